From an optimization exercise on the open Yosys and OpenROAD flow, aimed at small area; shortcuts taken in it are not production practice.
RTL that was checked went through simulation tests only; none was proved equivalent to the original.
The runs stand in the order in which they began. Some may have run side by side, so a run need not build on the results above it, and the first need not be the original design.
Some runs may be left out. An edit can pass the tests and still lose a function that they never use.
For runs 1 and 2, only the layout was checked, not whether the RTL still works.
The clock port is modelled as an ideal driver; clocking choices that lean on that would not hold on a real chip.
Power and IR drop assume default switching activity.

==> design/flow/design.v <==
module freq_meter_top (
    input  wire        clk,         
    input  wire        rst_n,       
    input  wire        sig_in,      
    input  wire        sig_ref,     
    output wire [15:0] freq_cnt,    
    output wire [15:0] ref_cnt,     
    output wire [15:0] high_cnt,    
    output wire [15:0] low_cnt,     
    output wire [15:0] phase_cnt    
    );
    localparam HALF = 25000;             
    localparam CW = $clog2(HALF);
    localparam [CW-1:0] LAST = HALF - 1;
    localparam [15:0] WIN = 2 * HALF;    
    reg [CW-1:0] c;
    reg gate, win;
    wire tc = (c & LAST) == LAST;        
    always @(posedge clk or negedge rst_n) begin
        if (!rst_n) begin
            c <= 0;
            gate <= 1'b0;
            win <= 1'b0;
        end else begin
            c <= tc ? {CW{1'b0}} : c + 1'b1;
            gate <= gate ^ tc;
            win <= win ^ (tc & gate);
        end
    end
    reg s0, s1, t0, t1;
    always @(posedge clk or negedge rst_n) begin
        if (!rst_n) begin
            s0 <= 1'b0; s1 <= 1'b0; t0 <= 1'b0; t1 <= 1'b0;
        end else begin
            s0 <= sig_in; s1 <= s0; t0 <= sig_ref; t1 <= t0;
        end
    end
    wire s_rise = s0 & ~s1;
    wire r_rise = t0 & ~t1;
    reg rg;
    reg [4:0] n;
    reg [15:0] fcnt, rcnt, fbuf, rbuf;
    wire fcap = (n == 5'd1);
    wire fclr = ~rg & n[4] & n[2] & n[0];    
    always @(posedge clk or negedge rst_n) begin
        if (!rst_n) begin
            rg <= 1'b0;
            n <= 5'd21;
            fcnt <= 16'd0;
            rcnt <= 16'd0;
            fbuf <= 16'd0;
            rbuf <= 16'd0;
        end else begin
            if (s_rise) rg <= gate;
            if (rg) n <= 5'd0;
            else if (!fclr) n <= n + 1'b1;
            if (rg & s_rise) fcnt <= fcnt + 1'b1;
            else if (fclr) fcnt <= 16'd0;
            if (rg & ~c[0]) rcnt <= rcnt + 1'b1;
            else if (fclr) rcnt <= 16'd0;
            if (fcap) begin
                fbuf <= fcnt;
                rbuf <= rcnt;
            end
        end
    end
    reg w0, w1, valid, flag;
    reg [15:0] hcnt, pcnt, hbuf, pbuf;
    wire dcap = w1 & ~w0;
    wire dclr = ~win & ~w0;
    always @(posedge clk or negedge rst_n) begin
        if (!rst_n) begin
            w0 <= 1'b0;
            w1 <= 1'b0;
            valid <= 1'b0;
            flag <= 1'b0;
            hcnt <= 16'd0;
            pcnt <= 16'd0;
            hbuf <= 16'd0;
            pbuf <= 16'd0;
        end else begin
            w0 <= win;
            w1 <= w0;
            if (dcap) valid <= 1'b1;
            if (s_rise) flag <= 1'b1;
            else if (r_rise) flag <= 1'b0;
            if (win & s1) hcnt <= hcnt + 1'b1;
            else if (dclr) hcnt <= 16'd0;
            if (win & flag) pcnt <= pcnt + 1'b1;
            else if (dclr) pcnt <= 16'd0;
            if (dcap) begin
                hbuf <= hcnt;
                pbuf <= pcnt;
            end
        end
    end
    assign freq_cnt  = fbuf;
    assign ref_cnt   = rbuf;
    assign high_cnt  = hbuf;
    assign low_cnt   = valid ? WIN - hbuf : 16'd0;
    assign phase_cnt = pbuf;
endmodule
==> design/flow/run.sh <==
#!/bin/bash
# synth_recipe.tcl (not shown) runs the flow's synth.tcl, then flattens the netlist and writes it again
# the make line also repeats each setting of config.mk as NAME=value (left out here)
make -C /OpenROAD-flow-scripts/flow DESIGN_CONFIG=/design/flow/config.mk WORK_HOME=/design/flow/orfs CLKGATE_MAP_FILE= SYNTH_SCRIPT=/design/flow/synth_recipe.tcl finish
==> design/flow/config.mk <==
export PLATFORM = sky130hd
export DESIGN_NAME = freq_meter_top
export DESIGN_NICKNAME = freq_meter_top
export VERILOG_FILES = /design/flow/design.v
export SDC_FILE = /design/flow/constraint.sdc
export NUM_CORES = 4
export LEC_CHECK = 0
export CAP_MARGIN = 20
export CORE_MARGIN = 2
export CORE_UTILIZATION = 35
export SLEW_MARGIN = 20
==> design/flow/constraint.sdc <==
create_clock -name core_clock -period 5.0 [get_ports {clk}]
set_input_delay 1.0000 -clock core_clock [delete_from_list [all_inputs] [get_ports {clk}]]
set_output_delay 1.0000 -clock core_clock [all_outputs]
set_load 0.01 [all_outputs]
==> flow_metrics.py, run 1 <==
metrics = {
    "status": {
        "status": "finished clean",
    },
    "finish": {
        "drive_gt1_frac": 0.146,
        "final_cell_mix": "dfrtp_1 (156), clkdlybuf4s50_1 (82), mux2_2 (63)",
        "final_common_cell": "dfrtp_1",
        "antenna_cells": 0,
        "syn2layout_area_growth_pct": 23.5,
        "finish.utilization": 0.442,
        "num-nets-final": 735,
    },
    "placement": {
        "dpl_worst_slack_ns": 1.68,
        "gp_congestion": 0.809,
        "io_buffers": 83,
        "dpl.hpwl_um": 10000,
    },
    "sta": {
        "finalMaxSlewViolations": 0,
        "worst_slack_ns": 1.24,
        "worst_pin_slew_ns": 0.898,
        "clock_skew_ns": 0.0146,
        "timing.setup.tns_ns": 0,
        "maxClockFrequency_mhz": 266,
        "final.period_utilization": 0.752,
        "setup_viol": 0,
        "relSlewSlack": 0.401,
        "post-route-min-period_ns": 3.76,
        "finalHoldViolations": 0,
        "grt_setup_unrepaired": "no",
    },
    "floorplanning": {
        "die-height_um": 148,
        "die_w_um": 148,
        "floorplan.initialDensity": 0.358,
        "core-area_um2": 20300,
        "dieArea_um2": 21900,
        "core.rowCount": 52,
        "pin_count": 84,
    },
    "synth": {
        "syn_area_um2": 7260,
        "async_flop_share": 1.00,
        "synth-seq-area-share": 0.548,
        "synth_ff_type": "dfrtp_1",
        "netlist_instances": 648,
        "syn-num-nets": 661,
        "synth-xor-area-share": 0.0229,
        "synth_top_family_by_area": "simple AND/OR/NAND/NOR gates",
        "synth-simple-area-share": 0.161,
        "synthAdderAreaFrac": 0.0155,
        "post_synth.cell_area_avg_um2": 11.2,
        "ys_ff_latch": 159,
        "synth_warnings": 1,
        "muxShareOfSynthArea": 0.131,
        "synth_edf_count": 0,
        "synth_cell_types": 56,
        "synth_compound_area_frac": 0.0994,
    },
    "setup_path": {
        "max_stage_delay_ns": 0.53,
        "path_max_fanout": 7,
        "cp-start-kind": "register",
        "r2r_setup_slack_ns": 3.10,
        "cp_top_family": "compound AO/OA/AOI/OAI gates",
        "cp_cell_sequence": "o41a_1 -> o311a_4 -> o41ai_1 -> o211a_1 -> clkdlybuf4s50_1",
        "worstPathArrival_ns": 2.76,
        "endpoint_kind": "output port",
        "critical_path_class": "register to output port",
        "path_buf_inv": 1,
        "slowest_stage": "clkdlybuf4s50_1",
        "crit_required_ns": 4.00,
    },
    "power_and_ir_drop": {
        "power.density_nw_per_um2": 298,
        "p_leak_nw": 4.10,
        "max-vdd-ir-drop_v": 0.000243,
    },
    "global_route": {
        "grt_start_max_net_pins": 116,
        "grt_use_total": 0.140,
        "grt_overflow": 0,
        "grt_pass1_vias": 5173,
        "antenna_found_initial": 0,
        "grt_pass1_wl_um": 25300,
    },
    "routing": {
        "drtIter0Drc": 411,
        "dr.pass1.iters": 4,
        "drc_errors": 0,
        "wl_per_cell_um": 14.5,
        "wl_um": 14600,
        "viasPerCell": 5.18,
        "drtAntennaViolNets": 0,
        "vias": 5205,
    },
    "cts": {
        "cts_root_buf": "clkbuf_16",
        "cts_max_level": 4,
        "clockBufferDepth": 2,
        "clk_latency_ns": 0.43,
        "cts.sinks": 159,
        "post-cts-setup-buffers": 0,
        "cts-buffers-inserted": 17,
        "cts_tree": "done",
        "post_cts_resized": 0,
        "hold_buffers": 0,
        "clkTransAtPathRegs_ns": 0.07,
    },
    "job": {
        "drv_cap": 0,
    },
    "worst_hold_path": {
        "hp-class": "register to register",
    },
}
==> path summary, 6_finish.rpt <==
check	startpoint	endpoint	cells after the start
min reg2reg	t0	t1	0
max in group asynchronous	rst_n	c[1]	2
min in group asynchronous	rst_n	pbuf[11]	1
max	hbuf[0]	low_cnt[13]	5
min	t0	t1	0
max reg2reg	c[0]	win	5
==> cells in the mapped netlist, types with 17 or more instances <==
master | number | share of area
and3_1 | 17 | 0.015
nand2_1 | 60 | 0.031
clkbuf_1 | 27 | 0.014
and2_1 | 17 | 0.015
mux2_2 | 63 | 0.098
dfrtp_1 | 156 | 0.54
nand4_1 | 19 | 0.016
o21ai_0 | 44 | 0.030
mux2i_1 | 24 | 0.033
nor2_1 | 30 | 0.016
nand3_1 | 34 | 0.023
==> final cells by class <==
cell class,instances,area (um^2)
repair buffers,88,872
clock inverters,11,159
flip-flops and latches,159,3980
clock buffers,21,460
inverters,8,30.0
well taps,270,338
fillers,1905,11300
multi-input cells,448,3130
==> flip-flops by register name (all words and copies together) (netlist names), 5 cells and up <==
name	count
n	5
rcnt	16
fcnt	16
hcnt	16
c	15
pcnt	16
pbuf	16
rbuf	16
hbuf	16
fbuf	16
==> report_power, final <==
part | switching, mW | internal, mW
clock network | 0.529 | 0.818
registers | 0.00263 | 1.29
logic | 0.0250 | 0.00466
==> metal layers <==
layer	vias to the layer above	track usage	wire (um)
li1	2511	-	-
met1	2583	0.186	6890
met2	98	0.226	7050
met3	13	0.0301	505
met4	0	0.0529	140
met5	-	0	0
==> worst reg2reg max path, stage by stage (launching register included) <==
cell	delay (ns)
dfrtp_1	0.39
ha_1	0.22
and3_1	0.27
and4_1	0.55
ha_1	0.27
xor2_1	0.14
==> per-stage QoR <==
stage	hold slack (ns)	cell area (um^2)	power, mW	instances
after floorplan	0.355	7260	1.32	648
after global placement	0.373	8350	1.35	973
after detailed placement	0.368	8350	1.35	973
after CTS	0.387	8970	2.70	1005
after global routing	0.416	8970	2.76	1005
final	0.383	8970	2.67	1005
==> cell families (layout without fill, tap and decap cells) <==
| family | count (synthesis) | count (layout) |
|---|---|---|
| AOI/OAI and AO/OA | 110 | 110 |
| xor gates and xnor gates | 19 | 19 |
| adders and majority gates | 9 | 9 |
| buffers and inverters | 41 | 128 |
| DFF | 159 | 159 |
| muxes | 87 | 87 |
| and+or+nand+nor | 223 | 223 |
==> run 2: changes to the inputs <==
--- a/design/flow/design.v
+++ b/design/flow/design.v
@@ -10,18 +10,20 @@
     output wire [15:0] phase_cnt    
     );
-    localparam HALF = 25000;             
-    localparam CW = $clog2(HALF);
-    localparam [CW-1:0] LAST = HALF - 1;
-    localparam [15:0] WIN = 2 * HALF;    
-    reg [CW-1:0] c;
+    localparam W = 15, TAP = 6;
+    localparam [W-1:0] START = 15'd19488, TC_VAL = 15'd9744, TC_MASK = 15'd30717;
+    localparam [15:0] WIN = 16'd50000;   
+    reg [W-1:0] lf;
+    reg ph;                              
     reg gate, win;
-    wire tc = (c & LAST) == LAST;        
+    wire tc = ((lf ^ TC_VAL) & TC_MASK) == {W{1'b0}};
     always @(posedge clk or negedge rst_n) begin
         if (!rst_n) begin
-            c <= 0;
+            lf <= START;
+            ph <= 1'b0;
             gate <= 1'b0;
             win <= 1'b0;
         end else begin
-            c <= tc ? {CW{1'b0}} : c + 1'b1;
+            lf <= {lf[W-2:0], ~(lf[W-1] ^ lf[TAP]) ^ tc};
+            ph <= ~ph;
             gate <= gate ^ tc;
             win <= win ^ (tc & gate);
@@ -47,6 +49,4 @@
             rg <= 1'b0;
             n <= 5'd21;
-            fcnt <= 16'd0;
-            rcnt <= 16'd0;
             fbuf <= 16'd0;
             rbuf <= 16'd0;
@@ -55,8 +55,4 @@
             if (rg) n <= 5'd0;
             else if (!fclr) n <= n + 1'b1;
-            if (rg & s_rise) fcnt <= fcnt + 1'b1;
-            else if (fclr) fcnt <= 16'd0;
-            if (rg & ~c[0]) rcnt <= rcnt + 1'b1;
-            else if (fclr) rcnt <= 16'd0;
             if (fcap) begin
                 fbuf <= fcnt;
@@ -64,4 +60,10 @@
             end
         end
+    end
+    always @(posedge clk) begin
+        if (rg & s_rise) fcnt <= fcnt + 1'b1;
+        else if (fclr) fcnt <= 16'd0;
+        if (rg & ~ph) rcnt <= rcnt + 1'b1;
+        else if (fclr) rcnt <= 16'd0;
     end
     reg w0, w1, valid, flag;
@@ -75,6 +77,4 @@
             valid <= 1'b0;
             flag <= 1'b0;
-            hcnt <= 16'd0;
-            pcnt <= 16'd0;
             hbuf <= 16'd0;
             pbuf <= 16'd0;
@@ -85,8 +85,4 @@
             if (s_rise) flag <= 1'b1;
             else if (r_rise) flag <= 1'b0;
-            if (win & s1) hcnt <= hcnt + 1'b1;
-            else if (dclr) hcnt <= 16'd0;
-            if (win & flag) pcnt <= pcnt + 1'b1;
-            else if (dclr) pcnt <= 16'd0;
             if (dcap) begin
                 hbuf <= hcnt;
@@ -94,4 +90,10 @@
             end
         end
+    end
+    always @(posedge clk) begin
+        if (win & s1) hcnt <= hcnt + 1'b1;
+        else if (dclr) hcnt <= 16'd0;
+        if (win & flag) pcnt <= pcnt + 1'b1;
+        else if (dclr) pcnt <= 16'd0;
     end
     assign freq_cnt  = fbuf;
==> design/flow/flow/run.sh (new file) <==
#!/bin/bash
set -euo pipefail
export BUFFER_PORTS_ARGS="-buffer_cell sky130_fd_sc_hd__buf_1"
export CTS_ARGS="-sink_clustering_enable -repair_clock_nets -dont_use_dummy_load -buf_list sky130_fd_sc_hd__clkbuf_8"
bash standard.sh > standard.log 2>&1
==> design/flow/standard.sh (new file) <==
#!/bin/bash
# synth_recipe.tcl (not shown) runs the flow's synth.tcl, then flattens the netlist and writes it again
# the make line also repeats each setting of config.mk as NAME=value (left out here)
make -C /OpenROAD-flow-scripts/flow DESIGN_CONFIG=/design/flow/config.mk WORK_HOME=/design/flow/orfs CLKGATE_MAP_FILE= SYNTH_SCRIPT=/design/flow/synth_recipe.tcl "${@:-finish}"
removed: design/flow/run.sh
==> flow_metrics.py, run 2 <==
metrics = {
    "cts": {
        "post_cts_resized": 0,
        "cts.sinks": 160,
        "clockBufferDepth": 2,
        "clk_latency_ns": 0.46,
        "clkTransAtPathRegs_ns": 0.07,
        "hold_buffers": 0,
        "cts-buffers-inserted": 17,
        "cts_tree": "done",
        "cts_max_level": 4,
        "cts_root_buf": "clkbuf_8",
        "post-cts-setup-buffers": 0,
    },
    "floorplanning": {
        "pin_count": 84,
        "die-height_um": 147,
        "floorplan.initialDensity": 0.356,
        "die_w_um": 147,
        "core.rowCount": 52,
        "dieArea_um2": 21700,
        "core-area_um2": 20200,
    },
    "global_route": {
        "grt_pass1_wl_um": 23000,
        "grt_use_total": 0.129,
        "grt_overflow": 0,
        "antenna_found_initial": 0,
        "grt_start_max_net_pins": 70,
        "grt_pass1_vias": 4744,
    },
    "routing": {
        "dr.pass1.iters": 4,
        "viasPerCell": 5.06,
        "drtIter0Drc": 294,
        "drc_errors": 0,
        "wl_per_cell_um": 14.3,
        "vias": 4770,
        "drtAntennaViolNets": 0,
        "wl_um": 13500,
    },
    "synth": {
        "syn_area_um2": 7200,
        "synth_common_cells": "dfrtp_1 (89), edfxtp_1 (64), nor2_1 (64)",
        "yosysTopAreaCell": "dfrtp_1",
        "netlist_instances": 585,
        "synth_edf_count": 64,
        "ys_ff_latch": 160,
        "async_flop_share": 0.600,
        "synth-seq-area-share": 0.602,
        "synth_warnings": 1,
        "post_synth.cell_area_avg_um2": 12.3,
        "syn-num-nets": 597,
        "yosysMostFrequentCell": "dfrtp_1",
        "synth_ff_type": "dfrtp_1",
        "synth_top_area_frac": 0.309,
        "synth_cell_types": 51,
        "yosys-top-cells-area": "dfrtp_1 (31%), edfxtp_1 (27%), mux2_2 (9.7%), xnor2_1 (3.7%), nor2_1 (3.3%)",
    },
    "worst_hold_path": {
        "hp-class": "register to register",
    },
    "placement": {
        "dpl_worst_slack_ns": 2.11,
        "gp_congestion": 0.788,
        "io_buffers": 83,
        "place_inst": 926,
        "dpl.hpwl_um": 9200,
    },
    "sta": {
        "worst_slack_ns": 1.68,
        "relSlewSlack": 0.362,
        "timing.setup.tns_ns": 0,
        "clock_skew_ns": 0.0439,
        "finalHoldViolations": 0,
        "grt_setup_unrepaired": "no",
        "final.period_utilization": 0.663,
        "setup_viol": 0,
        "maxClockFrequency_mhz": 302,
        "hold_ws_ns": 0.352,
        "post-route-min-period_ns": 3.32,
        "worst_pin_slew_ns": 0.957,
        "finalMaxSlewViolations": 0,
    },
    "finish": {
        "antenna_cells": 0,
        "syn2layout_area_growth_pct": 12.1,
        "final-instance-count-excl-fill": 943,
        "n_fill_cell": 1969,
        "final_common_cell": "dfrtp_1",
        "num-nets-final": 687,
        "seqCellArea_um2": 4330,
        "final_cell_mix": "dfrtp_1 (89), buf_1 (82), nor2_1 (64), edfxtp_1 (64), mux2_2 (62)",
        "multi_input_area_um2": 2740,
        "drive_gt1_frac": 0.147,
    },
    "setup_path": {
        "critical_path_class": "register to output port",
        "cp-start-kind": "register",
        "cp_top_family": "compound AO/OA/AOI/OAI gates",
        "path_max_fanout": 7,
        "endpoint_kind": "output port",
        "path_buf_inv": 1,
        "worstPathArrival_ns": 2.32,
        "slowest_stage": "o41a_1",
        "crit_required_ns": 4.00,
        "cp_cell_sequence": "o41a_1 -> o311a_4 -> o41ai_1 -> o211a_1 -> buf_1",
        "max_stage_delay_ns": 0.51,
    },
    "job": {
        "drv_cap": 0,
    },
    "status": {
        "status": "finished clean",
    },
}
==> run 2: cell count changes after synthesis, moves of 22 or more <==
cell	delta
nand2_1	-28
dfrtp_1	-67
mux2i_1	-22
o21ai_0	-29
edfxtp_1	+64
nor2_1	+34
xnor2_1	+23
==> run 2: routing by layer <==
metal  vias to the layer above  global-route usage  share of wire  routed length, um
li1                       2282                   -              -                  -
met1                      2367               0.169           0.47               6320
met2                       109               0.212           0.48               6450
met3                        12              0.0318          0.044                592
met4                         0              0.0385          0.010                138
met5                         -                   0              0                  0
==> run 2: layout make-up <==
type	instances	area share
Tap cell	270	0.0419
Inverter	15	0.00698
Multi-Input combinational cell	391	0.340
Clock buffer	17	0.0290
Timing Repair Buffer	90	0.0456
Sequential cell	160	0.537
==> run 2: logic make-up (layout without fill, tap and decap cells) <==
group	Yosys count	count (layout)	share of synthesized area
simple gates	208	208	0.147
flops	160	160	0.602
mux	64	64	0.0998
compound gates	61	61	0.0581
xor+xnor	50	50	0.0608
buf+inv	34	122	0.0183
fa+ha+maj	8	8	0.0139
==> run 2: final timing paths <==
kind / depth (start not counted) / endpoint / start / slack, ns
max reg2reg: 4 / fcnt[3] / s1 / 2.90
min: 0 / lf[11] / lf[10] / 0.35
max in group asynchronous: 2 / win / rst_n / 3.27
min in group asynchronous: 1 / rbuf[7] / rst_n / 0.73
min reg2reg: 0 / lf[11] / lf[10] / 0.35
max: 5 / low_cnt[13] / hbuf[1] / 1.68
==> run 2: metrics by stage <==
stage,utilization,cell area (um^2)
global placement,0.387,7840
CTS,0.399,8070
finish,0.399,8070
detailed placement,0.387,7840
global route,0.399,8070
floorplan,-,7200
Power of run 2 is not shown: the default activity estimate is doubtful for this run.
==> run 3: changes to the inputs <==
--- a/design/flow/design.v
+++ b/design/flow/design.v
@@ -62,8 +62,6 @@
     end
     always @(posedge clk) begin
-        if (rg & s_rise) fcnt <= fcnt + 1'b1;
-        else if (fclr) fcnt <= 16'd0;
-        if (rg & ~ph) rcnt <= rcnt + 1'b1;
-        else if (fclr) rcnt <= 16'd0;
+        fcnt <= (fcnt & {16{~fclr}}) + (rg & s_rise);
+        rcnt <= (rcnt & {16{~fclr}}) + (rg & ~ph);
     end
     reg w0, w1, valid, flag;
@@ -92,8 +90,6 @@
     end
     always @(posedge clk) begin
-        if (win & s1) hcnt <= hcnt + 1'b1;
-        else if (dclr) hcnt <= 16'd0;
-        if (win & flag) pcnt <= pcnt + 1'b1;
-        else if (dclr) pcnt <= 16'd0;
+        hcnt <= (hcnt & {16{~dclr}}) + (win & s1);
+        pcnt <= (pcnt & {16{~dclr}}) + (win & flag);
     end
     assign freq_cnt  = fbuf;
==> flow_metrics.py, run 3 <==
metrics = {
    "sta": {
        "setup_viol": 0,
        "maxClockFrequency_mhz": 297,
        "worst_pin_slew_ns": 0.897,
        "clock_skew_ns": 0.0285,
        "grt_setup_unrepaired": "no",
        "post-route-min-period_ns": 3.36,
        "final.period_utilization": 0.672,
        "relSlewSlack": 0.402,
        "timing.setup.tns_ns": 0,
        "finalMaxSlewViolations": 0,
        "finalHoldViolations": 0,
    },
    "setup_path": {
        "critical_path_class": "register to output port",
        "crit_required_ns": 4.00,
        "cp-start-kind": "register",
        "path_max_fanout": 7,
        "r2r_setup_slack_ns": 2.21,
        "endpoint_kind": "output port",
        "worstPathArrival_ns": 2.36,
    },
    "cts": {
        "cts_root_buf": "clkbuf_8",
        "cts_max_level": 4,
        "post_cts_resized": 0,
        "clkTransAtPathRegs_ns": 0.08,
        "clockBufferDepth": 2,
        "post-cts-setup-buffers": 0,
        "cts_tree": "done",
        "cts.sinks": 160,
        "clk_latency_ns": 0.45,
        "cts-buffers-inserted": 17,
        "hold_buffers": 0,
    },
    "finish": {
        "drive_gt1_frac": 0.153,
        "num-nets-final": 683,
        "final_cell_mix": "dfrtp_1 (89), buf_1 (82), mux2_2 (64), dfxtp_1 (64), nand2_1 (42)",
        "antenna_cells": 0,
        "syn2layout_area_growth_pct": 11.9,
        "finish.utilization": 0.398,
        "multi_input_area_um2": 2850,
        "seqCellArea_um2": 3690,
        "final_common_cell": "dfrtp_1",
        "n_fill_cell": 1808,
    },
    "synth": {
        "netlist_instances": 583,
        "synth-seq-area-share": 0.554,
        "synth_top_area_frac": 0.334,
        "syn_area_um2": 6660,
        "async_flop_share": 0.600,
        "syn-num-nets": 599,
        "synth_cell_types": 54,
        "yosysMostFrequentCell": "dfrtp_1",
        "ys_ff_latch": 160,
        "synth_edf_count": 0,
        "yosys-top-cells-area": "dfrtp_1 (33%), dfxtp_1 (19%), mux2_2 (11%), xor2_1 (3.0%), dfstp_2 (2.8%)",
        "yosysTopAreaCell": "dfrtp_1",
        "synth_warnings": 1,
        "synth_ff_type": "dfrtp_1",
        "synth_common_cells": "dfrtp_1 (89), dfxtp_1 (64), mux2_2 (64)",
        "post_synth.cell_area_avg_um2": 11.4,
    },
    "worst_hold_path": {
        "hp-class": "register to register",
    },
    "floorplanning": {
        "die_w_um": 142,
        "pin_count": 84,
        "die-height_um": 142,
        "dieArea_um2": 20200,
        "floorplan.initialDensity": 0.356,
        "core-area_um2": 18700,
        "core.rowCount": 50,
    },
    "global_route": {
        "antenna_found_initial": 1,
        "grt_pass1_wl_um": 21400,
        "grt_start_max_net_pins": 66,
        "grt_overflow": 0,
        "grt_pass1_vias": 4406,
        "grt_use_total": 0.132,
    },
    "placement": {
        "gp_congestion": 0.766,
        "io_buffers": 83,
        "dpl.hpwl_um": 8760,
    },
    "routing": {
        "vias": 4599,
        "dr.pass1.iters": 4,
        "drtAntennaViolNets": 0,
        "wl_per_cell_um": 14.1,
        "wl_um": 12700,
        "drc_errors": 0,
        "viasPerCell": 5.12,
        "drtIter0Drc": 208,
    },
    "status": {
        "status": "finished clean",
    },
    "job": {
        "drv_cap": 0,
    },
}
==> run 3: cell types whose count changed in the layout (fill, tap and decap cells not counted), moves of 6 or more <==
cell / before / now
and2_1: 10 / 21
nor4_1: 11 / 2
nand2_1: 32 / 42
dfxtp_1: 0 / 64
nor2_1: 64 / 40
edfxtp_1: 64 / 0
xnor2_1: 30 / 20
and4_1: 3 / 9
==> run 3: logic make-up (layout without fill, tap and decap cells) <==
kind of cell               count (synthesis)  in the layout  synth area share
xor gates and xnor gates                  43             43            0.0565
muxes                                     69             69             0.116
buffers and inverters                     32            114            0.0193
and+or+nand+nor                          205            205             0.169
DFF                                      160            160             0.554
adders and majority gates                 12             12            0.0225
AOI/OAI and AO/OA                         62             62            0.0629
==> run 3: metrics by stage <==
stage                     setup WS, ns  std cells  area [um^2]  hold slack (ns)
after global placement            2.16        882         7220            0.335
after global routing              1.51        899         7450            0.363
after CTS                         1.59        899         7450            0.345
final                             1.64        899         7450            0.346
after detailed placement          2.10        882         7220            0.354
after floorplan                   2.27        583         6660            0.331
==> run 3: routing by layer <==
metal  track usage  up-vias  routed length [um]
met5             0        -                  12
met4        0.0432        2                 138
met3        0.0441       14                 564
met2         0.217       98                6030
met1         0.164     2264                5930
li1              -     2221                   -
==> run 3: area by class of cell <==
cell class	instances	area share
inverter	10	0.00504
timing repair buffer	87	0.0463
multi-input combinational	391	0.383
sequential	160	0.495
tap	234	0.0393
clock buffer	17	0.0314
==> run 3: critical path, cell delays in order, from the launching register on <==
cell and delay [ns]:
dfrtp_1 0.44, o41a_1 0.50, o311a_4 0.37, o41ai_1 0.28, o211a_1 0.20, buf_1 0.14
==> run 3: final timing paths <==
path                         start          end  cells after the start
max                        hbuf[0]  low_cnt[13]                      5
min                          lf[1]        lf[2]                      0
max reg2reg                   n[2]     fcnt[12]                      8
min reg2reg                  lf[1]        lf[2]                      0
max in group asynchronous    rst_n         n[2]                      2
min in group asynchronous    rst_n     pbuf[13]                      1
Power of run 3 is not shown: the default activity estimate is doubtful for this run.
==> run 4: changes to the inputs <==
==> design/flow/flow/run.sh (replaced) <==
#!/bin/bash
# The standard layout (standard.sh) with these changes:
#  - synthesis maps the logic with an area-oriented ABC script (synth.tcl,
#    area.abc) and without ORFS's adder cells; registers are unchanged;
#  - the port buffers are the smallest buffer cell;
#  - clock tree synthesis uses clkbuf_8 and no dummy loads.
# The make output goes to standard.log here; ORFS's own per-step logs are
# under orfs/logs/.
set -euo pipefail
F="$(pwd)/flow"
export AREA_ABC_SCRIPT="$F/area.abc"
export BUFFER_PORTS_ARGS="-buffer_cell sky130_fd_sc_hd__buf_1"
export CTS_ARGS="-sink_clustering_enable -repair_clock_nets -dont_use_dummy_load -buf_list sky130_fd_sc_hd__clkbuf_8"
bash standard.sh SYNTH_SCRIPT="$F/synth.tcl" ADDER_MAP_FILE= finish > standard.log 2>&1
==> design/flow/flow/area.abc (new file) <==
strash
&get -n
&st
&syn2
&dch -f
&nf -R 1000
&st
&syn2
&dch -f
&nf -R 1000
&put
==> design/flow/flow/synth.tcl (new file) <==
# The standard flow's synthesis script (synth_recipe.tcl), except that ABC maps the logic
# with the area-oriented script in AREA_ABC_SCRIPT instead of ORFS's speed
# script. The registers come out as in the standard synthesis.
proc synth {args} { yosys synth -nofsm -noshare {*}$args }
proc abc {args} {
  set i [lsearch -exact $args -script]
  if { $i >= 0 } { lset args [expr { $i + 1 }] $::env(AREA_ABC_SCRIPT) }
  yosys abc {*}$args
}
source $::env(SCRIPTS_DIR)/synth.tcl
# left out here: clear keep_hierarchy, flatten, clean up, hide names made inside functions, write 1_2_yosys.v
==> flow_metrics.py, run 4 <==
metrics = {
    "global_route": {
        "grt_pass1_wl_um": 18500,
        "grt_start_max_net_pins": 52,
        "grt_overflow": 0,
        "grt_pass1_vias": 3920,
        "grt_use_total": 0.130,
        "antenna_found_initial": 0,
    },
    "floorplanning": {
        "die_w_um": 133,
        "floorplan.initialDensity": 0.355,
        "dieArea_um2": 17700,
        "core.rowCount": 47,
        "core-area_um2": 16400,
        "die-height_um": 133,
        "pin_count": 84,
    },
    "sta": {
        "grt_setup_unrepaired": "no",
        "final.period_utilization": 0.949,
        "relSlewSlack": 0.425,
        "finalMaxSlewViolations": 0,
        "finalHoldViolations": 0,
        "clock_skew_ns": 0.0222,
        "post-route-min-period_ns": 4.74,
        "timing.setup.tns_ns": 0,
        "setup_viol": 0,
        "maxClockFrequency_mhz": 211,
        "worst_pin_slew_ns": 0.860,
        "worst_slack_ns": 0.255,
    },
    "synth": {
        "syn_area_um2": 5830,
        "synth-seq-area-share": 0.634,
        "yosysTopAreaCell": "dfrtp_1",
        "synth_top_area_frac": 0.382,
        "ys_ff_latch": 160,
        "synth_edf_count": 0,
        "yosys-top-cells-area": "dfrtp_1 (38%), dfxtp_1 (22%), mux2_1 (12%), a21oi_1 (4.6%), dfstp_2 (3.2%)",
        "netlist_instances": 486,
        "synth_ff_type": "dfrtp_1",
        "syn-num-nets": 490,
        "synth_warnings": 1,
        "yosysMostFrequentCell": "dfrtp_1",
        "synth_common_cells": "dfrtp_1 (89), dfxtp_1 (64), mux2_1 (64)",
        "async_flop_share": 0.600,
        "post_synth.cell_area_avg_um2": 12.0,
        "synth_cell_types": 36,
    },
    "finish": {
        "num-nets-final": 597,
        "antenna_cells": 0,
        "drive_gt1_frac": 0.0508,
        "final_cell_mix": "dfrtp_1 (89), buf_1 (82), mux2_1 (64), dfxtp_1 (64), a21oi_1 (54)",
        "syn2layout_area_growth_pct": 14.8,
        "final_common_cell": "dfrtp_1",
    },
    "cts": {
        "clk_latency_ns": 0.44,
        "post_cts_resized": 0,
        "post-cts-setup-buffers": 0,
        "cts_max_level": 4,
        "hold_buffers": 0,
        "clockBufferDepth": 2,
        "clkTransAtPathRegs_ns": 0.08,
        "cts.sinks": 160,
        "cts_root_buf": "clkbuf_8",
        "cts_tree": "done",
        "cts-buffers-inserted": 17,
    },
    "worst_hold_path": {
        "hold_path_startpoint": "lf[2]",
        "hp-class": "register to register",
        "hold_end": "lf[3]",
        "hold_depth": 0,
    },
    "setup_path": {
        "r2r_setup_slack_ns": 1.87,
        "path_max_fanout": 7,
        "r2r_end": "hcnt[15]",
        "crit_required_ns": 4.00,
        "r2r.worst_path.cells": 12,
        "cp-start-kind": "register",
        "worstReg2RegStart": "win",
        "critical_path_class": "register to output port",
        "worstPathArrival_ns": 3.74,
        "endpoint_kind": "output port",
    },
    "routing": {
        "vias": 3917,
        "wl_met3_um": 589,
        "drc_errors": 0,
        "wl_met1_um": 4990,
        "viasPerCell": 4.83,
        "route.met2.wl_um": 5090,
        "wl_um": 10800,
        "wl_per_cell_um": 13.3,
        "drtIter0Drc": 199,
        "routed.top_layer": "met4",
        "dr.pass1.iters": 4,
        "drtAntennaViolNets": 0,
    },
    "placement": {
        "dpl.hpwl_um": 7510,
        "dpl_worst_slack_ns": 0.742,
        "gp_congestion": 0.739,
        "io_buffers": 83,
    },
    "status": {
        "status": "finished clean",
    },
    "job": {
        "drv_cap": 0,
    },
}
## run 4: per-layer routing
metal  vias to the layer above  global-route usage
met5                         -                   0
met2                        84               0.216
met1                      1885               0.160
met3                        15              0.0421
li1                       1933                   -
met4                         0              0.0466
## run 4: area by class of cell
| type | instances | area (um^2) |
|---|---|---|
| Clock buffer | 17 | 234 |
| Fill cell | 1608 | 9720 |
| Inverter | 2 | 7.51 |
| Multi-Input combinational cell | 324 | 2130 |
| Sequential cell | 160 | 3690 |
| Tap cell | 220 | 275 |
| Timing Repair Buffer | 88 | 353 |
## run 4: worst max-delay path by stage
stage / depth (start not counted) / slack [ns] / startpoint / to
2_1_floorplan: 10 / 0.91 / hbuf[0] / low_cnt[14]
5_1_grt: 11 / 0.04 / hbuf[0] / low_cnt[14]
3_5_place_dp: 11 / 0.74 / hbuf[0] / low_cnt[14]
3_3_place_gp: 11 / 0.82 / hbuf[0] / low_cnt[14]
4_1_cts: 11 / 0.23 / hbuf[0] / low_cnt[14]
6_report: 11 / 0.26 / hbuf[0] / low_cnt[14]
## run 4: through the flow
stage	utilization	hold slack, ns	std cells	cell area (um^2)
floorplan	-	0.331	486	5830
global placement	0.393	0.336	794	6450
detailed placement	0.393	0.346	794	6450
CTS	0.408	0.371	811	6690
global route	0.408	0.377	811	6690
finish	0.408	0.364	811	6690
## run 4: logic make-up (layout without fill, tap and decap cells)
family / after synthesis / after routing / share of synthesized area
flops: 160 / 160 / 0.634
simple gates: 154 / 154 / 0.133
compound gates: 91 / 91 / 0.0855
mux: 65 / 65 / 0.125
xor+xnor: 14 / 14 / 0.0210
buf+inv: 2 / 107 / 0.00129
## run 4: critical path, stage by stage (launching register included)
cell and delay [ns]:
dfrtp_1 0.44, or3_1 0.39, or2_0 0.26, and2_0 0.21
or2_0 0.28, a21o_1 0.25, and3_1 0.22, or3_1 0.36
or3_1 0.36, or2_0 0.21, a21boi_0 0.15, buf_1 0.17
Power of run 4 is not shown: the default activity estimate is doubtful for this run.
==> run 5: changes to the inputs <==
--- a/design/flow/flow/run.sh
+++ b/design/flow/flow/run.sh
@@ -11,4 +11,4 @@
 export AREA_ABC_SCRIPT="$F/area.abc"
 export BUFFER_PORTS_ARGS="-buffer_cell sky130_fd_sc_hd__buf_1"
-export CTS_ARGS="-sink_clustering_enable -repair_clock_nets -dont_use_dummy_load -buf_list sky130_fd_sc_hd__clkbuf_8"
+export CTS_ARGS="-sink_clustering_enable -repair_clock_nets -dont_use_dummy_load -buf_list sky130_fd_sc_hd__clkbuf_8 -sink_clustering_size 30 -sink_clustering_max_diameter 100"
 bash standard.sh SYNTH_SCRIPT="$F/synth.tcl" ADDER_MAP_FILE= finish > standard.log 2>&1
==> flow_metrics.py, run 5 <==
metrics = {
    "global_route": {
        "grt_overflow": 0,
        "antenna_found_initial": 0,
        "met3_usage": 0.0421,
        "grt_pass1_vias": 3920,
        "grtUsageMet2": 0.216,
        "grt_pass1_wl_um": 18500,
        "grt_start_max_net_pins": 52,
        "met1_usage": 0.160,
        "busiest_layer": "met2",
        "grt_use_total": 0.130,
    },
    "routing": {
        "drc_errors": 0,
        "drtIter0Drc": 199,
        "drtAntennaViolNets": 0,
        "wl_um": 10800,
        "vias": 3917,
        "wl_per_cell_um": 13.3,
        "dr.pass1.iters": 4,
        "viasPerCell": 4.83,
    },
    "finish": {
        "antenna_cells": 0,
        "syn2layout_area_growth_pct": 14.8,
        "n_fill_cell": 1608,
        "final_common_cell": "dfrtp_1",
        "final_cell_mix": "dfrtp_1 (89), buf_1 (82), mux2_1 (64), dfxtp_1 (64), a21oi_1 (54)",
        "drive_gt1_frac": 0.0508,
        "multi_input_area_um2": 2130,
        "seqCellArea_um2": 3690,
        "num-nets-final": 597,
    },
    "sta": {
        "post-route-min-period_ns": 4.74,
        "relSlewSlack": 0.425,
        "setup_viol": 0,
        "maxClockFrequency_mhz": 211,
        "timing.setup.tns_ns": 0,
        "final.period_utilization": 0.949,
        "clock_skew_ns": 0.0222,
        "finalMaxSlewViolations": 0,
        "worst_pin_slew_ns": 0.860,
        "finalHoldViolations": 0,
        "grt_setup_unrepaired": "no",
    },
    "setup_path": {
        "path_max_fanout": 7,
        "startpoint": "hbuf[0]",
        "worstReg2RegStart": "win",
        "worstPathArrival_ns": 3.74,
        "endpoint_kind": "output port",
        "critical_path_class": "register to output port",
        "crit_required_ns": 4.00,
        "cp-start-kind": "register",
    },
    "cts": {
        "post-cts-setup-buffers": 0,
        "post_cts_resized": 0,
        "cts_tree": "done",
        "clkTransAtPathRegs_ns": 0.08,
        "cts_max_level": 4,
        "cts_root_buf": "clkbuf_8",
        "clockBufferDepth": 2,
        "hold_buffers": 0,
        "clk_latency_ns": 0.44,
        "cts.sinks": 160,
        "cts-buffers-inserted": 17,
    },
    "worst_hold_path": {
        "hp-class": "register to register",
        "hold_path_startpoint": "lf[2]",
    },
    "synth": {
        "synth_top_area_frac": 0.382,
        "async_flop_share": 0.600,
        "yosysTopAreaCell": "dfrtp_1",
        "synth_common_cells": "dfrtp_1 (89), dfxtp_1 (64), mux2_1 (64)",
        "ys_ff_latch": 160,
        "syn-num-nets": 490,
        "netlist_instances": 486,
        "synth_ff_type": "dfrtp_1",
        "synth_cell_types": 36,
        "post_synth.cell_area_avg_um2": 12.0,
        "syn_area_um2": 5830,
        "yosys-top-cells-area": "dfrtp_1 (38%), dfxtp_1 (22%), mux2_1 (12%), a21oi_1 (4.6%), dfstp_2 (3.2%)",
        "synth_warnings": 1,
        "yosysMostFrequentCell": "dfrtp_1",
        "synth-seq-area-share": 0.634,
        "synth_edf_count": 0,
    },
    "floorplanning": {
        "die_w_um": 133,
        "core.rowCount": 47,
        "dieArea_um2": 17700,
        "die-height_um": 133,
        "core-area_um2": 16400,
        "pin_count": 84,
        "floorplan.initialDensity": 0.355,
    },
    "status": {
        "status": "finished clean",
    },
    "placement": {
        "io_buffers": 83,
        "gp_congestion": 0.739,
        "dpl.hpwl_um": 7510,
    },
    "job": {
        "drv_cap": 0,
    },
}
[run 5: cell counts in the layout (fill, tap and decap cells not counted)]
No cell type changed its count.
[run 5: area by class of cell]
class,instances,area share
sequential,160,0.552
multi-input combinational,324,0.318
timing repair buffer,88,0.0528
tap,220,0.0412
clock buffer,17,0.0350
inverter,2,0.00112
[run 5: kinds of logic (layout without fill, tap and decap cells)]
kind of cell           after synthesis  after routing  synth area share
AO/OA/AOI/OAI                       91             91            0.0855
XOR/XNOR                            14             14            0.0210
buffers and inverters                2            107           0.00129
flip-flops                         160            160             0.634
multiplexers                        65             65             0.125
AND/OR/NAND/NOR                    154            154             0.133
[run 5: critical path: stages, from the launching register on]
cell and delay (ns):
dfrtp_1 0.44, or3_1 0.39, or2_0 0.26, and2_0 0.21, or2_0 0.28, a21o_1 0.25, and3_1 0.22, or3_1 0.36
or3_1 0.36, or2_0 0.21, a21boi_0 0.15, buf_1 0.17
[run 5: per-layer routing]
layer,vias up,part of all wire
li1,1933,-
met1,1885,0.46
met2,84,0.47
met3,15,0.054
met4,0,0.015
met5,-,0
[run 5: path summary, 6_finish.rpt]
kind	endpoint	slack (ns)	depth (start not counted)
setup / recovery	low_cnt[14]	0.26	11
hold / removal	lf[3]	0.36	0
setup reg to reg	hcnt[15]	1.87	12
hold reg to reg	lf[3]	0.36	0
max in group asynchronous	lf[11]	3.30	2
min in group asynchronous	hbuf[4]	0.63	1
[run 5: through the flow]
stage               setup slack [ns]  cells  hold slack (ns)   util  area (um^2)
global placement               0.820    794            0.336  0.393         6450
CTS                            0.226    811            0.371  0.408         6690
floorplan                      0.909    486            0.331      -         5830
finish                         0.255    811            0.364  0.408         6690
global route                  0.0438    811            0.377  0.408         6690
detailed placement             0.742    794            0.346  0.393         6450
Power of run 5 is not shown: the default activity estimate is doubtful for this run.
==> run 6: changes to the inputs <==
--- a/design/flow/flow/run.sh
+++ b/design/flow/flow/run.sh
@@ -11,4 +11,4 @@
 export AREA_ABC_SCRIPT="$F/area.abc"
 export BUFFER_PORTS_ARGS="-buffer_cell sky130_fd_sc_hd__buf_1"
-export CTS_ARGS="-sink_clustering_enable -repair_clock_nets -dont_use_dummy_load -buf_list sky130_fd_sc_hd__clkbuf_8 -sink_clustering_size 30 -sink_clustering_max_diameter 100"
+export CTS_ARGS="-sink_clustering_enable -repair_clock_nets -dont_use_dummy_load -buf_list sky130_fd_sc_hd__clkbuf_4 -root_buf sky130_fd_sc_hd__clkbuf_8"
 bash standard.sh SYNTH_SCRIPT="$F/synth.tcl" ADDER_MAP_FILE= finish > standard.log 2>&1
==> flow_metrics.py, run 6 <==
metrics = {
    "synth": {
        "ys_ff_latch": 160,
        "synth_common_cells": "dfrtp_1 (89), dfxtp_1 (64), mux2_1 (64)",
        "synth_top_area_frac": 0.382,
        "synth_warnings": 1,
        "synth_edf_count": 0,
        "yosys-top-cells-area": "dfrtp_1 (38%), dfxtp_1 (22%), mux2_1 (12%), a21oi_1 (4.6%), dfstp_2 (3.2%)",
        "synth_ff_type": "dfrtp_1",
        "post_synth.cell_area_avg_um2": 12.0,
        "synth-seq-area-share": 0.634,
        "yosysTopAreaCell": "dfrtp_1",
        "syn-num-nets": 490,
        "syn_area_um2": 5830,
        "netlist_instances": 486,
        "synth_cell_types": 36,
        "yosysMostFrequentCell": "dfrtp_1",
        "async_flop_share": 0.600,
    },
    "finish": {
        "final-instance-count-excl-fill": 811,
        "final_cell_mix": "dfrtp_1 (89), buf_1 (82), mux2_1 (64), dfxtp_1 (64), a21oi_1 (54)",
        "num-nets-final": 597,
        "drive_gt1_frac": 0.0508,
        "syn2layout_area_growth_pct": 13.1,
        "n_fill_cell": 1621,
        "antenna_cells": 0,
        "fin_area_um2": 6590,
        "final_common_cell": "dfrtp_1",
    },
    "sta": {
        "setup_viol": 0,
        "post-route-min-period_ns": 4.73,
        "grt_setup_unrepaired": "no",
        "relSlewSlack": 0.417,
        "finalHoldViolations": 0,
        "worst_pin_slew_ns": 0.872,
        "clock_skew_ns": 0.0357,
        "finalMaxSlewViolations": 0,
        "final.period_utilization": 0.945,
        "timing.setup.tns_ns": 0,
        "maxClockFrequency_mhz": 212,
    },
    "floorplanning": {
        "die-height_um": 133,
        "pin_count": 84,
        "core-area_um2": 16400,
        "floorplan.initialDensity": 0.355,
        "core.rowCount": 47,
        "die_w_um": 133,
        "dieArea_um2": 17700,
    },
    "cts": {
        "cts-buffers-inserted": 17,
        "cts_max_level": 4,
        "clk_latency_ns": 0.41,
        "post-cts-setup-buffers": 0,
        "cts_root_buf": "clkbuf_8",
        "cts_tree": "done",
        "hold_buffers": 0,
        "cts.sinks": 160,
        "post_cts_resized": 0,
        "clockBufferDepth": 2,
        "clkTransAtPathRegs_ns": 0.12,
    },
    "global_route": {
        "antenna_found_initial": 0,
        "grt_use_total": 0.130,
        "grt_pass1_wl_um": 18500,
        "grt_start_max_net_pins": 52,
        "grt_pass1_vias": 3917,
        "grt_overflow": 0,
    },
    "routing": {
        "wl_per_cell_um": 13.3,
        "drtAntennaViolNets": 0,
        "viasPerCell": 4.83,
        "vias": 3916,
        "drc_errors": 0,
        "drtIter0Drc": 185,
        "dr.pass1.iters": 4,
        "wl_um": 10800,
    },
    "worst_hold_path": {
        "hp-class": "register to register",
    },
    "setup_path": {
        "worstPathArrival_ns": 3.73,
        "crit_required_ns": 4.00,
        "endpoint_kind": "output port",
        "cp-start-kind": "register",
        "critical_path_class": "register to output port",
        "path_max_fanout": 7,
    },
    "placement": {
        "postPlaceCellArea_um2": 6450,
        "io_buffers": 83,
        "place_inst": 794,
        "dpl.hpwl_um": 7510,
        "gp_congestion": 0.739,
    },
    "job": {
        "drv_cap": 0,
    },
    "status": {
        "status": "finished clean",
    },
}
-- run 6: cell count changes in the layout (fill, tap and decap cells not counted) --
cell,previous run,this run
clkbuf_4,1,17
clkbuf_8,17,1
-- run 6: kinds of logic (layout without fill, tap and decap cells) --
group,after synthesis,in the layout,share of synthesized area
AOI/OAI and AO/OA,91,91,0.0855
xor gates and xnor gates,14,14,0.0210
muxes,65,65,0.125
DFF,160,160,0.634
buffers and inverters,2,107,0.00129
and+or+nand+nor,154,154,0.133
-- run 6: worst paths after layout --
path	start	endpoint	slack (ns)	cells after the start
setup reg to reg	win	hcnt[15]	1.87	12
hold reg to reg	lf[2]	lf[3]	0.36	0
min in group asynchronous	rst_n	hbuf[1]	0.65	1
hold / removal	lf[2]	lf[3]	0.36	0
setup / recovery	hbuf[0]	low_cnt[14]	0.27	11
max in group asynchronous	rst_n	lf[11]	3.28	2
-- run 6: area by class of cell --
| cell class | instances | area [um^2] | share of cell area |
|---|---|---|---|
| Tap cell | 220 | 275 | 0.0418 |
| Timing Repair Buffer | 88 | 353 | 0.0536 |
| Sequential cell | 160 | 3690 | 0.560 |
| Inverter | 2 | 7.51 | 0.00114 |
| Clock buffer | 17 | 134 | 0.0203 |
| Multi-Input combinational cell | 324 | 2130 | 0.323 |
-- run 6: metal layers --
metal	part of all wire	GRT usage	vias to the layer above	wire (um)
met5	0	0	-	0
met4	0.013	0.0448	0	136
met3	0.052	0.0433	15	556
met2	0.47	0.214	83	5070
met1	0.47	0.161	1880	5020
li1	-	-	1938	-
-- run 6: critical path: stages (launching register included) --
cell	delay, ns
dfrtp_1	0.45
or3_1	0.39
or2_0	0.26
and2_0	0.21
or2_0	0.28
a21o_1	0.25
and3_1	0.22
or3_1	0.36
or3_1	0.36
or2_0	0.21
a21boi_0	0.15
buf_1	0.17
-- run 6: stage by stage --
step / worst slack, ns / util / hold slack (ns)
after floorplan: 0.909 / - / 0.331
after global placement: 0.820 / 0.393 / 0.336
after detailed placement: 0.742 / 0.393 / 0.346
after CTS: 0.238 / 0.402 / 0.362
after global routing: 0.0357 / 0.402 / 0.366
final: 0.274 / 0.402 / 0.360
Power of run 6 is not shown: the default activity estimate is doubtful for this run.
==> run 7: changes to the inputs <==
--- a/design/flow/design.v
+++ b/design/flow/design.v
@@ -40,19 +40,19 @@
     wire s_rise = s0 & ~s1;
     wire r_rise = t0 & ~t1;
+    localparam [4:0] N_START = 5'b01100;
     reg rg;
     reg [4:0] n;
     reg [15:0] fcnt, rcnt, fbuf, rbuf;
-    wire fcap = (n == 5'd1);
-    wire fclr = ~rg & n[4] & n[2] & n[0];    
+    wire fcap = ({n[4:2], n[0]} == 4'b1100);     
+    wire fclr = ~rg & n[4] & n[3] & n[1];        
     always @(posedge clk or negedge rst_n) begin
         if (!rst_n) begin
             rg <= 1'b0;
-            n <= 5'd21;
+            n <= 5'b11111;
             fbuf <= 16'd0;
             rbuf <= 16'd0;
         end else begin
             if (s_rise) rg <= gate;
-            if (rg) n <= 5'd0;
-            else if (!fclr) n <= n + 1'b1;
+            n <= rg ? N_START : {n[3:0], ~(n[4] ^ n[2]) | (&n[3:0])};
             if (fcap) begin
                 fbuf <= fcnt;
--- a/design/flow/flow/run.sh
+++ b/design/flow/flow/run.sh
@@ -11,4 +11,4 @@
 export AREA_ABC_SCRIPT="$F/area.abc"
 export BUFFER_PORTS_ARGS="-buffer_cell sky130_fd_sc_hd__buf_1"
-export CTS_ARGS="-sink_clustering_enable -repair_clock_nets -dont_use_dummy_load -buf_list sky130_fd_sc_hd__clkbuf_4 -root_buf sky130_fd_sc_hd__clkbuf_8"
+export CTS_ARGS="-sink_clustering_enable -repair_clock_nets -dont_use_dummy_load -buf_list sky130_fd_sc_hd__clkbuf_4 -root_buf sky130_fd_sc_hd__clkbuf_8 -tree_buf sky130_fd_sc_hd__clkbuf_8 -sink_clustering_size 8"
 bash standard.sh SYNTH_SCRIPT="$F/synth.tcl" ADDER_MAP_FILE= finish > standard.log 2>&1
--- a/design/flow/config.mk
+++ b/design/flow/config.mk
@@ -8,4 +8,5 @@
 export CAP_MARGIN = 20
 export CORE_MARGIN = 2
-export CORE_UTILIZATION = 35
+export CORE_UTILIZATION = 60
+export PLACE_DENSITY = 0.7
 export SLEW_MARGIN = 20
==> flow_metrics.py, run 7 <==
metrics = {
    "cts": {
        "cts_root_buf": "clkbuf_8",
        "cts.sinks": 160,
        "clk_latency_ns": 0.43,
        "cts_max_level": 4,
        "cts_tree": "done",
        "clockBufferDepth": 2,
        "cts-buffers-inserted": 17,
        "hold_buffers": 0,
        "clkTransAtPathRegs_ns": 0.07,
        "post-cts-setup-buffers": 0,
        "post_cts_resized": 0,
    },
    "sta": {
        "grt_setup_unrepaired": "no",
        "final.period_utilization": 0.944,
        "relSlewSlack": 0.439,
        "finalHoldViolations": 0,
        "post-route-min-period_ns": 4.72,
        "worst_pin_slew_ns": 0.839,
        "finalMaxSlewViolations": 0,
        "worst_slack_ns": 0.278,
        "timing.setup.tns_ns": 0,
        "setup_viol": 0,
        "maxClockFrequency_mhz": 212,
        "clock_skew_ns": 0.0292,
    },
    "setup_path": {
        "critical_path_class": "register to output port",
        "path_max_fanout": 7,
        "worstPathArrival_ns": 3.72,
        "r2r_end": "hcnt[15]",
        "critPathCapture": "low_cnt[14]",
        "worstReg2RegStart": "win",
        "r2r_setup_slack_ns": 1.87,
        "crit_required_ns": 4.00,
        "endpoint_kind": "output port",
        "r2r.worst_path.cells": 10,
        "startpoint": "hbuf[0]",
        "cp-start-kind": "register",
    },
    "finish": {
        "drive_gt1_frac": 0.0570,
        "syn2layout_area_growth_pct": 13.0,
        "num-nets-final": 585,
        "final_common_cell": "dfrtp_1",
        "antenna_cells": 0,
        "final_cell_mix": "dfrtp_1 (87), buf_1 (82), mux2_1 (64), dfxtp_1 (64), a21oi_1 (47)",
    },
    "power_and_ir_drop": {
        "p_clk_frac": 0.339,
        "max-vdd-ir-drop_v": 0.000204,
        "p_int_mw": 1.59,
        "power.density_nw_per_um2": 302,
        "p_leak_nw": 2.94,
        "p_seq_frac": 0.652,
        "pwr-share-comb": 0.009,
        "switchingPower_mw": 0.390,
        "sw_frac_of_total": 0.197,
        "power_mw": 1.98,
    },
    "floorplanning": {
        "core-area_um2": 9330,
        "dieArea_um2": 10500,
        "pin_count": 84,
        "die-height_um": 102,
        "core.rowCount": 35,
        "floorplan.initialDensity": 0.622,
        "die_w_um": 102,
    },
    "synth": {
        "syn-num-nets": 478,
        "synth_ff_type": "dfrtp_1",
        "async_flop_share": 0.600,
        "netlist_instances": 474,
        "syn_area_um2": 5800,
        "synth_common_cells": "dfrtp_1 (87), dfxtp_1 (64), mux2_1 (64)",
        "synth_cell_types": 33,
        "yosys-top-cells-area": "dfrtp_1 (38%), dfxtp_1 (22%), mux2_1 (12%), dfstp_2 (4.1%), a21oi_1 (4.1%)",
        "synth_warnings": 1,
        "yosysMostFrequentCell": "dfrtp_1",
        "yosysTopAreaCell": "dfrtp_1",
        "synth_edf_count": 0,
        "post_synth.cell_area_avg_um2": 12.2,
        "synth-seq-area-share": 0.637,
        "ys_ff_latch": 160,
        "synth_top_area_frac": 0.375,
    },
    "routing": {
        "viasPerCell": 5.48,
        "vias": 3882,
        "wl_um": 10200,
        "wl_per_cell_um": 14.3,
        "drtAntennaViolNets": 0,
        "drc_errors": 0,
        "drtIter0Drc": 141,
        "dr.pass1.iters": 5,
    },
    "placement": {
        "gp_congestion": 0.760,
        "io_buffers": 83,
        "dpl.hpwl_um": 7010,
        "dpl_worst_slack_ns": 0.729,
    },
    "job": {
        "drv_cap": 0,
    },
    "global_route": {
        "grt_pass1_wl_um": 16800,
        "grt_pass1_vias": 3647,
        "grt_use_total": 0.209,
        "grt_start_max_net_pins": 61,
        "grt_overflow": 0,
        "antenna_found_initial": 0,
    },
    "status": {
        "status": "finished clean",
    },
    "worst_hold_path": {
        "hp-class": "register to register",
    },
}
-- run 7: cell count changes after synthesis, sizes merged, moves of 3 or more --
cell / delta
a31oi: +3
and2: -5
nor2b: +3
a21oi: -7
and4: +3
o21ai: -4
a22oi: +4
nor2: -8
a32oi: +3
-- run 7: worst min path at each step --
stage | start | endpoint | depth (start not counted)
2_1_floorplan | lf[1] | lf[2] | 0
3_3_place_gp | lf[1] | lf[2] | 0
3_5_place_dp | lf[1] | lf[2] | 0
4_1_cts | lf[1] | lf[2] | 0
5_1_grt | lf[1] | lf[2] | 0
6_report | lf[1] | lf[2] | 0
-- run 7: cells by family (layout without fill, tap and decap cells) --
logic type      count (synthesis)  count (layout)  synth area share
simple gates                  144             144             0.127
mux                            65              65             0.126
buf+inv                         2             107           0.00129
compound gates                 88              88            0.0867
flops                         160             160             0.637
xor+xnor                       15              15            0.0226
-- run 7: cell type report --
| cell class | instances | area (um^2) |
|---|---|---|
| inverter | 2 | 7.51 |
| sequential | 160 | 3690 |
| clock buffer | 17 | 234 |
| fill | 719 | 2770 |
| timing repair buffer | 88 | 353 |
| multi-input combinational | 312 | 2110 |
| tap | 129 | 161 |
-- run 7: power by group through the flow --
stage               Combinational, mW  Sequential, mW  Clock, mW
global route                   0.0223            1.29      0.745
global placement               0.0189            1.32          0
finish                         0.0180            1.29      0.672
CTS                            0.0197            1.29      0.694
floorplan                     0.00165            1.32          0
detailed placement             0.0196            1.32          0
-- run 7: layer usage --
metal | vias up | wire (um) | global-route usage
met5 | - | 0 | 0
met4 | 0 | 97 | 0.0738
met3 | 8 | 379 | 0.0588
met2 | 64 | 4680 | 0.327
met1 | 1907 | 4990 | 0.282
li1 | 1903 | - | -
-- run 7: through the flow --
stage | hold slack, ns | utilization | std cells | area [um^2]
CTS | 0.352 | 0.703 | 708 | 6560
finish | 0.352 | 0.703 | 708 | 6560
global route | 0.361 | 0.703 | 708 | 6560
floorplan | 0.331 | - | 474 | 5800
global placement | 0.335 | 0.678 | 691 | 6320
detailed placement | 0.335 | 0.678 | 691 | 6320
-- run 7: critical path, cell delays in order, from the launching register on --
cell and delay, ns:
dfrtp_1 0.44, or3_1 0.40, or2_0 0.25, and2_0 0.20, or2_0 0.28, a21o_1 0.26, and3_1 0.23, or3_1 0.37
or3_1 0.36, or2_0 0.21, a21boi_0 0.15, buf_1 0.17
==> run 8: changes to the inputs <==
--- a/design/flow/flow/run.sh
+++ b/design/flow/flow/run.sh
@@ -11,4 +11,4 @@
 export AREA_ABC_SCRIPT="$F/area.abc"
 export BUFFER_PORTS_ARGS="-buffer_cell sky130_fd_sc_hd__buf_1"
-export CTS_ARGS="-sink_clustering_enable -repair_clock_nets -dont_use_dummy_load -buf_list sky130_fd_sc_hd__clkbuf_4 -root_buf sky130_fd_sc_hd__clkbuf_8 -tree_buf sky130_fd_sc_hd__clkbuf_8 -sink_clustering_size 8"
+export CTS_ARGS="-sink_clustering_enable -repair_clock_nets -dont_use_dummy_load -buf_list sky130_fd_sc_hd__clkbuf_8"
 bash standard.sh SYNTH_SCRIPT="$F/synth.tcl" ADDER_MAP_FILE= finish > standard.log 2>&1
==> flow_metrics.py, run 8 <==
metrics = {
    "floorplanning": {
        "dieArea_um2": 10500,
        "core.rowCount": 35,
        "pin_count": 84,
        "floorplan.initialDensity": 0.622,
        "die_w_um": 102,
        "die-height_um": 102,
        "core-area_um2": 9330,
    },
    "finish": {
        "antenna_cells": 0,
        "fin_area_um2": 6560,
        "n_fill_cell": 719,
        "final_cell_mix": "dfrtp_1 (87), buf_1 (82), mux2_1 (64), dfxtp_1 (64), a21oi_1 (47)",
        "drive_gt1_frac": 0.0570,
        "finish.utilization": 0.703,
        "syn2layout_area_growth_pct": 13.0,
        "final_common_cell": "dfrtp_1",
        "final-instance-count-excl-fill": 708,
        "num-nets-final": 585,
    },
    "sta": {
        "grt_setup_unrepaired": "no",
        "finalHoldViolations": 0,
        "maxClockFrequency_mhz": 212,
        "clock_skew_ns": 0.0292,
        "setup_viol": 0,
        "post-route-min-period_ns": 4.72,
        "finalMaxSlewViolations": 0,
        "timing.setup.tns_ns": 0,
        "worst_slack_ns": 0.278,
        "worst_pin_slew_ns": 0.839,
        "final.period_utilization": 0.944,
        "relSlewSlack": 0.439,
    },
    "placement": {
        "gp_congestion": 0.760,
        "postPlaceCellArea_um2": 6320,
        "dpl_worst_slack_ns": 0.729,
        "dpl.hpwl_um": 7010,
        "place_inst": 691,
        "io_buffers": 83,
    },
    "power_and_ir_drop": {
        "p_int_mw": 1.59,
        "switchingPower_mw": 0.390,
        "max-vdd-ir-drop_v": 0.000204,
        "p_clk_frac": 0.339,
        "sw_frac_of_total": 0.197,
        "p_leak_nw": 2.94,
        "power.density_nw_per_um2": 302,
        "pwr-share-comb": 0.009,
        "p_seq_frac": 0.652,
    },
    "cts": {
        "cts_tree": "done",
        "cts-buffers-inserted": 17,
        "post-cts-setup-buffers": 0,
        "clk_latency_ns": 0.43,
        "clkTransAtPathRegs_ns": 0.07,
        "post_cts_resized": 0,
        "clockBufferDepth": 2,
        "cts_root_buf": "clkbuf_8",
        "hold_buffers": 0,
        "cts.sinks": 160,
        "cts_max_level": 4,
    },
    "setup_path": {
        "endpoint_kind": "output port",
        "r2r_end": "hcnt[15]",
        "r2r_setup_slack_ns": 1.87,
        "critical_path_class": "register to output port",
        "worstReg2RegStart": "win",
        "path_max_fanout": 7,
        "crit_required_ns": 4.00,
        "r2r.worst_path.cells": 10,
        "worstPathArrival_ns": 3.72,
        "cp-start-kind": "register",
    },
    "worst_hold_path": {
        "hp-class": "register to register",
        "hold_depth": 0,
        "hold_path_startpoint": "lf[1]",
        "hold_end": "lf[2]",
    },
    "global_route": {
        "antenna_found_initial": 0,
        "busiest_layer": "met2",
        "grtUsageMet2": 0.327,
        "grt_use_total": 0.209,
        "grt_pass1_wl_um": 16800,
        "grt_pass1_vias": 3647,
        "met3_usage": 0.0588,
        "grt_overflow": 0,
        "grt_start_max_net_pins": 61,
        "met1_usage": 0.282,
    },
    "synth": {
        "synth_cell_types": 33,
        "post_synth.cell_area_avg_um2": 12.2,
        "ys_ff_latch": 160,
        "yosysTopAreaCell": "dfrtp_1",
        "yosys-top-cells-area": "dfrtp_1 (38%), dfxtp_1 (22%), mux2_1 (12%), dfstp_2 (4.1%), a21oi_1 (4.1%)",
        "synth_edf_count": 0,
        "synth_ff_type": "dfrtp_1",
        "yosysMostFrequentCell": "dfrtp_1",
        "synth_common_cells": "dfrtp_1 (87), dfxtp_1 (64), mux2_1 (64)",
        "synth_warnings": 1,
        "netlist_instances": 474,
        "synth-seq-area-share": 0.637,
        "syn-num-nets": 478,
        "synth_top_area_frac": 0.375,
        "async_flop_share": 0.600,
        "syn_area_um2": 5800,
    },
    "routing": {
        "wl_um": 10200,
        "drc_errors": 0,
        "viasPerCell": 5.48,
        "wl_per_cell_um": 14.3,
        "drtAntennaViolNets": 0,
        "vias": 3882,
        "drtIter0Drc": 141,
        "dr.pass1.iters": 5,
    },
    "status": {
        "status": "finished clean",
    },
    "job": {
        "drv_cap": 0,
    },
}
-- run 8: layout make-up --
class	instances	area [um^2]	area share
Sequential cell	160	3690	0.564
Multi-Input combinational cell	312	2110	0.321
Timing Repair Buffer	88	353	0.0538
Clock buffer	17	234	0.0357
Tap cell	129	161	0.0246
Inverter	2	7.51	0.00115
-- run 8: stage by stage --
stage,power [mW],hold slack (ns)
floorplan,1.32,0.331
global placement,1.34,0.335
detailed placement,1.34,0.335
CTS,2.01,0.352
global route,2.06,0.361
finish,1.98,0.352
-- run 8: power groups by stage --
stage | clock [mW] | sequential, mW | combinational (mW)
after floorplan | 0 | 1.32 | 0.00165
after global placement | 0 | 1.32 | 0.0189
after detailed placement | 0 | 1.32 | 0.0196
after CTS | 0.694 | 1.29 | 0.0197
after global routing | 0.745 | 1.29 | 0.0223
final | 0.672 | 1.29 | 0.0180
-- run 8: worst max-delay path by stage --
stage / start / to / depth (start not counted)
global route: hbuf[0] / low_cnt[14] / 11
global placement: hbuf[0] / low_cnt[14] / 11
finish: hbuf[0] / low_cnt[14] / 11
CTS: hbuf[0] / low_cnt[14] / 11
floorplan: hbuf[0] / low_cnt[14] / 10
detailed placement: hbuf[0] / low_cnt[14] / 11
-- run 8: routing by layer --
layer / share of wire / routed length, um
met5: 0 / 0
met4: 0.0096 / 97
met3: 0.037 / 379
met2: 0.46 / 4680
met1: 0.49 / 4990
-- run 8: cell families after synthesis --
family	Yosys count	share of synthesized area
buffers and inverters	2	0.00129
and+or+nand+nor	144	0.127
xor gates and xnor gates	15	0.0226
muxes	65	0.126
DFF	160	0.637
AOI/OAI and AO/OA	88	0.0867
-- run 8: worst max-delay path, cell delays in order, from the launching register on --
cell and delay, ns:
dfrtp_1 0.44, or3_1 0.40, or2_0 0.25, and2_0 0.20, or2_0 0.28, a21o_1 0.26
and3_1 0.23, or3_1 0.37, or3_1 0.36, or2_0 0.21, a21boi_0 0.15, buf_1 0.17
==> run 9: changes to the inputs <==
==> design/flow/flow/run.sh (replaced) <==
#!/bin/bash
# The standard layout (standard.sh) with these changes:
#  - synthesis maps the logic with an area-oriented ABC script (synth.tcl,
#    area.abc) and without ORFS's adder cells; registers are unchanged;
#  - the port buffers are the smallest buffer cell;
#  - clock tree synthesis uses clkbuf_4 leaf buffers under a clkbuf_8 root,
#    without dummy loads; post_cts.tcl then upsizes to clkbuf_8 each leaf
#    buffer whose flip-flops would see a slow clock edge.
# The make output goes to standard.log here; ORFS's own per-step logs are
# under orfs/logs/.
set -euo pipefail
F="$(pwd)/flow"
export AREA_ABC_SCRIPT="$F/area.abc"
export BUFFER_PORTS_ARGS="-buffer_cell sky130_fd_sc_hd__buf_1"
export CTS_ARGS="-sink_clustering_enable -repair_clock_nets -dont_use_dummy_load -buf_list sky130_fd_sc_hd__clkbuf_4 -root_buf sky130_fd_sc_hd__clkbuf_8"
export POST_CTS_TCL="$F/post_cts.tcl"
bash standard.sh SYNTH_SCRIPT="$F/synth.tcl" ADDER_MAP_FILE= finish > standard.log 2>&1
==> design/flow/flow/area.abc (replaced) <==
strash
&get -n
&st
&syn2
&dch -f
&nf -R 1000
&st
&syn2
&dch -f
&nf -R 1000
&st
&syn2
&dch -f
&nf -R 1000
&put
==> design/flow/flow/post_cts.tcl (new file) <==
# Upsize the clock tree's leaf buffers (clkbuf_4) whose flip-flops would see
# a slow clock edge, then legalise the placement again.
estimate_parasitics -placement
set upsized 0
foreach inst [get_cells clkbuf_*] {
  if { [get_property $inst ref_name] ne "sky130_fd_sc_hd__clkbuf_4" } { continue }
  set out [get_pins -of_objects $inst -filter "direction == output"]
  set worst 0
  foreach p [get_pins -of_objects [get_nets -of_objects $out] -filter "direction == input"] {
    set v [get_property $p slew_max]
    if { $v > $worst } { set worst $v }
  }
  if { $worst > 0.095 } {
    replace_cell $inst sky130_fd_sc_hd__clkbuf_8
    incr upsized
  }
}
puts "post_cts.tcl: upsized $upsized leaf clock buffers"
if { $upsized > 0 } {
  detailed_placement
  estimate_parasitics -placement
}
==> flow_metrics.py, run 9 <==
metrics = {
    "sta": {
        "clock_skew_ns": 0.0241,
        "grt_setup_unrepaired": "no",
        "finalMaxSlewViolations": 0,
        "timing.setup.tns_ns": 0,
        "finalHoldViolations": 0,
        "final.period_utilization": 0.945,
        "relSlewSlack": 0.350,
        "maxClockFrequency_mhz": 212,
        "setup_viol": 0,
        "post-route-min-period_ns": 4.72,
        "worst_slack_ns": 0.277,
        "worst_pin_slew_ns": 0.972,
    },
    "routing": {
        "drtAntennaViolNets": 0,
        "drtIter0Drc": 122,
        "wl_per_cell_um": 14.3,
        "drc_errors": 0,
        "viasPerCell": 5.44,
        "vias": 3852,
        "dr.pass1.iters": 6,
        "wl_um": 10100,
    },
    "setup_path": {
        "path_buf_inv": 1,
        "endpoint_kind": "output port",
        "worstPathArrival_ns": 3.72,
        "cp-start-kind": "register",
        "worstReg2RegStart": "rg",
        "path_max_fanout": 7,
        "max_stage_delay_ns": 0.43,
        "cp_top_family": "simple AND/OR/NAND/NOR gates",
        "r2r_end": "rcnt[15]",
        "crit_required_ns": 4.00,
        "r2r_setup_slack_ns": 1.83,
        "critical_path_class": "register to output port",
        "cp_cell_sequence": "or3_1 -> or2_0 -> and2_0 -> or2_0 -> a21o_1 -> and3_1 -> or3_1 -> or3_1 -> or2_0 -> a21boi_0 -> buf_1",
        "r2r.worst_path.cells": 11,
        "slowest_stage": "dfrtp_1",
    },
    "job": {
        "drv_cap": 0,
    },
    "worst_hold_path": {
        "hold_path_startpoint": "lf[10]",
        "hp-class": "register to register",
        "hold_depth": 0,
        "hold_end": "lf[11]",
    },
    "synth": {
        "synth_edf_count": 0,
        "synth-seq-area-share": 0.641,
        "post_synth.cell_area_avg_um2": 12.2,
        "syn_area_um2": 5770,
        "synth_warnings": 1,
        "synth_ff_type": "dfrtp_1",
        "synth_common_cells": "dfrtp_1 (87), mux2_1 (65), dfxtp_1 (64)",
        "yosysMostFrequentCell": "dfrtp_1",
        "synth_top_area_frac": 0.377,
        "ys_ff_latch": 160,
        "syn-num-nets": 478,
        "yosys-top-cells-area": "dfrtp_1 (38%), dfxtp_1 (22%), mux2_1 (13%), a21oi_1 (4.6%), dfstp_2 (4.1%)",
        "yosysTopAreaCell": "dfrtp_1",
        "netlist_instances": 474,
        "async_flop_share": 0.600,
        "synth_cell_types": 32,
    },
    "global_route": {
        "grt_pass1_vias": 3684,
        "grt_pass1_wl_um": 17100,
        "grt_use_total": 0.213,
        "antenna_found_initial": 0,
        "grt_start_max_net_pins": 55,
        "grt_overflow": 0,
    },
    "finish": {
        "syn2layout_area_growth_pct": 12.5,
        "num-nets-final": 585,
        "antenna_cells": 0,
        "final_cell_mix": "dfrtp_1 (87), buf_1 (82), mux2_1 (65)",
        "finish.utilization": 0.699,
        "final_common_cell": "dfrtp_1",
        "fin_area_um2": 6490,
        "drive_gt1_frac": 0.0570,
    },
    "cts": {
        "clkTransAtPathRegs_ns": 0.08,
        "clk_latency_ns": 0.43,
        "cts_tree": "done",
        "cts.sinks": 160,
    },
    "floorplanning": {
        "pin_count": 84,
        "core-area_um2": 9280,
        "die_w_um": 102,
        "floorplan.initialDensity": 0.621,
        "die-height_um": 102,
        "dieArea_um2": 10400,
        "core.rowCount": 35,
    },
    "placement": {
        "gp_congestion": 0.728,
        "io_buffers": 83,
        "dpl.hpwl_um": 7170,
        "postPlaceCellArea_um2": 6290,
        "dpl_worst_slack_ns": 0.739,
    },
    "status": {
        "status": "finished clean",
    },
}
## run 9: changes by cell type after synthesis, moves of 3 or more
| cell | change |
|---|---|
| a21oi_1 | +6 |
| and3_1 | +6 |
| nand2_1 | -6 |
| nand3_1 | +5 |
| nor3_1 | +5 |
| o21ai_0 | +5 |
| a22oi_1 | -4 |
| a32oi_1 | -4 |
| xnor2_1 | -3 |
## run 9: per-layer routing
metal / up-vias / wire (um) / GRT usage
li1: 1902 / - / -
met1: 1857 / 4910 / 0.282
met2: 75 / 4640 / 0.342
met3: 18 / 356 / 0.0472
met4: 0 / 231 / 0.0933
met5: - / 0 / 0
## run 9: cell families (layout without fill, tap and decap cells)
group,Yosys count,in the layout,synth area share
and+or+nand+nor,145,145,0.128
xor gates and xnor gates,11,11,0.0167
AOI/OAI and AO/OA,90,90,0.0844
muxes,66,66,0.129
DFF,160,160,0.641
buffers and inverters,2,107,0.00130
## run 9: final cells by class
class	instances	area, um^2
Tap cell	129	161
Inverter	2	7.51
Sequential cell	160	3690
Timing Repair Buffer	88	353
Fill cell	736	2790
Clock buffer	17	203
Multi-Input combinational cell	312	2070
## run 9: metrics by stage
step | hold WS, ns | cells
6_report | 0.374 | 708
5_1_grt | 0.373 | 708
3_5_place_dp | 0.349 | 691
3_3_place_gp | 0.344 | 691
2_1_floorplan | 0.331 | 474
## run 9: worst max path at each step
| stage | start | endpoint | slack (ns) | depth (start not counted) |
|---|---|---|---|---|
| after floorplan | hbuf[0] | low_cnt[14] | 0.89 | 10 |
| after global placement | hbuf[0] | low_cnt[14] | 0.82 | 11 |
| after detailed placement | hbuf[0] | low_cnt[14] | 0.74 | 11 |
| after global routing | hbuf[0] | low_cnt[14] | 0.02 | 11 |
| final | hbuf[0] | low_cnt[14] | 0.28 | 11 |
Power of run 9 is not shown: the default activity estimate is doubtful for this run.
==> run 10: changes to the inputs <==
--- a/design/flow/design.v
+++ b/design/flow/design.v
@@ -41,8 +41,8 @@
     wire r_rise = t0 & ~t1;
     localparam [4:0] N_START = 5'b01100;
-    reg rg;
+    reg rg, fcap, fhold;
     reg [4:0] n;
     reg [15:0] fcnt, rcnt, fbuf, rbuf;
-    wire fcap = ({n[4:2], n[0]} == 4'b1100);     
+    wire fall = ~rg & (n[4:1] == N_START[4:1]);   
     wire fclr = ~rg & n[4] & n[3] & n[1];        
     always @(posedge clk or negedge rst_n) begin
@@ -50,4 +50,6 @@
             rg <= 1'b0;
             n <= 5'b11111;
+            fcap <= 1'b0;
+            fhold <= 1'b1;
             fbuf <= 16'd0;
             rbuf <= 16'd0;
@@ -55,8 +57,8 @@
             if (s_rise) rg <= gate;
             n <= rg ? N_START : {n[3:0], ~(n[4] ^ n[2]) | (&n[3:0])};
-            if (fcap) begin
-                fbuf <= fcnt;
-                rbuf <= rcnt;
-            end
+            fcap <= fall;
+            fhold <= ~fall;
+            fbuf <= ({16{fcap}} & fcnt) | ({16{fhold}} & fbuf);
+            rbuf <= ({16{fcap}} & rcnt) | ({16{fhold}} & rbuf);
         end
     end
@@ -65,12 +67,11 @@
         rcnt <= (rcnt & {16{~fclr}}) + (rg & ~ph);
     end
-    reg w0, w1, valid, flag;
+    reg w0, dcap, dhold, valid, flag;
     reg [15:0] hcnt, pcnt, hbuf, pbuf;
-    wire dcap = w1 & ~w0;
-    wire dclr = ~win & ~w0;
     always @(posedge clk or negedge rst_n) begin
         if (!rst_n) begin
             w0 <= 1'b0;
-            w1 <= 1'b0;
+            dcap <= 1'b0;
+            dhold <= 1'b1;
             valid <= 1'b0;
             flag <= 1'b0;
@@ -79,17 +80,16 @@
         end else begin
             w0 <= win;
-            w1 <= w0;
+            dcap <= w0 & ~win;
+            dhold <= ~(w0 & ~win);
             if (dcap) valid <= 1'b1;
             if (s_rise) flag <= 1'b1;
             else if (r_rise) flag <= 1'b0;
-            if (dcap) begin
-                hbuf <= hcnt;
-                pbuf <= pcnt;
-            end
+            hbuf <= ({16{dcap}} & hcnt) | ({16{dhold}} & hbuf);
+            pbuf <= ({16{dcap}} & pcnt) | ({16{dhold}} & pbuf);
         end
     end
     always @(posedge clk) begin
-        hcnt <= (hcnt & {16{~dclr}}) + (win & s1);
-        pcnt <= (pcnt & {16{~dclr}}) + (win & flag);
+        hcnt <= (hcnt & {16{w0 | win}}) + (win & s1);
+        pcnt <= (pcnt & {16{w0 | win}}) + (win & flag);
     end
     assign freq_cnt  = fbuf;
==> flow_metrics.py, run 10 <==
metrics = {
    "sta": {
        "worst_slack_ns": 0.241,
        "setup_viol": 0,
        "timing.setup.tns_ns": 0,
        "worst_pin_slew_ns": 0.820,
        "finalMaxSlewViolations": 0,
        "maxClockFrequency_mhz": 210,
        "post-route-min-period_ns": 4.76,
        "final.period_utilization": 0.952,
        "relSlewSlack": 0.454,
        "finalHoldViolations": 0,
        "grt_setup_unrepaired": "no",
        "clock_skew_ns": 0.0308,
    },
    "setup_path": {
        "slowest_stage": "dfrtp_1",
        "startpoint": "hbuf[0]",
        "r2r_setup_slack_ns": 1.83,
        "cp_top_family": "simple AND/OR/NAND/NOR gates",
        "cp_cell_sequence": "or3_1 -> or2_0 -> and2_0 -> or2_0 -> a21o_1 -> and3_1 -> or3_1 -> or3_1 -> or2_0 -> a21boi_0 -> buf_1",
        "cp-start-kind": "register",
        "max_stage_delay_ns": 0.46,
        "crit_required_ns": 4.00,
        "worstPathArrival_ns": 3.76,
        "path_max_fanout": 7,
        "critical_path_class": "register to output port",
        "worstReg2RegStart": "rg",
        "endpoint_kind": "output port",
        "path_buf_inv": 1,
    },
    "floorplanning": {
        "pin_count": 84,
        "floorplan.initialDensity": 0.617,
        "core.rowCount": 35,
        "die-height_um": 101,
        "die_w_um": 101,
        "core-area_um2": 9240,
        "dieArea_um2": 10300,
    },
    "finish": {
        "syn2layout_area_growth_pct": 12.0,
        "final_common_cell": "dfrtp_1",
        "drive_gt1_frac": 0.0571,
        "num-nets-final": 584,
        "final-instance-count-excl-fill": 707,
        "final_cell_mix": "dfrtp_1 (86), buf_1 (82), a22o_1 (64), dfxtp_1 (64), a21oi_1 (49)",
        "antenna_cells": 0,
    },
    "synth": {
        "syn_area_um2": 5700,
        "synth_common_cells": "dfrtp_1 (88), a22o_1 (64), dfxtp_1 (64)",
        "synth_edf_count": 0,
        "synth_top_area_frac": 0.386,
        "synth-seq-area-share": 0.662,
        "yosysMostFrequentCell": "dfrtp_1",
        "synth_cell_types": 33,
        "post_synth.cell_area_avg_um2": 12.0,
        "netlist_instances": 476,
        "synth_ff_type": "dfrtp_1",
        "yosys-top-cells-area": "dfrtp_1 (39%), dfxtp_1 (22%), a22o_1 (9.8%), dfstp_2 (5.1%), a21oi_1 (4.3%)",
        "syn-num-nets": 480,
        "synth_warnings": 1,
        "yosysTopAreaCell": "dfrtp_1",
        "async_flop_share": 0.607,
        "ys_ff_latch": 163,
    },
    "routing": {
        "drc_errors": 0,
        "vias": 4050,
        "dr.pass1.iters": 5,
        "drtAntennaViolNets": 0,
        "drtIter0Drc": 118,
        "wl_per_cell_um": 14.8,
        "viasPerCell": 5.73,
        "wl_um": 10500,
    },
    "placement": {
        "dpl_worst_slack_ns": 0.704,
        "place_inst": 690,
        "dpl.hpwl_um": 6750,
        "gp_congestion": 0.763,
        "io_buffers": 83,
    },
    "cts": {
        "cts.sinks": 163,
        "cts_tree": "done",
        "clkTransAtPathRegs_ns": 0.09,
        "clk_latency_ns": 0.42,
    },
    "global_route": {
        "grt_overflow": 0,
        "grt_start_max_net_pins": 63,
        "antenna_found_initial": 0,
        "grt_pass1_vias": 3803,
        "grt_use_total": 0.221,
        "grt_pass1_wl_um": 17800,
    },
    "status": {
        "status": "finished clean",
    },
    "worst_hold_path": {
        "hold_path_startpoint": "s0",
        "hp-class": "register to register",
    },
    "job": {
        "drv_cap": 0,
    },
}
[run 10: cell types whose count changed after synthesis, moves of 5 or more]
cell / previous run / this run
mux2_1: 65 / 1
and3_1: 29 / 24
a22o_1: 0 / 64
nor3_1: 22 / 17
[run 10: worst paths after layout]
path                                to  cells past startpoint
max reg2reg                   rcnt[15]                     11
min in group asynchronous        valid                      1
min                                 s1                      0
min reg2reg                         s1                      0
max                        low_cnt[14]                     11
max in group asynchronous      fbuf[9]                      2
[run 10: per-stage QoR]
step / hold WS, ns / util / cell area (um^2)
detailed placement: 0.339 / 0.670 / 6190
global placement: 0.336 / 0.670 / 6190
finish: 0.340 / 0.691 / 6390
global route: 0.353 / 0.691 / 6390
floorplan: 0.331 / - / 5700
[run 10: final cells by class]
cell class | count | area [um^2]
clock buffer | 17 | 190
fill | 723 | 2850
inverter | 4 | 15.0
multi-input combinational | 309 | 1910
sequential | 163 | 3770
tap | 129 | 161
timing repair buffer | 85 | 330
[run 10: cell families after synthesis]
group | Yosys count | share of synthesized area
DFF | 163 | 0.662
xor gates and xnor gates | 10 | 0.0154
and+or+nand+nor | 139 | 0.126
AOI/OAI and AO/OA | 159 | 0.192
buffers and inverters | 4 | 0.00263
muxes | 1 | 0.00197
[run 10: worst register-to-register path, stage by stage, from the launching register on]
cell and delay [ns]:
dfrtp_1 0.49, nor2b_1 0.31, and3_1 0.28, and3_1 0.25, and3_1 0.25, and3_1 0.26
and3_1 0.21, and2_0 0.24, and3_1 0.23, and2_0 0.24, a21oi_1 0.10, a311oi_1 0.23
[run 10: layer usage]
metal,wire length (um),track usage,part of all wire,vias to the layer above
met2,4940,0.354,0.47,100
li1,-,-,-,1968
met3,491,0.0580,0.047,16
met1,4910,0.293,0.47,1966
met5,0,0,0,-
met4,145,0.0863,0.014,0
Power of run 10 is not shown: the default activity estimate is doubtful for this run.
==> run 11: changes to the inputs <==
--- a/design/flow/flow/post_cts.tcl
+++ b/design/flow/flow/post_cts.tcl
@@ -11,5 +11,5 @@
     if { $v > $worst } { set worst $v }
   }
-  if { $worst > 0.095 } {
+  if { $worst > 0.105 } {
     replace_cell $inst sky130_fd_sc_hd__clkbuf_8
     incr upsized
--- a/design/flow/config.mk
+++ b/design/flow/config.mk
@@ -8,5 +8,5 @@
 export CAP_MARGIN = 20
 export CORE_MARGIN = 2
-export CORE_UTILIZATION = 60
-export PLACE_DENSITY = 0.7
+export CORE_UTILIZATION = 70
+export PLACE_DENSITY = 0.8
 export SLEW_MARGIN = 20
==> flow_metrics.py, run 11 <==
metrics = {
    "setup_path": {
        "worstReg2RegStart": "rg",
        "r2r.worst_path.cells": 11,
        "path_max_fanout": 7,
        "path_buf_inv": 1,
        "cp_top_family": "simple AND/OR/NAND/NOR gates",
        "slowest_stage": "dfrtp_1",
        "critical_path_class": "register to output port",
        "max_stage_delay_ns": 0.44,
        "crit_required_ns": 4.00,
        "r2r_setup_slack_ns": 1.79,
        "r2r_end": "rcnt[15]",
        "worstPathArrival_ns": 3.69,
        "cp-start-kind": "register",
        "cp_cell_sequence": "or3_1 -> or2_0 -> and2_0 -> or2_0 -> a21o_1 -> and3_1 -> or3_1 -> or3_1 -> or2_0 -> a21boi_0 -> buf_1",
        "endpoint_kind": "output port",
    },
    "synth": {
        "synthAdderAreaFrac": 0,
        "post_synth.cell_area_avg_um2": 12.0,
        "synth_common_cells": "dfrtp_1 (88), a22o_1 (64), dfxtp_1 (64)",
        "yosys-top-cells-area": "dfrtp_1 (39%), dfxtp_1 (22%), a22o_1 (9.8%), dfstp_2 (5.1%), a21oi_1 (4.3%)",
        "synth_ff_type": "dfrtp_1",
        "muxShareOfSynthArea": 0.00197,
        "synth-xor-area-share": 0.0154,
        "async_flop_share": 0.607,
        "netlist_instances": 476,
        "syn-num-nets": 480,
        "synth_warnings": 1,
        "synth_compound_area_frac": 0.192,
        "synth_top_area_frac": 0.386,
        "synth_edf_count": 0,
        "synth_cell_types": 33,
        "syn_area_um2": 5700,
        "yosysMostFrequentCell": "dfrtp_1",
        "ys_ff_latch": 163,
        "synth_top_family_by_area": "compound AO/OA/AOI/OAI gates",
        "synth-simple-area-share": 0.126,
        "synth-seq-area-share": 0.662,
        "yosysTopAreaCell": "dfrtp_1",
    },
    "finish": {
        "syn2layout_area_growth_pct": 11.0,
        "n_fill_cell": 508,
        "drive_gt1_frac": 0.0587,
        "seqCellArea_um2": 3770,
        "final_common_cell": "dfrtp_1",
        "num-nets-final": 585,
        "final_cell_mix": "dfrtp_1 (86), buf_1 (82), a22o_1 (64), dfxtp_1 (64), a21oi_1 (49)",
        "multi_input_area_um2": 1910,
        "antenna_cells": 0,
    },
    "cts": {
        "cts_tree": "done",
        "clkTransAtPathRegs_ns": 0.09,
        "clk_latency_ns": 0.41,
        "cts.sinks": 163,
    },
    "sta": {
        "grt_setup_unrepaired": "no",
        "worst_pin_slew_ns": 0.821,
        "relSlewSlack": 0.453,
        "clock_skew_ns": 0.0259,
        "finalHoldViolations": 0,
        "final.period_utilization": 0.938,
        "maxClockFrequency_mhz": 213,
        "timing.setup.tns_ns": 0,
        "post-route-min-period_ns": 4.69,
        "setup_viol": 0,
        "finalMaxSlewViolations": 0,
    },
    "worst_hold_path": {
        "hold_path_startpoint": "lf[1]",
        "hold_depth": 0,
        "hp-class": "register to register",
        "hold_end": "lf[2]",
    },
    "floorplanning": {
        "dieArea_um2": 8880,
        "core-area_um2": 7810,
        "die_w_um": 94.3,
        "floorplan.initialDensity": 0.730,
        "core.rowCount": 32,
        "die-height_um": 94.3,
        "pin_count": 84,
    },
    "placement": {
        "io_buffers": 83,
        "dpl.hpwl_um": 7180,
        "gp_congestion": 0.776,
    },
    "routing": {
        "dr.pass1.iters": 5,
        "wl_per_cell_um": 16.0,
        "viasPerCell": 6.08,
        "drtAntennaViolNets": 0,
        "drc_errors": 0,
        "drtIter0Drc": 200,
        "vias": 4142,
        "wl_um": 10900,
    },
    "global_route": {
        "grt_start_max_net_pins": 62,
        "grt_pass1_wl_um": 17900,
        "grt_use_total": 0.266,
        "antenna_found_initial": 0,
        "grt_pass1_vias": 3779,
        "grt_overflow": 0,
    },
    "status": {
        "status": "finished clean",
    },
    "job": {
        "drv_cap": 0,
    },
}
run 11: cell type report:
class	count	share of cell area
Inverter	4	0.00237
Tap cell	102	0.0202
Timing Repair Buffer	86	0.0534
Clock buffer	17	0.0251
Sequential cell	163	0.596
Multi-Input combinational cell	309	0.302
run 11: worst max-delay path by stage:
| stage | cells after the start | start | endpoint | slack (ns) |
|---|---|---|---|---|
| after floorplan | 10 | hbuf[0] | low_cnt[14] | 0.91 |
| after detailed placement | 11 | hbuf[0] | low_cnt[14] | 0.72 |
| after global placement | 11 | hbuf[0] | low_cnt[14] | 0.82 |
| final | 11 | hbuf[0] | low_cnt[14] | 0.31 |
| after global routing | 11 | hbuf[0] | low_cnt[14] | 0.07 |
run 11: worst reg2reg max path, stage by stage, from the launching register on:
cell,delay (ns)
dfrtp_1,0.48
nor2b_1,0.28
and3_1,0.27
and3_1,0.25
and3_1,0.26
and3_1,0.28
and3_1,0.22
and2_0,0.23
and3_1,0.22
and2_0,0.26
a21oi_1,0.10
a311oi_1,0.25
run 11: per-layer routing:
metal  GRT usage  routed length, um  share of wire  up-vias
met2       0.429               5400           0.50      109
met3      0.0770                475          0.044       11
met5           0                  0              0        -
met4      0.0966                107         0.0098        0
met1       0.346               4890           0.45     2040
li1            -                  -              -     1982
run 11: cell families after synthesis:
group | Yosys count
flops | 163
xor+xnor | 10
buf+inv | 4
mux | 1
simple gates | 139
compound gates | 159
run 11: metrics by stage:
step,worst slack [ns],instance area [um^2],hold WS [ns],instances,util
finish,0.309,6330,0.366,681,0.811
global placement,0.823,6170,0.336,664,0.790
global route,0.0719,6330,0.365,681,0.811
floorplan,0.907,5700,0.331,476,-
detailed placement,0.724,6170,0.343,664,0.790
Power of run 11 is not shown: the default activity estimate is doubtful for this run.
==> run 12: changes to the inputs <==
--- a/design/flow/config.mk
+++ b/design/flow/config.mk
@@ -8,5 +8,5 @@
 export CAP_MARGIN = 20
 export CORE_MARGIN = 2
-export CORE_UTILIZATION = 70
-export PLACE_DENSITY = 0.8
+export CORE_UTILIZATION = 60
+export PLACE_DENSITY = 0.7
 export SLEW_MARGIN = 20
==> flow_metrics.py, run 12 <==
metrics = {
    "floorplanning": {
        "core.rowCount": 35,
        "dieArea_um2": 10300,
        "pin_count": 84,
        "core-area_um2": 9240,
        "die-height_um": 101,
        "floorplan.initialDensity": 0.617,
        "die_w_um": 101,
    },
    "sta": {
        "setup_viol": 0,
        "finalHoldViolations": 0,
        "worst_pin_slew_ns": 0.823,
        "grt_setup_unrepaired": "no",
        "post-route-min-period_ns": 4.75,
        "relSlewSlack": 0.451,
        "timing.setup.tns_ns": 0,
        "finalMaxSlewViolations": 0,
        "clock_skew_ns": 0.0317,
        "final.period_utilization": 0.950,
        "maxClockFrequency_mhz": 211,
    },
    "routing": {
        "viasPerCell": 5.70,
        "drc_errors": 0,
        "wl_um": 10500,
        "vias": 4031,
        "drtIter0Drc": 161,
        "dr.pass1.iters": 4,
        "wl_per_cell_um": 14.8,
        "drtAntennaViolNets": 0,
    },
    "synth": {
        "netlist_instances": 476,
        "synth_compound_area_frac": 0.192,
        "synth-xor-area-share": 0.0154,
        "yosysTopAreaCell": "dfrtp_1",
        "synth_warnings": 1,
        "synth_top_area_frac": 0.386,
        "synth_top_family_by_area": "compound AO/OA/AOI/OAI gates",
        "synth-seq-area-share": 0.662,
        "yosysMostFrequentCell": "dfrtp_1",
        "synth_common_cells": "dfrtp_1 (88), a22o_1 (64), dfxtp_1 (64)",
        "muxShareOfSynthArea": 0.00197,
        "synth_ff_type": "dfrtp_1",
        "synthAdderAreaFrac": 0,
        "ys_ff_latch": 163,
        "async_flop_share": 0.607,
        "syn-num-nets": 480,
        "yosys-top-cells-area": "dfrtp_1 (39%), dfxtp_1 (22%), a22o_1 (9.8%), dfstp_2 (5.1%), a21oi_1 (4.3%)",
        "post_synth.cell_area_avg_um2": 12.0,
        "synth_edf_count": 0,
        "synth-simple-area-share": 0.126,
        "synth_cell_types": 33,
        "syn_area_um2": 5700,
    },
    "placement": {
        "gp_congestion": 0.763,
        "dpl.hpwl_um": 6750,
        "io_buffers": 83,
    },
    "worst_hold_path": {
        "hold_path_startpoint": "s0",
        "hp-class": "register to register",
        "hold_end": "s1",
        "hold_depth": 0,
    },
    "finish": {
        "final_cell_mix": "dfrtp_1 (86), buf_1 (82), a22o_1 (64), dfxtp_1 (64), a21oi_1 (49)",
        "antenna_cells": 0,
        "multi_input_area_um2": 1910,
        "final_common_cell": "dfrtp_1",
        "drive_gt1_frac": 0.0571,
        "seqCellArea_um2": 3770,
        "syn2layout_area_growth_pct": 11.7,
        "num-nets-final": 584,
        "n_fill_cell": 726,
    },
    "setup_path": {
        "slowest_stage": "dfrtp_1",
        "critical_path_class": "register to output port",
        "cp_cell_sequence": "or3_1 -> or2_0 -> and2_0 -> or2_0 -> a21o_1 -> and3_1 -> or3_1 -> or3_1 -> or2_0 -> a21boi_0 -> buf_1",
        "path_max_fanout": 7,
        "worstPathArrival_ns": 3.75,
        "cp_top_family": "simple AND/OR/NAND/NOR gates",
        "crit_required_ns": 4.00,
        "worstReg2RegStart": "rg",
        "r2r.worst_path.cells": 11,
        "cp-start-kind": "register",
        "max_stage_delay_ns": 0.46,
        "r2r_setup_slack_ns": 1.83,
        "endpoint_kind": "output port",
        "r2r_end": "rcnt[15]",
        "path_buf_inv": 1,
    },
    "global_route": {
        "antenna_found_initial": 0,
        "grt_use_total": 0.221,
        "grt_pass1_wl_um": 17700,
        "grt_overflow": 0,
        "grt_pass1_vias": 3797,
        "grt_start_max_net_pins": 63,
    },
    "cts": {
        "clkTransAtPathRegs_ns": 0.09,
        "cts.sinks": 163,
        "clk_latency_ns": 0.42,
        "cts_tree": "done",
    },
    "job": {
        "drv_cap": 0,
    },
    "status": {
        "status": "finished clean",
    },
}
[run 12: cell counts after synthesis]
Identical to the previous run, type by type.
[run 12: cell families after synthesis]
logic type	count (synthesis)
muxes	1
AOI/OAI and AO/OA	159
DFF	163
buffers and inverters	4
xor gates and xnor gates	10
and+or+nand+nor	139
[run 12: per-stage QoR]
stage / worst slack, ns / utilization / instance area (um^2) / hold slack [ns] / instances
floorplan: 0.907 / - / 5700 / 0.331 / 476
global placement: 0.811 / 0.670 / 6190 / 0.336 / 690
detailed placement: 0.704 / 0.670 / 6190 / 0.339 / 690
global route: 0.0402 / 0.689 / 6370 / 0.353 / 707
finish: 0.252 / 0.689 / 6370 / 0.340 / 707
[run 12: routing by layer]
| layer | GRT usage | routed length [um] | vias to the layer above |
|---|---|---|---|
| met5 | 0 | 0 | - |
| met4 | 0.0863 | 130 | 0 |
| met3 | 0.0559 | 521 | 13 |
| met2 | 0.353 | 4930 | 107 |
| met1 | 0.293 | 4880 | 1945 |
| li1 | - | - | 1966 |
[run 12: cell type report]
class | count | share of cell area
Clock buffer | 17 | 0.0269
Inverter | 4 | 0.00236
Multi-Input combinational cell | 309 | 0.301
Timing Repair Buffer | 85 | 0.0519
Tap cell | 129 | 0.0253
Sequential cell | 163 | 0.593
[run 12: worst reg2reg max path: stages (launching register included)]
cell and delay, ns:
dfrtp_1 0.49, nor2b_1 0.31, and3_1 0.28, and3_1 0.25
and3_1 0.25, and3_1 0.26, and3_1 0.21, and2_0 0.24
and3_1 0.23, and2_0 0.24, a21oi_1 0.09, a311oi_1 0.23
[run 12: worst max path at each step]
stage                  from  depth (start not counted)     endpoint  slack [ns]
finish              hbuf[0]                         11  low_cnt[14]        0.25
global placement    hbuf[0]                         11  low_cnt[14]        0.81
floorplan           hbuf[0]                         10  low_cnt[14]        0.91
detailed placement  hbuf[0]                         11  low_cnt[14]        0.70
global route        hbuf[0]                         11  low_cnt[14]        0.04
Power of run 12 is not shown: the default activity estimate is doubtful for this run.

static timing again, ports no longer ideal:
The flow's constraints put no driver on any port. The routed layouts listed below were extracted and timed again, unchanged, in two steps.
Step 1 assumes that a clkbuf_16 drives the clock port and a buf_2 every other input.
Step 2 also shifts input and output timing later by t, the mid clock arrival at the registers, as if the neighbouring blocks saw the same clock.
Three values: no drivers, after step 1, after step 2; two values: the first two.
run | t, ns | slack for setup (ns) | worst hold slack (ns) | worst register clock-pin slew, ns | cell pins on the clock port's net
run 1 | 0.464 | 1.239 / 1.198 / 1.662 | 0.383 / 0.383 / 0.383 | 0.07 / 0.07 | 1
run 2 | 0.468 | 1.684 / 1.651 / 2.119 | 0.352 / 0.352 / 0.352 | 0.11 / 0.11 | 1
run 3 | 0.472 | 1.638 / 1.601 / 2.073 | 0.346 / 0.346 / 0.346 | 0.09 / 0.09 | 1
run 4 | 0.457 | 0.255 / 0.226 / 0.683 | 0.364 / 0.364 / 0.364 | 0.08 / 0.08 | 1
run 5 | 0.457 | 0.255 / 0.226 / 0.683 | 0.364 / 0.364 / 0.364 | 0.08 / 0.08 | 1
run 6 | 0.428 | 0.274 / 0.244 / 0.672 | 0.360 / 0.360 / 0.360 | 0.12 / 0.12 | 1
run 7 | 0.452 | 0.278 / 0.245 / 0.696 | 0.352 / 0.352 / 0.352 | 0.09 / 0.09 | 1
run 8 | 0.452 | 0.278 / 0.245 / 0.696 | 0.352 / 0.352 / 0.352 | 0.09 / 0.09 | 1
run 9 | 0.451 | 0.277 / 0.246 / 0.697 | 0.374 / 0.374 / 0.374 | 0.09 / 0.09 | 1
run 10 | 0.438 | 0.241 / 0.207 / 0.645 | 0.340 / 0.340 / 0.340 | 0.09 / 0.09 | 1
run 11 | 0.433 | 0.309 / 0.275 / 0.709 | 0.366 / 0.366 / 0.366 | 0.10 / 0.10 | 1
run 12 | 0.434 | 0.252 / 0.217 / 0.651 | 0.340 / 0.340 / 0.340 | 0.10 / 0.10 | 1
After both steps setup and hold are still met in every run listed.
